This design comes from an exercise in tuning for small area and a short achievable clock period on the open sky130 flow, not from production work. RTL that was checked went through simulation tests only; none was proved equivalent to the original. Runs are listed by start time; runs that overlapped did not see each other's results, and the first one shown may already differ from the original design. Not every run is shown, and edits may drop behaviour that the tests do not exercise. Only the layout flow was run in run 2; the RTL was not checked for function there. No activity file was given, so power comes from the tool's default toggle rates.

File: flow/config.mk
export PLATFORM = sky130hd
export DESIGN_NAME = singlecycle
export DESIGN_NICKNAME = singlecycle
export VERILOG_FILES = /design/flow/design.v
export SDC_FILE = /design/flow/constraint.sdc
export NUM_CORES = 4
export LEC_CHECK = 0
export CAP_MARGIN = 20
export CORE_MARGIN = 2
export CORE_UTILIZATION = 35
export SETUP_SLACK_MARGIN = 0.5
export SLEW_MARGIN = 20
export SYNTH_HIERARCHICAL = 1
File: flow/constraint.sdc
create_clock -name core_clock -period 30.0 [get_ports {i_clk}]
set_input_delay 6.0000 -clock core_clock [delete_from_list [all_inputs] [get_ports {i_clk}]]
set_output_delay 6.0000 -clock core_clock [all_outputs]
set_load 0.01 [all_outputs]
File: flow/design.v
module cell_aoi222 (
    input  logic a1, a2, b1, b2, c1, c2,
    output logic y
);
    assign y = ~((a1 & a2) | (b1 & b2) | (c1 & c2));
endmodule
module rf_rdbit (
    input  logic [31:1] d,
    input  logic [31:1] s,
    output logic        y
);
    logic [10:0] t;
    for (genvar g = 0; g < 10; g++) begin : g_aoi
        cell_aoi222 u (.a1(d[3*g+1]), .a2(s[3*g+1]), .b1(d[3*g+2]), .b2(s[3*g+2]),
                       .c1(d[3*g+3]), .c2(s[3*g+3]), .y(t[g]));
    end
    assign t[10] = ~(d[31] & s[31]);
    assign y = ~(&t[3:0]) | ~(&t[7:4]) | ~(&t[10:8]);
endmodule
module singlecycle (
    input  logic        i_clk,
    input  logic        i_reset,
    input  logic [31:0] i_io_sw,
    output logic [31:0] o_io_lcd,
    output logic [31:0] o_io_ledg,
    output logic [31:0] o_io_ledr,
    output logic [6:0]  o_io_hex0,
    output logic [6:0]  o_io_hex1,
    output logic [6:0]  o_io_hex2,
    output logic [6:0]  o_io_hex3,
    output logic [6:0]  o_io_hex4,
    output logic [6:0]  o_io_hex5,
    output logic [6:0]  o_io_hex6,
    output logic [6:0]  o_io_hex7,
    output logic [31:0] o_pc_debug,
    output logic [31:0] o_imem_addr,
    input  logic [31:0] i_imem_data,
    output logic [12:0] o_dmem_addr,
    output logic [31:0] o_dmem_wdata,
    output logic [3:0]  o_dmem_be,
    output logic        o_dmem_we,
    input  logic [31:0] i_dmem_rdata
);
    logic [31:0] ins;
    logic [4:0]  opc;
    logic [2:0]  f3;
    logic        b30;
    assign ins = i_imem_data;
    assign opc = ins[6:2];
    assign f3  = ins[14:12];
    assign b30 = ins[30];
    logic is_op, is_opimm, is_lui, is_auipc, is_jal, is_jalr, is_br, is_load, is_store;
    assign is_op    = (opc == 5'b01100);
    assign is_opimm = (opc == 5'b00100);
    assign is_lui   = (opc == 5'b01101);
    assign is_auipc = (opc == 5'b00101);
    assign is_jal   = (opc == 5'b11011);
    assign is_jalr  = (opc == 5'b11001);
    assign is_br    = (opc == 5'b11000);
    assign is_load  = (opc == 5'b00000);
    assign is_store = (opc == 5'b01000);
    logic [31:0] imm_i, imm_s, imm_b, imm_j, imm_u;
    assign imm_i = {{20{ins[31]}}, ins[31:20]};
    assign imm_s = {{20{ins[31]}}, ins[31:25], ins[11:7]};
    assign imm_b = {{20{ins[31]}}, ins[7], ins[30:25], ins[11:8], 1'b0};
    assign imm_j = {{12{ins[31]}}, ins[19:12], ins[20], ins[30:21], 1'b0};
    assign imm_u = {ins[31:12], 12'b0};
    logic [31:1][31:0] rf;
    logic [31:1]       rf_v;
    logic [31:1]       sel1, sel2, wsel;
    logic [31:0]       rs1, rs2, wb;
    logic              rd_we;
    assign rd_we = ~i_reset & (is_op | is_opimm | is_lui | is_auipc | is_jal | is_jalr | is_load);
    logic [31:0][31:1] rf_t;    
    always_comb begin
        for (int i = 1; i < 32; i++) begin
            sel1[i] = (ins[19:15] == i[4:0]) & rf_v[i];
            sel2[i] = (ins[24:20] == i[4:0]) & rf_v[i];
            wsel[i] = (ins[11:7]  == i[4:0]) & rd_we;
            for (int b = 0; b < 32; b++) rf_t[b][i] = rf[i][b];
        end
    end
    for (genvar b = 0; b < 32; b++) begin : g_rd
        rf_rdbit u_rs1 (.d(rf_t[b]), .s(sel1), .y(rs1[b]));
        rf_rdbit u_rs2 (.d(rf_t[b]), .s(sel2), .y(rs2[b]));
    end
    always_ff @(posedge i_clk) begin
        for (int i = 1; i < 32; i++)
            if (wsel[i]) rf[i] <= wb;
    end
    always_ff @(posedge i_clk) begin
        if (i_reset) rf_v <= '0;
        else         rf_v <= rf_v | wsel;
    end
    logic [31:0] pc, pc4, tgt, pc_next;
    assign pc4 = pc + 32'd4;
    assign tgt = pc + (is_jal ? imm_j : is_auipc ? imm_u : imm_b);
    logic [31:0] maddr;
    assign maddr = rs1 + ((~ins[6] & ins[5]) ? imm_s : imm_i);
    logic [31:0] opb, addsub, sh_in, sh_out, alu;
    logic [32:0] diff;
    logic        sub, ltu, lts, eq, brc;
    assign opb = is_opimm ? imm_i : rs2;
    assign sub = (f3 != 3'b000) | is_br | (is_op & b30);
    assign diff = {1'b0, rs1} + {1'b0, opb ^ {32{sub}}} + {32'd0, sub};
    assign addsub = diff[31:0];
    assign ltu = ~diff[32];
    assign lts = ltu ^ rs1[31] ^ opb[31];
    assign eq  = (rs1 == rs2);
    always_comb begin
        case (f3)
            3'b000:  brc = eq;
            3'b001:  brc = ~eq;
            3'b100:  brc = lts;
            3'b101:  brc = ~lts;
            3'b110:  brc = ltu;
            3'b111:  brc = ~ltu;
            default: brc = 1'b0;
        endcase
    end
    always_comb begin
        for (int i = 0; i < 32; i++)
            sh_in[i] = f3[2] ? rs1[i] : rs1[31-i];
    end
    logic [31:0] sh_wide, sh1, sh2, sh3, sh4;
    logic        fill;
    assign fill = f3[2] & b30 & rs1[31];
    assign sh1 = opb[4] ? {{16{fill}}, sh_in[31:16]} : sh_in;
    assign sh2 = opb[3] ? {{8{fill}},  sh1[31:8]}    : sh1;
    assign sh3 = opb[2] ? {{4{fill}},  sh2[31:4]}    : sh2;
    assign sh4 = opb[1] ? {{2{fill}},  sh3[31:2]}    : sh3;
    assign sh_wide = opb[0] ? {fill, sh4[31:1]}     : sh4;
    always_comb begin
        for (int i = 0; i < 32; i++)
            sh_out[i] = f3[2] ? sh_wide[i] : sh_wide[31-i];
    end
    always_comb begin
        case (f3)
            3'b000:  alu = addsub;
            3'b001:  alu = sh_out;
            3'b010:  alu = {31'd0, lts};
            3'b011:  alu = {31'd0, ltu};
            3'b100:  alu = rs1 ^ opb;
            3'b101:  alu = sh_out;
            3'b110:  alu = rs1 | opb;
            default: alu = rs1 & opb;
        endcase
    end
    logic is_ram, is_ledr, is_ledg, is_hex03, is_hex47, is_lcd, is_sw;
    assign is_ram   = (maddr[31:15] == 17'd0);
    assign is_ledr  = (maddr[31:12] == 20'h10000);
    assign is_ledg  = (maddr[31:12] == 20'h10001);
    assign is_hex03 = (maddr[31:12] == 20'h10002);
    assign is_hex47 = (maddr[31:12] == 20'h10003);
    assign is_lcd   = (maddr[31:12] == 20'h10004);
    assign is_sw    = (maddr[31:12] == 20'h10010);
    logic acc_word, acc_half, misal, st_ok;
    assign acc_word = f3[1];
    assign acc_half = ~f3[1] & f3[0];
    assign misal    = (acc_word & (maddr[1] | maddr[0])) | (acc_half & maddr[0]);
    assign st_ok    = is_store & ~i_reset & ~misal & ~f3[2] & ~(f3[1] & f3[0]);
    logic [3:0]  st_be;
    logic [31:0] st_data;
    always_comb begin
        if (f3[1])      st_be = 4'b1111;
        else if (f3[0]) st_be = maddr[1] ? 4'b1100 : 4'b0011;
        else            st_be = 4'b0001 << maddr[1:0];
        st_data[7:0]   = rs2[7:0];
        st_data[15:8]  = (f3[1:0] == 2'b00) ? rs2[7:0] : rs2[15:8];
        st_data[23:16] = f3[1] ? rs2[23:16] : rs2[7:0];
        st_data[31:24] = f3[1] ? rs2[31:24] : f3[0] ? rs2[15:8] : rs2[7:0];
    end
    assign o_dmem_addr  = maddr[14:2];
    assign o_dmem_wdata = st_data;
    assign o_dmem_be    = st_be;
    assign o_dmem_we    = st_ok & is_ram;
    logic [31:0] ledr, ledg, lcd;
    logic [6:0]  hex [0:7];
    logic [31:0] io_d;
    logic [3:0]  hex_en_lo, hex_en_hi;
    logic        ledr_en, ledg_en, lcd_en;
    assign io_d = i_reset ? 32'd0 : st_data;
    assign ledr_en = i_reset | (st_ok & is_ledr);
    assign ledg_en = i_reset | (st_ok & is_ledg);
    assign lcd_en  = i_reset | (st_ok & is_lcd);
    for (genvar k = 0; k < 4; k++) begin : g_hex_en
        assign hex_en_lo[k] = i_reset | (st_ok & is_hex03 & st_be[k]);
        assign hex_en_hi[k] = i_reset | (st_ok & is_hex47 & st_be[k]);
    end
    logic [31:0] rs2_z;
    assign rs2_z = i_reset ? 32'd0 : rs2;
    always_ff @(posedge i_clk) begin
        if (ledr_en) ledr <= rs2_z;
        if (ledg_en) ledg <= rs2_z;
        if (lcd_en)  lcd  <= rs2_z;
        for (int k = 0; k < 4; k++) begin
            if (hex_en_lo[k]) hex[k]   <= io_d[8*k +: 7];
            if (hex_en_hi[k]) hex[k+4] <= io_d[8*k +: 7];
        end
    end
    assign o_io_ledr = ledr;
    assign o_io_ledg = ledg;
    assign o_io_lcd  = lcd;
    assign o_io_hex0 = hex[0];
    assign o_io_hex1 = hex[1];
    assign o_io_hex2 = hex[2];
    assign o_io_hex3 = hex[3];
    assign o_io_hex4 = hex[4];
    assign o_io_hex5 = hex[5];
    assign o_io_hex6 = hex[6];
    assign o_io_hex7 = hex[7];
    logic [31:0] ld, ram_ld;
    logic [7:0]  lb;
    logic [15:0] lh;
    always_comb begin
        case (maddr[1:0])
            2'b00:   lb = i_dmem_rdata[7:0];
            2'b01:   lb = i_dmem_rdata[15:8];
            2'b10:   lb = i_dmem_rdata[23:16];
            default: lb = i_dmem_rdata[31:24];
        endcase
        lh = maddr[1] ? i_dmem_rdata[31:16] : i_dmem_rdata[15:0];
        if (acc_word)      ram_ld = i_dmem_rdata;
        else if (acc_half) ram_ld = {{16{~f3[2] & lh[15]}}, lh};
        else               ram_ld = {{24{~f3[2] & lb[7]}}, lb};
        ld = '0;
        if (!misal) begin
            if (is_ram)   ld = ram_ld;
            if (is_ledr)  ld = ledr;
            if (is_ledg)  ld = ledg;
            if (is_hex03) ld = {1'b0, hex[3], 1'b0, hex[2], 1'b0, hex[1], 1'b0, hex[0]};
            if (is_hex47) ld = {1'b0, hex[7], 1'b0, hex[6], 1'b0, hex[5], 1'b0, hex[4]};
            if (is_lcd)   ld = lcd;
            if (is_sw)    ld = i_io_sw;
        end
    end
    always_comb begin
        if (is_load)                wb = ld;
        else if (is_jal | is_jalr)  wb = pc4;
        else if (is_lui)            wb = imm_u;
        else if (is_auipc)          wb = tgt;
        else                        wb = alu;
    end
    always_comb begin
        if (is_jalr)                          pc_next = maddr;
        else if (is_jal | (is_br & brc))      pc_next = tgt;
        else                                  pc_next = pc4;
    end
    always_ff @(posedge i_clk) begin
        if (i_reset) pc <= '0;
        else         pc <= pc_next;
        o_pc_debug <= pc;
    end
    assign o_imem_addr = pc;
endmodule
File: flow/run.sh
#!/bin/bash
# synth_recipe.tcl (not shown) runs the flow's synth.tcl, then flattens the netlist and writes it again
# the make line also repeats each setting of config.mk as NAME=value (left out here)
make -C /OpenROAD-flow-scripts/flow DESIGN_CONFIG=/design/flow/config.mk WORK_HOME=/design/flow/orfs CLKGATE_MAP_FILE= SYNTH_SCRIPT=/design/flow/synth_recipe.tcl finish
==> results.yml, run 1 <==
status:
  status: "no timing/DRC/antenna violations"
sta:
  setup_viol: 0
  fmax_mhz: 49.17
  tns_ns: 0
  worst_slack_ns: 9.660
  tightest_slew_ns: 1.171
  finalHoldViolCount: 0
  relSlewSlack_pct: 20.40
  finClkSkew_ns: 0.05008
  fin_crit_sh_pct: 67.80
  final.min_clock_period_ns: 20.34
  rsz0062_at_grt: "no"
  slew_violations: 0
layout:
  layout.nets: 5848
  register_area_um2: 36250
  layout_commonest_cell: "edfxtp_1"
  instances_no_fill: 8089
  layout-drive-gt1-share_pct: 11.29
  area_growth_pct: 19.13
  final_cell_area_um2: 75600
  multi_input_area_um2: 26210
  final_cell_mix: "edfxtp_1, a222oi_1, clkdlybuf4s50_1"
  nFillCells: 16940
pwr:
  p_leak_nw: 27.24
  pwr-share-seq_pct: 49.8
  p_clk_share_pct: 41.0
  vdd_ir_drop_max_uv: 40.44
  p_int_mw: 2.897
  switching_power_uw: 997.5
  power_density_nw_per_um2: 51.52
  switching_share_pct: 25.61
  finalPower_mw: 3.895
  combPwrFrac_pct: 9.2
place:
  place_congestion: 1.032
  post-place-ws_ns: 9.984
  io_buffers: 361
  dp_hpwl_um: 200400
  placed_cell_area_um2: 71350
  place_inst: 7825
setup_path:
  path_max_fanout: 32
  worstPathRequired_ns: 24.00
  reg2regPathDepth: 25
  reg2reg_from: "rf_v[28]"
  r2r_slack_ns: 21.17
  worstSetupStartpointType: "primary input"
  cp_slowest_cell: "clkdlybuf4s50_1"
  cp_top_family: "simple AND/OR/NAND/NOR gates"
  worst_path_most_repeated_cell: "buf_4"
  cp.depth: 22
  arrival_ns: 14.34
  crit_type: "primary input to output port"
  r2r_end: "rf[912]"
  cp_num_buf_inv: 5
  cpPeakStageDelay_ns: 0.97
  endpoint_kind: "output port"
  critical_path.cell_chain: "clkdlybuf4s50_1 > nor2b_1 > and2_1 > and3_1 > buf_4 > a222oi_1 > nand4_1 > a2111o_1 > buf_4 > ha_1 > fa_1 > a211oi_1 > o21ai_1 > a21oi_2 > o41ai_1 > xor2_1 > or3_1 > nor4_4 > buf_4 > nand2_2 > nor3_1 > clkdlybuf4s50_1"
hold_path:
  hp-start: "pc[7]"
  min_to: "o_pc_debug[7]"
  min_path_type: "flop to flop"
  holdPathStages: 0
clock_network:
  numCtsBuffers: 133
  cts_setup_buffers: 0
  clk_latency_ns: 0.82
  clockBufferDepth: 3
  cts_tree: "done"
  root_buffer: "clkbuf_16"
  cts_resized: 0
  cts-htree-levels: 4
  cts_hold_buf: 0
  clk_pin_slew_worst_paths_ns: 0.06
  cts_sinks: 1239
synth:
  synth.cell_area_um2: 63460
  ys_seq_area_share_pct: 57.13
  synth_edf_count: 1144
  synthArstFlopShare_pct: 0
  syn_avg_cell_area_um2: 12.53
  synth_warnings: 8
  yosysUniqueCellTypes: 118
  netlist_instances: 5063
  synth_ff_type: "edfxtp_1"
  ys_seq_elements: 1239
grt:
  grt_usage_pct: 32.24
  grt_pass1_vias: 53100
  grt_max_degree: 69
  grt_pass1_wl_um: 421600
  antenna_found_initial: 38
  gr-total-overflow: 0
detailed_routing:
  vias: 56500
  drt-vias-per-instance: 6.985
  routed_wl_um: 309200
  drt_pre_antenna_iters: 13
  wl_per_cell_um: 38.22
  drc_errors: 0
  drtAntennaViolNets: 0
  drt_iter0_drc: 12820
floorplan:
  fp-row-count: 156
  ios: 364
  die_w_um: 429.8
  die-area_um2: 184700
  start_util_pct: 35.15
  die_h_um: 429.8
  core_um2: 180500
run:
  cap_viol_max_count: 0
## per-module statistics from Yosys (local to each module, per instance)
module / flip-flops and latches / copies in the design
singlecycle: 1239 / 1
rf_rdbit: 0 / 64
cell_aoi222: 0 / 640
## layout make-up
| type | count | share of cell area, % |
|---|---|---|
| Antenna cell | 23 | 0.07613 |
| Clock inverter | 80 | 0.9467 |
| Clock buffer | 161 | 4.583 |
| Multi-Input combinational cell | 3484 | 34.67 |
| Timing Repair Buffer | 610 | 7.233 |
| Tap cell | 2370 | 3.923 |
| Inverter | 122 | 0.6091 |
| Sequential cell | 1239 | 47.96 |
## layer usage
metal,GRT usage (%),part of all wire (%)
met2,47.15,43
met5,0,0.027
met4,22.55,8.2
met1,40.57,35
met3,9.969,14
## cells by family after synthesis
logic type,after synthesis,synth area share (%)
muxes,122,2.498
and+or+nand+nor,1298,10.21
buffers and inverters,340,2.291
AOI/OAI and AO/OA,1742,22.41
DFF,1239,57.13
xor gates and xnor gates,162,2.271
adders and majority gates,160,3.190
## flip-flops by register name, summed over array words and instances, names as in the netlist
register	flops
hex	56
rf_v	31
o_pc_debug	32
ledr	32
pc	32
ledg	32
lcd	32
rf	992
## synth_stat cells (all sizes together), types with 26 or more instances
cell,count,share of area [%]
a2111o,70,1.2
a211oi,56,0.68
a21o,64,0.76
a21oi,247,2.0
a221oi,30,0.45
a222oi,641,10
a22oi,42,0.50
a31oi,33,0.35
and2,41,0.41
and3,91,0.90
buf,82,0.76
clkbuf,136,0.80
dfxtp,95,3.0
edfxtp,1144,54
ha,157,3.1
inv,121,0.72
mux2,28,0.50
mux2i,68,1.1
mux4,26,0.92
nand2,348,2.1
nand3,89,0.73
nand4,164,1.6
nor2,304,1.8
nor2b,82,0.81
nor3,69,0.56
o211ai,48,0.57
o21a,28,0.33
o21ai,208,1.7
o22ai,32,0.32
xnor2,89,1.3
xor2,73,1.0
## worst reg2reg max path, stage by stage, from the launching register on
cell	delay [ns]
dfxtp_1	0.32
and3_1	0.15
buf_4	0.30
a222oi_1	0.44
nand4_1	0.37
a2111o_1	0.46
buf_4	0.25
o21ai_0	0.18
and2_1	0.17
buf_4	0.35
inv_2	0.41
a21boi_0	0.53
fa_1	0.31
a21oi_1	0.10
o31ai_1	0.51
o22ai_1	0.35
o2bb2ai_1	0.23
buf_4	0.20
o21a_1	0.13
nor2_1	0.04
xnor2_1	0.41
a221oi_2	0.14
o31ai_1	0.75
o2111ai_1	0.68
o31ai_4	0.29
buf_4	0.41
## worst max path at each step
stage | startpoint | end
floorplan | i_imem_data[15] | o_dmem_we
global placement | i_imem_data[18] | o_dmem_we
detailed placement | i_imem_data[18] | o_dmem_we
CTS | i_imem_data[18] | o_dmem_we
global route | i_imem_data[18] | o_dmem_we
finish | i_imem_data[18] | o_dmem_we
## power groups by stage
| stage | Sequential [mW] | Clock [mW] | Combinational [mW] |
|---|---|---|---|
| 2_1_floorplan | 1.98 | 0 | 0.162 |
| 3_3_place_gp | 1.98 | 0 | 0.340 |
| 3_5_place_dp | 1.98 | 0 | 0.344 |
| 4_1_cts | 1.94 | 1.60 | 0.345 |
| 5_1_grt | 1.94 | 1.67 | 0.369 |
| 6_report | 1.94 | 1.60 | 0.358 |
## per-stage QoR
step / hold slack [ns] / util, %
5_1_grt: 0.4524 / 41.86
2_1_floorplan: 0.4004 / -
6_report: 0.4309 / 41.87
3_3_place_gp: 0.4256 / 39.52
4_1_cts: 0.4335 / 41.84
3_5_place_dp: 0.4217 / 39.52
==> inputs of run 2 (changes only) <==
==> flow/design.v (replaced) <==
module add_inc4 (
    input  logic [31:0] a,
    output logic [31:0] y
);
    logic [32:2] c;
    assign y[1:0] = a[1:0];
    assign y[2]   = ~a[2];
    assign c[3]   = a[2];
    for (genvar i = 3; i < 32; i++) begin : g_ha
        cell_ha u (.a(a[i]), .b(c[i]), .s(y[i]), .co(c[i+1]));
    end
endmodule
module add_rip #(
    parameter int N = 8
) (
    input  logic [N-1:0] a,
    input  logic [N-1:0] b,
    input  logic         ci,
    output logic [N-1:0] s,
    output logic         co
);
    logic [N:0] c;
    assign c[0] = ci;
    for (genvar i = 0; i < N; i++) begin : g_fa
        cell_fa u (.a(a[i]), .b(b[i]), .c(c[i]), .s(s[i]), .co(c[i+1]));
    end
    assign co = c[N];
endmodule
module add_csel #(
    parameter int NB = 4,
    parameter int W  = 8
) (
    input  logic [NB*W-1:0] a,
    input  logic [NB*W-1:0] b,
    input  logic            ci,
    output logic [NB*W-1:0] s,
    output logic            co
);
    logic [NB:0] c;
    assign c[0] = ci;
    add_rip #(.N(W)) u_lo (.a(a[W-1:0]), .b(b[W-1:0]), .ci(ci), .s(s[W-1:0]), .co(c[1]));
    for (genvar k = 1; k < NB; k++) begin : g_blk
        logic [W-1:0] s0, s1;
        logic         c0, c1;
        add_rip #(.N(W)) u0 (.a(a[k*W +: W]), .b(b[k*W +: W]), .ci(1'b0), .s(s0), .co(c0));
        add_rip #(.N(W)) u1 (.a(a[k*W +: W]), .b(b[k*W +: W]), .ci(1'b1), .s(s1), .co(c1));
        assign s[k*W +: W] = c[k] ? s1 : s0;
        assign c[k+1]      = c[k] ? c1 : c0;
    end
    assign co = c[NB];
endmodule
module add_mem (
    input  logic [31:0] a,
    input  logic [11:0] b,
    output logic [31:0] y,
    output logic        ram
);
    logic [14:0] bl;
    logic [15:0] lo;
    logic        s, c15, up;
    logic [31:15] d, ab, flip;
    assign s  = b[11];
    assign bl = {{3{s}}, b};
    assign lo = {1'b0, a[14:0]} + {1'b0, bl};
    assign c15 = lo[15];
    assign y[14:0] = lo[14:0];
    assign up = c15 ^ s;
    assign d  = s ? ~a[31:15] : a[31:15];
    always_comb begin
        flip[15] = 1'b1;
        for (int i = 16; i < 32; i++) flip[i] = flip[i-1] & d[i-1];
    end
    assign y[31:15] = a[31:15] ^ (flip & {17{up}});
    always_comb begin
        for (int i = 16; i < 32; i++) ab[i] = (a[i] ^ s) ~^ (a[i-1] | s);
        ab[15] = (a[15] ^ s) ~^ c15;
    end
    assign ram = &ab;
endmodule
module shift_r (
    input  logic [31:0] a,
    input  logic        right,
    input  logic        fill,
    input  logic [4:0]  s,
    output logic [31:0] y
);
    logic [5:0][31:0] x;    
    logic [5:0]       f;
    for (genvar i = 0; i < 32; i++) begin : g_rev
        cell_mux2i u (.a0(a[31-i]), .a1(a[i]), .s(right), .y(x[0][i]));
    end
    assign f[0] = ~fill;
    for (genvar k = 0; k < 5; k++) begin : g_st
        localparam int SH = 16 >> k;
        if (k > 0) begin : g_f
            assign f[k] = ~f[k-1];
        end
        for (genvar i = 0; i < 32; i++) begin : g_b
            cell_mux2i u (.a0(x[k][i]), .a1((i + SH < 32) ? x[k][(i + SH) % 32] : f[k]),
                          .s(s[4-k]), .y(x[k+1][i]));
        end
    end
    assign y = x[5];
endmodule
module andor #(
    parameter int N = 3
) (
    input  logic [N-1:0] d,
    input  logic [N-1:0] s,
    output logic         y
);
    localparam int G = N / 3;
    localparam int R = N % 3;
    localparam int T = G + (R != 0 ? 1 : 0);
    logic [T-1:0] t;
    for (genvar g = 0; g < G; g++) begin : g_aoi
        cell_aoi222 u (.a1(d[3*g]), .a2(s[3*g]), .b1(d[3*g+1]), .b2(s[3*g+1]),
                       .c1(d[3*g+2]), .c2(s[3*g+2]), .y(t[g]));
    end
    if (R == 2) begin : g_r2
        cell_aoi22 u (.a1(d[3*G]), .a2(s[3*G]), .b1(d[3*G+1]), .b2(s[3*G+1]), .y(t[G]));
    end else if (R == 1) begin : g_r1
        assign t[G] = ~(d[3*G] & s[3*G]);
    end
    assign y = ~(&t);
endmodule
module cell_aoi222 (
    input  logic a1, a2, b1, b2, c1, c2,
    output logic y
);
    assign y = ~((a1 & a2) | (b1 & b2) | (c1 & c2));
endmodule
module cell_aoi22 (
    input  logic a1, a2, b1, b2,
    output logic y
);
    assign y = ~((a1 & a2) | (b1 & b2));
endmodule
module cell_mux2i (
    input  logic a0, a1, s,
    output logic y
);
    assign y = ~(s ? a1 : a0);
endmodule
module cell_fa (
    input  logic a, b, c,
    output logic s, co
);
    assign s  = a ^ b ^ c;
    assign co = (a & b) | (c & (a ^ b));
endmodule
module cell_ha (
    input  logic a, b,
    output logic s, co
);
    assign s  = a ^ b;
    assign co = a & b;
endmodule
module rf_rdbit #(
    parameter bit EXTRA = 1'b0
) (
    input  logic [31:1] d,
    input  logic [31:1] s,
    input  logic        d0,
    input  logic        s0,
    output logic        y
);
    logic [10:0] t;
    for (genvar g = 0; g < 10; g++) begin : g_aoi
        cell_aoi222 u (.a1(d[3*g+1]), .a2(s[3*g+1]), .b1(d[3*g+2]), .b2(s[3*g+2]),
                       .c1(d[3*g+3]), .c2(s[3*g+3]), .y(t[g]));
    end
    if (EXTRA) begin : g_x
        cell_aoi22 u (.a1(d[31]), .a2(s[31]), .b1(d0), .b2(s0), .y(t[10]));
    end else begin : g_n
        assign t[10] = ~(d[31] & s[31]);
    end
    assign y = ~(&t[3:0]) | ~(&t[7:4]) | ~(&t[10:8]);
endmodule
module singlecycle (
    input  logic        i_clk,
    input  logic        i_reset,
    input  logic [31:0] i_io_sw,
    output logic [31:0] o_io_lcd,
    output logic [31:0] o_io_ledg,
    output logic [31:0] o_io_ledr,
    output logic [6:0]  o_io_hex0,
    output logic [6:0]  o_io_hex1,
    output logic [6:0]  o_io_hex2,
    output logic [6:0]  o_io_hex3,
    output logic [6:0]  o_io_hex4,
    output logic [6:0]  o_io_hex5,
    output logic [6:0]  o_io_hex6,
    output logic [6:0]  o_io_hex7,
    output logic [31:0] o_pc_debug,
    output logic [31:0] o_imem_addr,
    input  logic [31:0] i_imem_data,
    output logic [12:0] o_dmem_addr,
    output logic [31:0] o_dmem_wdata,
    output logic [3:0]  o_dmem_be,
    output logic        o_dmem_we,
    input  logic [31:0] i_dmem_rdata
);
    logic [31:0] ins;
    logic [4:0]  opc;
    logic [2:0]  f3;
    logic        b30;
    assign ins = i_imem_data;
    assign opc = ins[6:2];
    assign f3  = ins[14:12];
    assign b30 = ins[30];
    logic is_op, is_opimm, is_lui, is_auipc, is_jal, is_jalr, is_br, is_load, is_store, is_alu;
    assign is_op    = (opc == 5'b01100);
    assign is_opimm = (opc == 5'b00100);
    assign is_lui   = (opc == 5'b01101);
    assign is_auipc = (opc == 5'b00101);
    assign is_jal   = (opc == 5'b11011);
    assign is_jalr  = (opc == 5'b11001);
    assign is_br    = (opc == 5'b11000);
    assign is_load  = (opc == 5'b00000);
    assign is_store = (opc == 5'b01000);
    assign is_alu   = is_op | is_opimm;
    logic [31:0] imm_i, imm_s, imm_b, imm_j, imm_u;
    assign imm_i = {{20{ins[31]}}, ins[31:20]};
    assign imm_s = {{20{ins[31]}}, ins[31:25], ins[11:7]};
    assign imm_b = {{20{ins[31]}}, ins[7], ins[30:25], ins[11:8], 1'b0};
    assign imm_j = {{12{ins[31]}}, ins[19:12], ins[20], ins[30:21], 1'b0};
    assign imm_u = {ins[31:12], 12'b0};
    logic [31:1][31:0] rf;
    logic [31:1]       rf_v;
    logic [31:1]       sel1, sel2, wsel;
    logic [31:0]       rs1, rs2, wb;
    logic              rd_we;
    assign rd_we = ~i_reset & (is_alu | is_lui | is_auipc | is_jal | is_jalr | is_load);
    logic [31:0][31:1] rf_t;    
    always_comb begin
        for (int i = 1; i < 32; i++) begin
            sel1[i] = (ins[19:15] == i[4:0]) & rf_v[i];
            sel2[i] = (ins[24:20] == i[4:0]) & rf_v[i] & ~is_opimm & ~i_reset;
            wsel[i] = (ins[11:7]  == i[4:0]) & rd_we;
            for (int b = 0; b < 32; b++) rf_t[b][i] = rf[i][b];
        end
    end
    for (genvar b = 0; b < 32; b++) begin : g_rd
        rf_rdbit #(.EXTRA(1'b0)) u_rs1 (.d(rf_t[b]), .s(sel1), .d0(1'b0), .s0(1'b0), .y(rs1[b]));
        rf_rdbit #(.EXTRA(1'b1)) u_rs2 (.d(rf_t[b]), .s(sel2), .d0(imm_i[b]), .s0(is_opimm & ~i_reset), .y(rs2[b]));
    end
    always_ff @(posedge i_clk) begin
        for (int i = 1; i < 32; i++)
            if (wsel[i]) rf[i] <= wb;
    end
    always_ff @(posedge i_clk) begin
        if (i_reset) rf_v <= '0;
        else         rf_v <= rf_v | wsel;
    end
    logic [31:0] pc, pc4, tgt, maddr, opb, addsub;
    logic [32:0] diff;
    logic        sub;
    add_inc4 u_pc4 (.a(pc), .y(pc4));
    logic tgt_co, sub_co;
    add_csel #(.NB(2), .W(16)) u_tgt (.a(pc), .b(is_jal ? imm_j : is_auipc ? imm_u : imm_b), .ci(1'b0),
                                      .s(tgt), .co(tgt_co));
    logic is_ram;
    add_mem  u_mem (.a(rs1), .b((~ins[6] & ins[5]) ? imm_s[11:0] : imm_i[11:0]), .y(maddr), .ram(is_ram));
    assign opb = rs2;    
    assign sub = is_br | (f3 == 3'b010) | (f3 == 3'b011) | (is_op & b30);
    add_csel #(.NB(4), .W(8)) u_sub (.a(rs1), .b(opb ^ {32{sub}}), .ci(sub), .s(diff[31:0]), .co(diff[32]));
    assign addsub = diff[31:0];
    logic [31:0] lx, la;
    assign lx = rs1 ^ opb;
    assign la = rs1 & opb;
    logic ltu, lts, eq, brc;
    assign ltu = ~diff[32];
    assign lts = ltu ^ rs1[31] ^ opb[31];
    assign eq  = ~|lx;
    always_comb begin
        case (f3)
            3'b000:  brc = eq;
            3'b001:  brc = ~eq;
            3'b100:  brc = lts;
            3'b101:  brc = ~lts;
            3'b110:  brc = ltu;
            3'b111:  brc = ~ltu;
            default: brc = 1'b0;
        endcase
    end
    logic [31:0] sh_r;
    shift_r u_sh (.a(rs1), .right(f3[2]), .fill(f3[2] & b30 & rs1[31]), .s(opb[4:0]), .y(sh_r));
    logic is_ledr, is_ledg, is_hex03, is_hex47, is_lcd, is_sw;
    assign is_ledr  = (maddr[31:12] == 20'h10000);
    assign is_ledg  = (maddr[31:12] == 20'h10001);
    assign is_hex03 = (maddr[31:12] == 20'h10002);
    assign is_hex47 = (maddr[31:12] == 20'h10003);
    assign is_lcd   = (maddr[31:12] == 20'h10004);
    assign is_sw    = (maddr[31:12] == 20'h10010);
    logic acc_word, acc_half, acc_byte, misal, st_ok;
    assign acc_word = f3[1];
    assign acc_half = ~f3[1] & f3[0];
    assign acc_byte = ~f3[1] & ~f3[0];
    assign misal    = (acc_word & (maddr[1] | maddr[0])) | (acc_half & maddr[0]);
    assign st_ok    = is_store & ~i_reset & ~misal & ~f3[2] & ~(f3[1] & f3[0]);
    logic [3:0]  st_be;
    logic [31:0] st_data;
    always_comb begin
        if (f3[1])      st_be = 4'b1111;
        else if (f3[0]) st_be = maddr[1] ? 4'b1100 : 4'b0011;
        else            st_be = 4'b0001 << maddr[1:0];
        st_data[7:0]   = rs2[7:0];
        st_data[15:8]  = (f3[1:0] == 2'b00) ? rs2[7:0] : rs2[15:8];
        st_data[23:16] = f3[1] ? rs2[23:16] : rs2[7:0];
        st_data[31:24] = f3[1] ? rs2[31:24] : f3[0] ? rs2[15:8] : rs2[7:0];
    end
    assign o_dmem_addr  = maddr[14:2];
    assign o_dmem_wdata = st_data;
    assign o_dmem_be    = st_be;
    assign o_dmem_we    = st_ok & is_ram;
    logic [31:0] ledr, ledg, lcd;
    logic [6:0]  hex [0:7];
    logic [31:0] io_d, rs2_z;    
    logic [3:0]  hex_en_lo, hex_en_hi;
    logic        ledr_en, ledg_en, lcd_en;
    assign io_d    = st_data;
    assign rs2_z   = rs2;
    assign ledr_en = i_reset | (st_ok & is_ledr);
    assign ledg_en = i_reset | (st_ok & is_ledg);
    assign lcd_en  = i_reset | (st_ok & is_lcd);
    for (genvar k = 0; k < 4; k++) begin : g_hex_en
        assign hex_en_lo[k] = i_reset | (st_ok & is_hex03 & st_be[k]);
        assign hex_en_hi[k] = i_reset | (st_ok & is_hex47 & st_be[k]);
    end
    always_ff @(posedge i_clk) begin
        if (ledr_en) ledr <= rs2_z;
        if (ledg_en) ledg <= rs2_z;
        if (lcd_en)  lcd  <= rs2_z;
        for (int k = 0; k < 4; k++) begin
            if (hex_en_lo[k]) hex[k]   <= io_d[8*k +: 7];
            if (hex_en_hi[k]) hex[k+4] <= io_d[8*k +: 7];
        end
    end
    assign o_io_ledr = ledr;
    assign o_io_ledg = ledg;
    assign o_io_lcd  = lcd;
    assign o_io_hex0 = hex[0];
    assign o_io_hex1 = hex[1];
    assign o_io_hex2 = hex[2];
    assign o_io_hex3 = hex[3];
    assign o_io_hex4 = hex[4];
    assign o_io_hex5 = hex[5];
    assign o_io_hex6 = hex[6];
    assign o_io_hex7 = hex[7];
    logic [31:0] hex_lo, hex_hi;
    assign hex_lo = {1'b0, hex[3], 1'b0, hex[2], 1'b0, hex[1], 1'b0, hex[0]};
    assign hex_hi = {1'b0, hex[7], 1'b0, hex[6], 1'b0, hex[5], 1'b0, hex[4]};
    logic ld_ok, ld_ram;
    assign ld_ok  = is_load & ~misal;
    assign ld_ram = ld_ok & is_ram;
    logic s_l0, s_l1, s_l2, s_l3, s_m0, s_m1, s_w, s_x8, s_x16;
    logic sgn;
    assign s_l0 = ld_ram & (acc_word | (acc_half & ~maddr[1]) | (acc_byte & maddr[1:0] == 2'b00));
    assign s_l1 = ld_ram & acc_byte & (maddr[1:0] == 2'b01);
    assign s_l2 = ld_ram & ((acc_half & maddr[1]) | (acc_byte & maddr[1:0] == 2'b10));
    assign s_l3 = ld_ram & acc_byte & (maddr[1:0] == 2'b11);
    assign s_m0 = ld_ram & (acc_word | (acc_half & ~maddr[1]));
    assign s_m1 = ld_ram & acc_half & maddr[1];
    assign s_w  = ld_ram & acc_word;
    always_comb begin
        if (acc_half) sgn = maddr[1] ? i_dmem_rdata[31] : i_dmem_rdata[15];
        else case (maddr[1:0])
            2'b00:   sgn = i_dmem_rdata[7];
            2'b01:   sgn = i_dmem_rdata[15];
            2'b10:   sgn = i_dmem_rdata[23];
            default: sgn = i_dmem_rdata[31];
        endcase
    end
    assign s_x8  = ld_ram & acc_byte & ~f3[2];
    assign s_x16 = ld_ram & (acc_byte | acc_half) & ~f3[2];
    logic s_ledr, s_ledg, s_lcd, s_sw, s_hlo, s_hhi;
    assign s_ledr = ld_ok & is_ledr;
    assign s_ledg = ld_ok & is_ledg;
    assign s_lcd  = ld_ok & is_lcd;
    assign s_sw   = ld_ok & is_sw;
    assign s_hlo  = ld_ok & is_hex03;
    assign s_hhi  = ld_ok & is_hex47;
    logic s_add, s_shr, s_shl, s_xo, s_ao, s_slt, s_sltu, s_pc4, s_auipc, s_lui;
    assign s_add   = is_alu & (f3 == 3'b000);
    assign s_shr   = is_alu & (f3 == 3'b101);
    assign s_shl   = is_alu & (f3 == 3'b001);
    assign s_xo    = is_alu & (f3 == 3'b100 || f3 == 3'b110);
    assign s_ao    = is_alu & (f3 == 3'b111 || f3 == 3'b110);
    assign s_slt   = is_alu & (f3 == 3'b010);
    assign s_sltu  = is_alu & (f3 == 3'b011);
    assign s_pc4   = is_jal | is_jalr;
    assign s_auipc = is_auipc;
    assign s_lui   = is_lui;
    for (genvar b = 0; b < 32; b++) begin : g_wb
        localparam int NB = (b == 0) ? 16 : (b < 8) ? 14 : (b < 12) ? 13 :
                            (b < 16) ? 14 : 13;
        logic [NB-1:0] d, s;
        if (b == 0) begin : g0
            assign d = {lts, ltu, i_dmem_rdata[24], i_dmem_rdata[16], i_dmem_rdata[8], i_dmem_rdata[0],
                        hex_hi[b], hex_lo[b], i_io_sw[b], lcd[b], ledg[b], ledr[b],
                        tgt[b], pc4[b], lx[b], la[b]};
            assign s = {s_slt, s_sltu, s_l3, s_l2, s_l1, s_l0,
                        s_hhi, s_hlo, s_sw, s_lcd, s_ledg, s_ledr,
                        s_auipc, s_pc4, s_xo, s_ao};
        end else if (b < 8) begin : g1
            assign d = {i_dmem_rdata[b+24], i_dmem_rdata[b+16], i_dmem_rdata[b+8], i_dmem_rdata[b],
                        hex_hi[b], hex_lo[b], i_io_sw[b], lcd[b], ledg[b], ledr[b],
                        tgt[b], pc4[b], lx[b], la[b]};
            assign s = {s_l3, s_l2, s_l1, s_l0,
                        s_hhi, s_hlo, s_sw, s_lcd, s_ledg, s_ledr,
                        s_auipc, s_pc4, s_xo, s_ao};
        end else if (b < 16) begin : g2
            if (b < 12) begin : g2a
                assign d = {sgn, i_dmem_rdata[b+16], i_dmem_rdata[b],
                            hex_hi[b], hex_lo[b], i_io_sw[b], lcd[b], ledg[b], ledr[b],
                            tgt[b], pc4[b], lx[b], la[b]};
                assign s = {s_x8, s_m1, s_m0,
                            s_hhi, s_hlo, s_sw, s_lcd, s_ledg, s_ledr,
                            s_auipc, s_pc4, s_xo, s_ao};
            end else begin : g2b
                assign d = {ins[b], sgn, i_dmem_rdata[b+16], i_dmem_rdata[b],
                            hex_hi[b], hex_lo[b], i_io_sw[b], lcd[b], ledg[b], ledr[b],
                            tgt[b], pc4[b], lx[b], la[b]};
                assign s = {s_lui, s_x8, s_m1, s_m0,
                            s_hhi, s_hlo, s_sw, s_lcd, s_ledg, s_ledr,
                            s_auipc, s_pc4, s_xo, s_ao};
            end
        end else begin : g3
            assign d = {ins[b], sgn, i_dmem_rdata[b],
                        hex_hi[b], hex_lo[b], i_io_sw[b], lcd[b], ledg[b], ledr[b],
                        tgt[b], pc4[b], lx[b], la[b]};
            assign s = {s_lui, s_x16, s_w,
                        s_hhi, s_hlo, s_sw, s_lcd, s_ledg, s_ledr,
                        s_auipc, s_pc4, s_xo, s_ao};
        end
        andor #(.N(NB + 3)) u_wb (.d({addsub[b], sh_r[b], sh_r[31-b], d}), .s({s_add, s_shr, s_shl, s}), .y(wb[b]));
    end
    logic s_pjalr, s_ptgt, s_pinc;
    assign s_pjalr = ~i_reset & is_jalr;
    assign s_ptgt  = ~i_reset & (is_jal | (is_br & brc));
    assign s_pinc  = ~i_reset & ~is_jalr & ~(is_jal | (is_br & brc));
    logic [31:0] pc_next_n;
    for (genvar b = 0; b < 32; b++) begin : g_pcn
        cell_aoi222 u (.a1(maddr[b]), .a2(s_pjalr), .b1(tgt[b]), .b2(s_ptgt),
                       .c1(pc4[b]), .c2(s_pinc), .y(pc_next_n[b]));
    end
    always_ff @(posedge i_clk) begin
        pc         <= ~pc_next_n;
        o_pc_debug <= pc;
    end
    assign o_imem_addr = pc;
endmodule
==> flow/flow/run.sh (new file) <==
#!/bin/bash
# The standard ORFS layout (standard.sh), with these changes:
#  - ports are buffered with plain buffers instead of delay cells;
#  - the clock tree uses clkbuf_8 leaf clusters and no dummy loads;
#  - timing repair aims below the period (SETUP_SLACK_MARGIN).
# Every tool's output stays in orfs/logs; make's output goes to flow_make.log.
set -u
source flow/settings.sh
bash standard.sh \
  BUFFER_PORTS_ARGS="-buffer_cell $PORT_BUF" \
  CTS_ARGS="-sink_clustering_enable -repair_clock_nets -dont_use_dummy_load -sink_clustering_size $CTS_SIZE -sink_clustering_max_diameter $CTS_DIAM -buf_list $CTS_BUF" \
  SETUP_SLACK_MARGIN="$SETUP_MARGIN" \
  finish > flow_make.log 2>&1
==> flow/flow/settings.sh (new file) <==
PORT_BUF=sky130_fd_sc_hd__buf_2
CTS_SIZE=20
CTS_DIAM=50
CTS_BUF=sky130_fd_sc_hd__clkbuf_8
SETUP_MARGIN=0.5
==> flow/standard.sh (new file) <==
#!/bin/bash
# synth_recipe.tcl (not shown) runs the flow's synth.tcl, then flattens the netlist and writes it again
# the make line also repeats each setting of config.mk as NAME=value (left out here)
make -C /OpenROAD-flow-scripts/flow DESIGN_CONFIG=/design/flow/config.mk WORK_HOME=/design/flow/orfs CLKGATE_MAP_FILE= SYNTH_SCRIPT=/design/flow/synth_recipe.tcl "${@:-finish}"
--- a/flow/config.mk
+++ b/flow/config.mk
@@ -8,5 +8,5 @@
 export CAP_MARGIN = 20
 export CORE_MARGIN = 2
-export CORE_UTILIZATION = 35
+export CORE_UTILIZATION = 50
 export SETUP_SLACK_MARGIN = 0.5
 export SLEW_MARGIN = 20
removed: flow/run.sh
==> run 2 against run 1 <==
Effect of this change: first-iteration DRC count fell by 20%; worst hold slack got worse by 0.033 ns; sequential share of layout area rose by 8.7 points; clock-buffer cell count fell by 49; die area fell by 35%; still clean; flip-flop and latch count did not move; critical endpoint unchanged; routed wire length fell by 24%; core utilization rose by 13 points; sequential power fell by 3%; worst setup slack improved by 2.2 ns; register-to-register slack got worse by 0.74 ns; synthesized cell count fell by 26%.
==> results.yml, run 2 <==
status:
  status: "no timing/DRC/antenna violations"
layout:
  top_regs: "rf x992, hex x56"
  regMostFlops: "rf"
  layout-drive-gt1-share_pct: 20.34
  largest_register_ffs: 992
  register_area_um2: 36250
  final_cell_mix: "edfxtp_1, a222oi_1, buf_2"
  multi_input_area_um2: 20930
  layout.nets: 4461
  nFillCells: 9498
  area_growth_pct: 8.965
  layout_commonest_cell: "edfxtp_1"
setup_path:
  reg2regPathDepth: 24
  cp.depth: 18
  arrival_ns: 12.11
  path_max_fanout: 32
  critical_path.cell_chain: "buf_2 > nor2b_1 > nor2b_1 > and3_1 > buf_4 > a222oi_1 > nand4_1 > a2111o_1 > ha_1 > nand3_1 > a211oi_2 > o31ai_2 > a22oi_4 > xor2_1 > nor3_1 > inv_1 > nor2_1 > buf_2"
  crit_end: "o_dmem_we"
  startpoint: "i_imem_data[19]"
  cpPeakStageDelay_ns: 0.78
  worstPathRequired_ns: 24.00
  r2r_end: "pc[15]"
  cp_slowest_cell: "nor3_1"
  reg2reg_from: "rf_v[1]"
  worstSetupStartpointType: "primary input"
  cp_top_family: "simple AND/OR/NAND/NOR gates"
  r2r_slack_ns: 20.43
  endpoint_kind: "output port"
  crit_type: "primary input to output port"
  cp_num_buf_inv: 4
sta:
  tightest_slew_ns: 1.326
  fin_crit_sh_pct: 60.36
  relSlewSlack_pct: 11.61
  tns_ns: 0
  fmax_mhz: 55.23
  final.min_clock_period_ns: 18.11
  slew_violations: 0
  finalHoldViolCount: 0
  finClkSkew_ns: 0.1135
  rsz0062_at_grt: "no"
  fin_hold_ws_ns: 0.3975
  setup_viol: 0
pwr:
  pwr-share-seq_pct: 64.8
  switching_share_pct: 22.58
  p_leak_nw: 23.39
  finalPower_mw: 2.919
  vdd_ir_drop_max_uv: 35.17
  p_int_mw: 2.260
  p_clk_share_pct: 29.9
  switching_power_uw: 659.1
  combPwrFrac_pct: 5.3
  power_density_nw_per_um2: 45.59
grt:
  grt_usage_pct: 37.90
  grt_pass1_vias: 42210
  grt_pass1_wl_um: 322700
  antenna_found_initial: 11
  gr-total-overflow: 0
  grt_max_degree: 44
detailed_routing:
  routed_wl_um: 235500
  drt_iter0_drc: 10200
  drt-vias-per-instance: 7.774
  drtAntennaViolNets: 0
  wl_per_cell_um: 41.34
  vias: 44290
  drc_errors: 0
  drt_pre_antenna_iters: 15
hold_path:
  min_path_type: "flop to flop"
clock_network:
  cts_hold_buf: 0
  root_buffer: "clkbuf_8"
  cts_setup_buffers: 0
  clk_latency_ns: 0.86
  clockBufferDepth: 3
  cts_tree: "done"
  cts_resized: 0
  cts-htree-levels: 3
  numCtsBuffers: 112
  clk_pin_slew_worst_paths_ns: 0.06
  cts_sinks: 1239
floorplan:
  core_um2: 116400
  start_util_pct: 50.50
  die_w_um: 346.8
  die_h_um: 346.8
  fp-row-count: 125
  ios: 364
  die-area_um2: 120300
place:
  dp_hpwl_um: 154800
  io_buffers: 361
  place_congestion: 1.004
synth:
  syn_avg_cell_area_um2: 15.69
  synth_warnings: 9
  synth.cell_area_um2: 58770
  netlist_instances: 3746
run:
  cap_viol_max_count: 0
==> run 2: metrics by stage <==
stage | setup WS [ns] | area [µm²] | utilization [%] | cells
after floorplan | 11.60 | 58820 | - | 3759
after detailed placement | 12.33 | 62440 | 53.66 | 5575
after global routing | 11.81 | 64030 | 55.03 | 5694
after CTS | 12.34 | 63980 | 54.99 | 5687
final | 11.89 | 64040 | 55.03 | 5697
after global placement | 12.30 | 62420 | 53.64 | 5574
==> run 2: worst min-delay path by stage <==
stage	from	endpoint	slack, ns	depth (start not counted)
final	pc[15]	o_pc_debug[15]	0.40	0
after global routing	pc[15]	o_pc_debug[15]	0.40	0
after CTS	pc[15]	o_pc_debug[15]	0.40	0
after detailed placement	pc[10]	o_pc_debug[10]	0.42	0
after global placement	pc[10]	o_pc_debug[10]	0.41	0
after floorplan	pc[0]	o_pc_debug[0]	0.43	0
==> run 2: layer usage <==
metal | GRT usage [%] | wire (µm) | up-vias
met5 | 0 | 117 | -
met4 | 19.81 | 14060 | 4
met3 | 11.33 | 34120 | 654
met2 | 58.91 | 105900 | 3733
met1 | 48.03 | 81380 | 22260
li1 | - | - | 17640
==> run 2: area by class of cell <==
class | count | share of cell area [%]
clock buffer | 112 | 2.407
tap | 1524 | 2.978
sequential | 1239 | 56.62
antenna | 9 | 0.03517
multi-input combinational | 2211 | 32.68
inverter | 67 | 0.3927
timing repair buffer | 535 | 4.893
==> run 2: power by group through the flow <==
| stage | sequential (mW) | combinational [mW] | clock [mW] |
|---|---|---|---|
| after CTS | 1.89 | 0.150 | 0.875 |
| after global placement | 1.93 | 0.147 | 0 |
| final | 1.89 | 0.155 | 0.872 |
| after floorplan | 1.93 | 0.0892 | 0 |
| after global routing | 1.89 | 0.162 | 0.933 |
| after detailed placement | 1.93 | 0.149 | 0 |
==> inputs of run 3 (changes only) <==
--- a/flow/design.v
+++ b/flow/design.v
@@ -261,6 +261,7 @@
     add_csel #(.NB(2), .W(16)) u_tgt (.a(pc), .b(is_jal ? imm_j : is_auipc ? imm_u : imm_b), .ci(1'b0),
                                       .s(tgt), .co(tgt_co));
-    logic is_ram;
-    add_mem  u_mem (.a(rs1), .b((~ins[6] & ins[5]) ? imm_s[11:0] : imm_i[11:0]), .y(maddr), .ram(is_ram));
+    logic is_ram, ram_we;
+    add_mem  u_mem (.a(rs1), .b((~ins[6] & ins[5]) ? imm_s[11:0] : imm_i[11:0]), .y(maddr), .ram(ram_we));
+    assign is_ram = (maddr[31:15] == 17'd0);
     assign opb = rs2;    
     assign sub = is_br | (f3 == 3'b010) | (f3 == 3'b011) | (is_op & b30);
@@ -314,5 +315,5 @@
     assign o_dmem_wdata = st_data;
     assign o_dmem_be    = st_be;
-    assign o_dmem_we    = st_ok & is_ram;
+    assign o_dmem_we    = st_ok & ram_we;
     logic [31:0] ledr, ledg, lcd;
     logic [6:0]  hex [0:7];
--- a/flow/flow/run.sh
+++ b/flow/flow/run.sh
@@ -3,5 +3,5 @@
 #  - ports are buffered with plain buffers instead of delay cells;
 #  - the clock tree uses clkbuf_8 leaf clusters and no dummy loads;
-#  - timing repair aims below the period (SETUP_SLACK_MARGIN).
+#  - timing repair aims below the period (SETUP_SLACK_MARGIN in settings.sh).
 # Every tool's output stays in orfs/logs; make's output goes to flow_make.log.
 set -u
==> flow/flow/settings.sh (replaced) <==
PORT_BUF=sky130_fd_sc_hd__buf_2
CTS_SIZE=20
CTS_DIAM=50
CTS_BUF=sky130_fd_sc_hd__clkbuf_8
SETUP_MARGIN=12.5
--- a/flow/config.mk
+++ b/flow/config.mk
@@ -8,5 +8,5 @@
 export CAP_MARGIN = 20
 export CORE_MARGIN = 2
-export CORE_UTILIZATION = 50
+export CORE_UTILIZATION = 60
 export SETUP_SLACK_MARGIN = 0.5
 export SLEW_MARGIN = 20
==> run 3 against run 2 <==
Effect of this change: worst hold slack got worse by 0.019 ns; sequential power hardly changed; clock-buffer cell count shrank 3; maximum frequency up 3.8%; clock skew is 0.0041 ns lower; cell area decreased by 0.60%; flip-flop and latch count unchanged.
==> results.yml, run 3 <==
status:
  status: "no timing/DRC/antenna violations"
layout:
  regMostFlops: "rf"
  largest_register_ffs: 992
  final_util_pct: 65.72
  layout_commonest_cell: "edfxtp_1"
  top_regs: "rf x992, hex x56"
  area_growth_pct: 8.469
  nFillCells: 6837
  final_cell_mix: "edfxtp_1, a222oi_1, buf_2"
  instances_no_fill: 5471
  layout-drive-gt1-share_pct: 19.86
  layout.nets: 4481
pwr:
  p_int_mw: 2.257
  vdd_ir_drop_max_uv: 56.65
  p_clk_share_pct: 29.3
  switching_power_uw: 658.4
  finalPower_mw: 2.915
  p_leak_nw: 22.49
  combPwrFrac_pct: 5.7
  power_density_nw_per_um2: 45.81
  switching_share_pct: 22.58
  pwr-share-seq_pct: 65.0
sta:
  fin_crit_sh_pct: 58.14
  slew_violations: 0
  setup_viol: 0
  final.min_clock_period_ns: 17.44
  finalHoldViolCount: 0
  tns_ns: 0
  relSlewSlack_pct: 20.11
  rsz0062_at_grt: "no"
  fin_hold_ws_ns: 0.3782
  finClkSkew_ns: 0.1094
  fmax_mhz: 57.33
  tightest_slew_ns: 1.196
detailed_routing:
  vias: 45960
  wl_per_cell_um: 42.54
  drc_errors: 0
  drt-vias-per-instance: 8.401
  drtAntennaViolNets: 0
  drt_pre_antenna_iters: 22
  drt_iter0_drc: 12550
  routed_wl_um: 232800
setup_path:
  endpoint_kind: "output port"
  path_max_fanout: 32
  reg2regPathDepth: 22
  worstPathRequired_ns: 24.00
  r2r_slack_ns: 20.25
  r2r_end: "rf[480]"
  startpoint: "i_imem_data[15]"
  arrival_ns: 11.44
  crit_end: "o_dmem_addr[12]"
  crit_type: "primary input to output port"
  reg2reg_from: "rf_v[13]"
  worstSetupStartpointType: "primary input"
synth:
  syn_avg_cell_area_um2: 15.54
  netlist_instances: 3776
  synth.cell_area_um2: 58680
  synth_warnings: 9
floorplan:
  die_w_um: 316.7
  die-area_um2: 100300
  fp-row-count: 114
  ios: 364
  core_um2: 96850
  die_h_um: 316.7
  start_util_pct: 60.59
run:
  cap_viol_max_count: 0
clock_network:
  cts_sinks: 1239
  cts_hold_buf: 0
  cts-htree-levels: 3
  cts_tree: "done"
  clk_latency_ns: 0.86
  root_buffer: "clkbuf_8"
  cts_setup_buffers: 0
  numCtsBuffers: 109
  clockBufferDepth: 3
  clk_pin_slew_worst_paths_ns: 0.10
grt:
  grt_max_degree: 52
  grt_usage_pct: 45.24
  grt_pass1_wl_um: 319200
  gr-total-overflow: 0
  grt_pass1_vias: 43650
  antenna_found_initial: 8
hold_path:
  min_path_type: "flop to flop"
place:
  io_buffers: 361
  place_inst: 5345
  dp_hpwl_um: 153900
  place_congestion: 1.008
[run 3: worst min path at each step]
stage                      to  cells past startpoint  slack [ns]   start
2_1_floorplan   o_pc_debug[0]                      0        0.43   pc[0]
3_3_place_gp   o_pc_debug[14]                      0        0.41  pc[14]
3_5_place_dp    o_pc_debug[7]                      0        0.42   pc[7]
4_1_cts        o_pc_debug[14]                      0        0.38  pc[14]
5_1_grt        o_pc_debug[14]                      0        0.38  pc[14]
6_report       o_pc_debug[14]                      0        0.38  pc[14]
[run 3: area by class of cell]
type	instances	area, µm²	share of cell area (%)
Multi-Input combinational cell	2218	20870	32.78
Tap cell	1276	1597	2.508
Antenna cell	11	27.53	0.04325
Clock buffer	109	1500	2.357
Inverter	96	360.3	0.5661
Timing Repair Buffer	522	3045	4.785
Sequential cell	1239	36250	56.96
[run 3: stage by stage]
| step | instance area [µm²] | worst slack, ns |
|---|---|---|
| floorplan | 58730 | 13.23 |
| global placement | 61970 | 12.51 |
| detailed placement | 61990 | 12.42 |
| CTS | 63500 | 12.56 |
| global route | 63640 | 12.51 |
| finish | 63650 | 12.56 |
[run 3: repair_timing]
item	in CTS	in global routing
pin swaps	0	2
hold endpoints to repair	0	0
gates resized for setup	2	3
endpoints found under the setup margin	1	3
[run 3: per-layer routing]
| metal | global-route usage (%) | vias to the layer above | part of all wire, % |
|---|---|---|---|
| met5 | 0 | - | 0.021 |
| met3 | 16.60 | 941 | 17 |
| li1 | - | 17680 | - |
| met1 | 56.69 | 22540 | 33 |
| met4 | 22.27 | 8 | 6.4 |
| met2 | 69.89 | 4791 | 44 |
[run 3: critical path, cell delays in order]
cell,delay [ns]
buf_2,0.36
nor3b_1,0.70
and3_1,0.28
buf_4,0.48
a222oi_1,0.22
nand4_1,0.18
a2111o_1,0.49
ha_1,0.29
inv_1,0.07
fa_1,0.41
nor2b_1,0.14
o21a_1,0.14
o21ai_1,0.14
a21boi_0,0.35
o21ai_0,0.17
a21oi_1,0.26
xor2_2,0.48
buf_2,0.24
[run 3: power groups by stage]
stage / sequential (mW) / combinational, mW / clock [mW]
after floorplan: 1.93 / 0.0927 / 0
after global routing: 1.90 / 0.173 / 0.904
after global placement: 1.93 / 0.153 / 0
after detailed placement: 1.93 / 0.158 / 0
final: 1.90 / 0.166 / 0.853
after CTS: 1.90 / 0.159 / 0.849
==> inputs of run 4 (changes only) <==
--- a/flow/design.v
+++ b/flow/design.v
@@ -112,16 +112,15 @@
     localparam int G = N / 3;
     localparam int R = N % 3;
-    localparam int T = G + (R != 0 ? 1 : 0);
-    logic [T-1:0] t;
+    logic [G-1:0] t;
     for (genvar g = 0; g < G; g++) begin : g_aoi
         cell_aoi222 u (.a1(d[3*g]), .a2(s[3*g]), .b1(d[3*g+1]), .b2(s[3*g+1]),
                        .c1(d[3*g+2]), .c2(s[3*g+2]), .y(t[g]));
     end
-    if (R == 2) begin : g_r2
-        cell_aoi22 u (.a1(d[3*G]), .a2(s[3*G]), .b1(d[3*G+1]), .b2(s[3*G+1]), .y(t[G]));
-    end else if (R == 1) begin : g_r1
-        assign t[G] = ~(d[3*G] & s[3*G]);
+    logic [R:0] r;
+    assign r[0] = 1'b1;
+    for (genvar k = 0; k < R; k++) begin : g_r
+        assign r[k+1] = ~(d[3*G+k] & s[3*G+k]);
     end
-    assign y = ~(&t);
+    assign y = ~((&t) & (&r));
 endmodule
 module cell_aoi222 (
@@ -171,10 +170,8 @@
                        .c1(d[3*g+3]), .c2(s[3*g+3]), .y(t[g]));
     end
-    if (EXTRA) begin : g_x
-        cell_aoi22 u (.a1(d[31]), .a2(s[31]), .b1(d0), .b2(s0), .y(t[10]));
-    end else begin : g_n
-        assign t[10] = ~(d[31] & s[31]);
-    end
-    assign y = ~(&t[3:0]) | ~(&t[7:4]) | ~(&t[10:8]);
+    logic x;
+    assign t[10] = ~(d[31] & s[31]);
+    assign x     = EXTRA ? ~(d0 & s0) : 1'b1;
+    assign y = ~(&t[3:0]) | ~(&t[7:4]) | ~(&t[10:8] & x);
 endmodule
 module singlecycle (
@@ -395,46 +392,52 @@
     assign s_lui   = is_lui;
     for (genvar b = 0; b < 32; b++) begin : g_wb
-        localparam int NB = (b == 0) ? 16 : (b < 8) ? 14 : (b < 12) ? 13 :
-                            (b < 16) ? 14 : 13;
+        localparam int NB = (b == 0) ? 14 : (b < 8) ? 12 : (b < 12) ? 11 :
+                            (b < 16) ? 12 : 11;
         logic [NB-1:0] d, s;
         if (b == 0) begin : g0
             assign d = {lts, ltu, i_dmem_rdata[24], i_dmem_rdata[16], i_dmem_rdata[8], i_dmem_rdata[0],
-                        hex_hi[b], hex_lo[b], i_io_sw[b], lcd[b], ledg[b], ledr[b],
+                        i_io_sw[b], lcd[b], ledg[b], ledr[b],
                         tgt[b], pc4[b], lx[b], la[b]};
             assign s = {s_slt, s_sltu, s_l3, s_l2, s_l1, s_l0,
-                        s_hhi, s_hlo, s_sw, s_lcd, s_ledg, s_ledr,
+                        s_sw, s_lcd, s_ledg, s_ledr,
                         s_auipc, s_pc4, s_xo, s_ao};
         end else if (b < 8) begin : g1
             assign d = {i_dmem_rdata[b+24], i_dmem_rdata[b+16], i_dmem_rdata[b+8], i_dmem_rdata[b],
-                        hex_hi[b], hex_lo[b], i_io_sw[b], lcd[b], ledg[b], ledr[b],
+                        i_io_sw[b], lcd[b], ledg[b], ledr[b],
                         tgt[b], pc4[b], lx[b], la[b]};
             assign s = {s_l3, s_l2, s_l1, s_l0,
-                        s_hhi, s_hlo, s_sw, s_lcd, s_ledg, s_ledr,
+                        s_sw, s_lcd, s_ledg, s_ledr,
                         s_auipc, s_pc4, s_xo, s_ao};
         end else if (b < 16) begin : g2
             if (b < 12) begin : g2a
                 assign d = {sgn, i_dmem_rdata[b+16], i_dmem_rdata[b],
-                            hex_hi[b], hex_lo[b], i_io_sw[b], lcd[b], ledg[b], ledr[b],
+                            i_io_sw[b], lcd[b], ledg[b], ledr[b],
                             tgt[b], pc4[b], lx[b], la[b]};
                 assign s = {s_x8, s_m1, s_m0,
-                            s_hhi, s_hlo, s_sw, s_lcd, s_ledg, s_ledr,
+                            s_sw, s_lcd, s_ledg, s_ledr,
                             s_auipc, s_pc4, s_xo, s_ao};
             end else begin : g2b
                 assign d = {ins[b], sgn, i_dmem_rdata[b+16], i_dmem_rdata[b],
-                            hex_hi[b], hex_lo[b], i_io_sw[b], lcd[b], ledg[b], ledr[b],
+                            i_io_sw[b], lcd[b], ledg[b], ledr[b],
                             tgt[b], pc4[b], lx[b], la[b]};
                 assign s = {s_lui, s_x8, s_m1, s_m0,
-                            s_hhi, s_hlo, s_sw, s_lcd, s_ledg, s_ledr,
+                            s_sw, s_lcd, s_ledg, s_ledr,
                             s_auipc, s_pc4, s_xo, s_ao};
             end
         end else begin : g3
             assign d = {ins[b], sgn, i_dmem_rdata[b],
-                        hex_hi[b], hex_lo[b], i_io_sw[b], lcd[b], ledg[b], ledr[b],
+                        i_io_sw[b], lcd[b], ledg[b], ledr[b],
                         tgt[b], pc4[b], lx[b], la[b]};
             assign s = {s_lui, s_x16, s_w,
-                        s_hhi, s_hlo, s_sw, s_lcd, s_ledg, s_ledr,
+                        s_sw, s_lcd, s_ledg, s_ledr,
                         s_auipc, s_pc4, s_xo, s_ao};
         end
-        andor #(.N(NB + 3)) u_wb (.d({addsub[b], sh_r[b], sh_r[31-b], d}), .s({s_add, s_shr, s_shl, s}), .y(wb[b]));
+        if (b % 8 != 7) begin : g_hx
+            andor #(.N(NB + 5)) u_wb (.d({addsub[b], sh_r[b], sh_r[31-b], hex_hi[b], hex_lo[b], d}),
+                                      .s({s_add, s_shr, s_shl, s_hhi, s_hlo, s}), .y(wb[b]));
+        end else begin : g_nhx
+            andor #(.N(NB + 3)) u_wb (.d({addsub[b], sh_r[b], sh_r[31-b], d}),
+                                      .s({s_add, s_shr, s_shl, s}), .y(wb[b]));
+        end
     end
     logic s_pjalr, s_ptgt, s_pinc;
==> flow/flow/settings.sh (replaced) <==
PORT_BUF=sky130_fd_sc_hd__buf_2
CTS_SIZE=16
CTS_DIAM=40
CTS_BUF=sky130_fd_sc_hd__clkbuf_8
SETUP_MARGIN=0.5
--- a/flow/config.mk
+++ b/flow/config.mk
@@ -8,5 +8,5 @@
 export CAP_MARGIN = 20
 export CORE_MARGIN = 2
-export CORE_UTILIZATION = 60
+export CORE_UTILIZATION = 55
 export SETUP_SLACK_MARGIN = 0.5
 export SLEW_MARGIN = 20
==> run 4 against run 3 <==
Effect of this change: cell count is 2.8% higher; non-clock buffer count increased by 19; synthesized cell count is 1.7% lower; power is 5.4% higher; die area up 7.9%; largest cell class unchanged; highest routed layer unchanged.
==> results.yml, run 4 <==
status:
  status: "no timing/DRC/antenna violations"
floorplan:
  fp-row-count: 119
  die_w_um: 329.0
  ios: 364
  die-area_um2: 108200
  start_util_pct: 55.33
  die_h_um: 329.0
  core_um2: 105000
hold_path:
  hp-start: "pc[7]"
  holdPathStages: 0
  min_path_type: "flop to flop"
  min_to: "o_pc_debug[7]"
sta:
  fin_crit_sh_pct: 59.69
  tightest_slew_ns: 1.325
  rsz0062_at_grt: "no"
  slew_violations: 0
  setup_viol: 0
  final.min_clock_period_ns: 17.91
  tns_ns: 0
  finalHoldViolCount: 0
  finClkSkew_ns: 0.09670
  relSlewSlack_pct: 11.64
  worst_slack_ns: 12.09
  fmax_mhz: 55.85
layout:
  top_regs: "rf x992, hex x56"
  layout-drive-gt1-share_pct: 20.43
  nFillCells: 8008
  multi_input_area_um2: 20620
  instances_no_fill: 5625
  layout_commonest_cell: "edfxtp_1"
  register_area_um2: 36250
  largest_register_ffs: 992
  area_growth_pct: 10.61
  final_cell_mix: "edfxtp_1, a222oi_1, buf_2"
  layout.nets: 4526
  regMostFlops: "rf"
clock_network:
  clk_latency_ns: 0.89
  numCtsBuffers: 150
  cts_hold_buf: 0
  root_buffer: "clkbuf_8"
  cts-htree-levels: 4
  cts_sinks: 1239
  cts_resized: 0
  clockBufferDepth: 3
  cts_setup_buffers: 0
  clk_pin_slew_worst_paths_ns: 0.07
  cts_tree: "done"
place:
  place_congestion: 1.059
  dp_hpwl_um: 166200
  place_inst: 5464
  post-place-ws_ns: 12.50
  io_buffers: 361
detailed_routing:
  drt_iter0_drc: 12870
  drt-vias-per-instance: 8.248
  routed_wl_um: 250700
  wl_per_cell_um: 44.56
  drc_errors: 0
  drt_pre_antenna_iters: 22
  vias: 46390
  drtAntennaViolNets: 0
grt:
  grt_usage_pct: 45.15
  grt_max_degree: 52
  antenna_found_initial: 16
  gr-total-overflow: 0
  grt_pass1_vias: 44270
  grt_pass1_wl_um: 337600
pwr:
  vdd_ir_drop_max_uv: 50.55
  finalPower_mw: 3.074
  p_leak_nw: 23.05
  pwr-share-seq_pct: 61.8
  switching_power_uw: 693.5
  p_int_mw: 2.380
  switching_share_pct: 22.56
  power_density_nw_per_um2: 47.84
  combPwrFrac_pct: 5.6
  p_clk_share_pct: 32.6
setup_path:
  path_max_fanout: 32
  endpoint_kind: "output port"
  reg2regPathDepth: 24
  crit_type: "primary input to output port"
  worstPathRequired_ns: 24.00
  worstSetupStartpointType: "primary input"
  r2r_end: "pc[0]"
  r2r_slack_ns: 20.02
  reg2reg_from: "rf_v[19]"
  arrival_ns: 11.91
run:
  cap_viol_max_count: 0
synth:
  synth_warnings: 9
  synth.cell_area_um2: 58080
  syn_avg_cell_area_um2: 15.65
  netlist_instances: 3711
## run 4: how the worst max path moves through the flow
stage	start	endpoint	slack (ns)	depth (start not counted)
2_1_floorplan	i_imem_data[6]	pc[0]	13.89	24
3_3_place_gp	i_imem_data[15]	o_dmem_we	12.54	17
3_5_place_dp	i_imem_data[17]	o_dmem_we	12.50	17
4_1_cts	i_imem_data[17]	o_dmem_we	12.46	17
5_1_grt	i_imem_data[17]	o_dmem_we	12.12	17
6_report	i_imem_data[15]	o_dmem_we	12.09	17
## run 4: final cells by class
| class | count | area share [%] |
|---|---|---|
| flip-flops and latches | 1239 | 56.44 |
| clock buffers | 150 | 3.214 |
| diodes | 5 | 0.01948 |
| repair buffers | 541 | 4.970 |
| inverters | 95 | 0.5551 |
| well taps | 1391 | 2.709 |
| multi-input cells | 2204 | 32.10 |
## run 4: through the flow
stage | utilization [%] | cell area [µm²] | hold WS [ns]
2_1_floorplan | - | 58100 | 0.4278
3_3_place_gp | 59.09 | 62030 | 0.4012
3_5_place_dp | 59.14 | 62080 | 0.4003
4_1_cts | 61.10 | 64140 | 0.3967
5_1_grt | 61.19 | 64230 | 0.3938
6_report | 61.20 | 64240 | 0.4080
## run 4: power groups by stage
| stage | logic (mW) | registers, mW | clock network [mW] |
|---|---|---|---|
| 2_1_floorplan | 0.0864 | 1.93 | 0 |
| 3_3_place_gp | 0.158 | 1.94 | 0 |
| 3_5_place_dp | 0.163 | 1.94 | 0 |
| 4_1_cts | 0.164 | 1.90 | 1.00 |
| 5_1_grt | 0.177 | 1.90 | 1.07 |
| 6_report | 0.172 | 1.90 | 1.00 |
## run 4: worst max-delay path: stages
cell,delay (ns)
buf_2,0.27
and3_1,0.34
and3_1,0.22
buf_4,0.30
a222oi_1,0.93
nand2_1,0.20
a2111o_1,0.71
ha_1,0.50
a2111oi_2,0.35
o21ai_1,0.15
a211oi_2,0.42
o21ai_0,0.21
a31oi_1,0.45
xnor2_1,0.13
nor3_1,0.25
and2_1,0.26
buf_2,0.16
## run 4: metal layers
metal  track usage [%]  vias up  wire (µm)
met1             54.77    22970      81120
met3             15.71      965      39130
met5            0.3043        -        100
met2             69.41     4682     111600
li1                  -    17770          -
met4             28.08       16      18680
==> inputs of run 5 (changes only) <==
==> flow/flow/settings.sh (replaced) <==
PORT_BUF=sky130_fd_sc_hd__buf_2
CTS_SIZE=16
CTS_DIAM=60
CTS_BUF=sky130_fd_sc_hd__clkbuf_8
SETUP_MARGIN=14
--- a/flow/config.mk
+++ b/flow/config.mk
@@ -8,5 +8,5 @@
 export CAP_MARGIN = 20
 export CORE_MARGIN = 2
-export CORE_UTILIZATION = 55
+export CORE_UTILIZATION = 60
 export SETUP_SLACK_MARGIN = 0.5
 export SLEW_MARGIN = 20
==> run 5 against run 4 <==
Effect of this change: worst hold slack improved by 0.0079 ns; flip-flop and latch count did not move; critical path depth did not move; cell count fell by 1.1%; sequential share of layout area fell by 1.0 points; sequential power barely moved; cell area rose by 1.9%; routed wire length rose by 4.2%; synthesized area did not move; worst setup slack improved by 1.5 ns; core utilization rose by 6.8 points; clock-buffer cell count fell by 49; critical path type unchanged.
==> results.yml, run 5 <==
pwr:
  p_leak_nw: 23.51
  vdd_ir_drop_max_uv: 54.32
  power_density_nw_per_um2: 44.62
clock_network:
  cts_tree: "done"
  cts-htree-levels: 3
  root_buffer: "clkbuf_8"
  clk_latency_ns: 0.87
  clk_pin_slew_worst_paths_ns: 0.10
  numCtsBuffers: 101
  cts_sinks: 1239
  cts_hold_buf: 0
  clockBufferDepth: 3
grt:
  met3_usage_pct: 21.11
  busiest_layer: "met2"
  grt_pass1_vias: 45610
  gr-total-overflow: 0
  grt_usage_pct: 50.47
  grt_pass1_wl_um: 347700
  grt_max_degree: 52
  antenna_found_initial: 22
  use_met2_pct: 74.94
  met1_usage_pct: 60.56
setup_path:
  worstSetupStartpointType: "primary input"
  endpoint_kind: "output port"
  reg2reg_from: "rf_v[7]"
  arrival_ns: 10.43
  crit_type: "primary input to output port"
  worstPathRequired_ns: 24.00
  reg2regPathDepth: 24
  path_max_fanout: 16
  r2r_slack_ns: 20.08
  r2r_end: "rf[910]"
floorplan:
  die_w_um: 315.1
  fp-row-count: 114
  die-area_um2: 99300
  start_util_pct: 60.32
  die_h_um: 315.1
  core_um2: 96280
  ios: 364
status:
  status: "no timing/DRC/antenna violations"
sta:
  fmax_mhz: 60.87
  worst_slack_ns: 13.57
  slew_violations: 0
  tns_ns: 0
  finalHoldViolCount: 0
  final.min_clock_period_ns: 16.43
  finClkSkew_ns: 0.1102
  setup_viol: 0
  tightest_slew_ns: 1.366
  rsz0062_at_grt: "yes"
  relSlewSlack_pct: 8.931
  fin_crit_sh_pct: 54.76
layout:
  layout.nets: 4576
  largest_register_ffs: 992
  register_area_um2: 36250
  multi_input_area_um2: 21190
  layout-drive-gt1-share_pct: 23.00
  nFillCells: 6494
  top_regs: "rf x992, hex x56"
  area_growth_pct: 12.70
  layout_commonest_cell: "edfxtp_1"
  regMostFlops: "rf"
  final_cell_mix: "edfxtp_1, a222oi_1, buf_2"
hold_path:
  min_to: "o_pc_debug[6]"
  holdPathStages: 0
  hp-start: "pc[6]"
  min_path_type: "flop to flop"
place:
  dp_hpwl_um: 166300
  place_congestion: 1.017
  post-place-ws_ns: 12.65
  io_buffers: 361
synth:
  synth_warnings: 9
  syn_avg_cell_area_um2: 15.65
  synth.cell_area_um2: 58080
  netlist_instances: 3711
detailed_routing:
  vias: 48440
  drt-vias-per-instance: 8.707
  routed_wl_um: 261100
  drt_iter0_drc: 14600
  drtAntennaViolNets: 0
  wl_per_cell_um: 46.93
  drt_pre_antenna_iters: 19
  drc_errors: 0
run:
  cap_viol_max_count: 0
==> run 5: cell types whose count changed in the layout (fill, tap and decap cells not counted), sizes merged <==
cell / delta
buf: +79
bufbuf: +8
clkbuf: -44
diode: +3
nand4: +1
or4: +6
==> run 5: through the flow <==
step	instances	area [µm²]	util, %	total power, mW	hold slack [ns]
after floorplan	3716	58100	-	2.021	0.4278
after global placement	5340	61870	64.26	2.095	0.3990
after detailed placement	5343	61900	64.30	2.101	0.4050
after CTS	5493	64540	67.04	2.888	0.4192
after global routing	5557	65440	67.97	2.971	0.4365
final	5563	65450	67.98	2.920	0.4159
==> run 5: layout make-up <==
class	instances	share of cell area [%]
multi-input combinational	2211	32.37
tap	1276	2.439
inverter	95	0.5448
sequential	1239	55.39
antenna	8	0.03059
timing repair buffer	633	7.096
clock buffer	101	2.124
==> run 5: how the worst max path moves through the flow <==
stage / startpoint / to / slack [ns] / cells after the start
after global placement: i_imem_data[17] / o_dmem_we / 12.61 / 17
after floorplan: i_imem_data[15] / o_dmem_we / 14.34 / 14
after CTS: i_imem_data[18] / o_dmem_we / 13.77 / 17
final: i_imem_data[18] / o_dmem_we / 13.57 / 17
after global routing: i_imem_data[18] / o_dmem_we / 13.58 / 17
after detailed placement: i_imem_data[17] / o_dmem_we / 12.65 / 17
==> run 5: what timing repair did <==
action	in CTS	in global routing
endpoints found under the setup margin	49	42
gates cloned	13	7
pin swaps	66	42
gates resized for setup	157	55
setup buffers	36	43
==> run 5: worst max-delay path: stages <==
cell and delay [ns]:
buf_4 0.18, and2_4 0.22, and3_4 0.21, buf_12 0.16, a222oi_1 0.52, nand4_1 0.38, a2111o_2 0.64, ha_4 0.30
a2111oi_4 0.33, o21ai_2 0.14, a211oi_4 0.39, o21ai_2 0.12, a31oi_4 0.26, xnor2_2 0.09, nor3_2 0.15, and2_4 0.20
buf_6 0.10
==> run 5: per-layer routing <==
layer	wire, µm	vias to the layer above
li1	-	17890
met1	79160	23290
met2	109800	5749
met3	46440	1481
met4	25140	28
met5	502	-
==> run 5: where the power goes <==
| group | internal [mW] | switching [mW] |
|---|---|---|
| logic | 0.0586 | 0.126 |
| clock network | 0.299 | 0.538 |
| registers | 1.89 | 0.0127 |
| total | 2.24 | 0.677 |
==> inputs of run 6 (changes only) <==
--- a/flow/design.v
+++ b/flow/design.v
@@ -51,11 +51,13 @@
 endmodule
 module add_mem (
-    input  logic [31:0] a,
+    input  logic [31:0] a_n,    
     input  logic [11:0] b,
     output logic [31:0] y,
     output logic        ram
 );
+    logic [31:0] a;
     logic [14:0] bl;
     logic [15:0] lo;
+    assign a = ~a_n;
     logic        s, c15, up;
     logic [31:15] d, ab, flip;
@@ -175,4 +177,19 @@
     assign y = ~(&t[3:0]) | ~(&t[7:4]) | ~(&t[10:8] & x);
 endmodule
+module rf_rdbit2 (
+    input  logic [31:1] d,
+    input  logic [31:1] s,
+    output logic        y,
+    output logic        yn
+);
+    logic [10:0] t;
+    for (genvar g = 0; g < 10; g++) begin : g_aoi
+        cell_aoi222 u (.a1(d[3*g+1]), .a2(s[3*g+1]), .b1(d[3*g+2]), .b2(s[3*g+2]),
+                       .c1(d[3*g+3]), .c2(s[3*g+3]), .y(t[g]));
+    end
+    assign t[10] = ~(d[31] & s[31]);
+    assign yn = &t;
+    assign y  = ~yn;
+endmodule
 module singlecycle (
     input  logic        i_clk,
@@ -227,5 +244,5 @@
     logic [31:1]       rf_v;
     logic [31:1]       sel1, sel2, wsel;
-    logic [31:0]       rs1, rs2, wb;
+    logic [31:0]       rs1, rs1_n, rs2, wb;
     logic              rd_we;
     assign rd_we = ~i_reset & (is_alu | is_lui | is_auipc | is_jal | is_jalr | is_load);
@@ -240,5 +257,5 @@
     end
     for (genvar b = 0; b < 32; b++) begin : g_rd
-        rf_rdbit #(.EXTRA(1'b0)) u_rs1 (.d(rf_t[b]), .s(sel1), .d0(1'b0), .s0(1'b0), .y(rs1[b]));
+        rf_rdbit2 u_rs1 (.d(rf_t[b]), .s(sel1), .y(rs1[b]), .yn(rs1_n[b]));
         rf_rdbit #(.EXTRA(1'b1)) u_rs2 (.d(rf_t[b]), .s(sel2), .d0(imm_i[b]), .s0(is_opimm & ~i_reset), .y(rs2[b]));
     end
@@ -259,5 +276,5 @@
                                       .s(tgt), .co(tgt_co));
     logic is_ram, ram_we;
-    add_mem  u_mem (.a(rs1), .b((~ins[6] & ins[5]) ? imm_s[11:0] : imm_i[11:0]), .y(maddr), .ram(ram_we));
+    add_mem  u_mem (.a_n(rs1_n), .b((~ins[6] & ins[5]) ? imm_s[11:0] : imm_i[11:0]), .y(maddr), .ram(ram_we));
     assign is_ram = (maddr[31:15] == 17'd0);
     assign opb = rs2;    
==> run 6 against run 5 <==
Effect of this change: still clean on timing, DRC and antenna; power grew 0.34%; critical path depth grew 2; cell area grew 1.4%; sequential power is essentially flat; non-clock buffer count grew 26; via count grew 2.2%; first-iteration DRC count grew 1.1%; maximum frequency shrank 1.5%; flip-flop and latch count is the same; sequential share of layout area shrank 0.75 points; synthesized area grew 1.0%; critical path type unchanged; largest power group unchanged.
==> results.yml, run 6 <==
clock_network:
  clk_latency_ns: 0.87
  root_buffer: "clkbuf_8"
  cts_hold_buf: 0
  cts-htree-levels: 3
  clk_pin_slew_worst_paths_ns: 0.09
  cts_sinks: 1239
  clockBufferDepth: 3
  numCtsBuffers: 102
  cts_tree: "done"
pwr:
  power_density_nw_per_um2: 44.17
  p_leak_nw: 23.88
  vdd_ir_drop_max_uv: 53.45
layout:
  instances_no_fill: 5635
  top_regs: "rf x992, hex x56"
  largest_register_ffs: 992
  regMostFlops: "rf"
  final_cell_mix: "edfxtp_1, a222oi_1, buf_2"
  nFillCells: 6481
  layout-drive-gt1-share_pct: 24.38
  layout.nets: 4636
  area_growth_pct: 13.07
  layout_commonest_cell: "edfxtp_1"
sta:
  fin_crit_sh_pct: 55.58
  slew_violations: 0
  finalHoldViolCount: 0
  final.min_clock_period_ns: 16.68
  setup_viol: 0
  tns_ns: 0
  rsz0062_at_grt: "yes"
  fin_hold_ws_ns: 0.4050
  fmax_mhz: 59.97
  relSlewSlack_pct: 1.423
  tightest_slew_ns: 1.479
  finClkSkew_ns: 0.1456
place:
  io_buffers: 361
  dp_hpwl_um: 180300
  place_inst: 5395
  place_congestion: 1.075
setup_path:
  reg2reg_from: "rf_v[19]"
  path_max_fanout: 5
  worstPathRequired_ns: 24.00
  endpoint_kind: "output port"
  reg2regPathDepth: 25
  crit_type: "primary input to output port"
  startpoint: "i_imem_data[15]"
  worstSetupStartpointType: "primary input"
  arrival_ns: 10.68
detailed_routing:
  drt_pre_antenna_iters: 15
  drc_errors: 0
  wl_per_cell_um: 47.63
  drtAntennaViolNets: 0
  vias: 49520
  drt-vias-per-instance: 8.787
  drt_iter0_drc: 14760
  routed_wl_um: 268400
status:
  status: "no timing/DRC/antenna violations"
hold_path:
  holdPathStages: 0
  hp-start: "pc[12]"
  min_path_type: "flop to flop"
grt:
  antenna_found_initial: 32
  grt_max_degree: 53
  grt_pass1_wl_um: 358300
  grt_usage_pct: 52.06
  gr-total-overflow: 0
  grt_pass1_vias: 45730
floorplan:
  die_h_um: 316.7
  die_w_um: 316.7
  die-area_um2: 100300
  core_um2: 96850
  start_util_pct: 60.59
  ios: 364
  fp-row-count: 114
run:
  cap_viol_max_count: 0
synth:
  synth.cell_area_um2: 58680
  syn_avg_cell_area_um2: 15.64
  netlist_instances: 3752
  synth_warnings: 9
==> run 6: worst paths after layout <==
path	to	slack, ns
setup reg to reg	pc[5]	20.20
hold reg to reg	o_pc_debug[12]	0.40
setup / recovery	o_dmem_we	13.32
hold / removal	o_pc_debug[12]	0.40
==> run 6: repair_timing <==
item	in CTS	in global routing
gates cloned	7	3
gates resized for setup	180	63
endpoints found under the setup margin	46	72
buffers inserted	64	31
pin swaps	121	31
==> run 6: layout make-up <==
class | instances | area (µm²) | area share, %
Sequential cell | 1239 | 36250 | 54.64
Clock buffer | 102 | 1404 | 2.116
Antenna cell | 20 | 50.05 | 0.07543
Timing Repair Buffer | 659 | 4583 | 6.908
Tap cell | 1276 | 1597 | 2.406
Multi-Input combinational cell | 2249 | 22120 | 33.34
Inverter | 90 | 341.6 | 0.5148
==> run 6: through the flow <==
step	total power, mW	util, %	worst slack [ns]	instance area (µm²)
floorplan	2.021	-	14.35	58710
global placement	2.094	64.57	12.49	62540
detailed placement	2.099	64.62	12.42	62590
CTS	2.898	67.73	13.71	65590
global route	2.973	68.46	13.46	66310
finish	2.930	68.51	13.32	66350
==> run 6: routing by layer <==
metal	global-route usage [%]	part of all wire, %	vias up
met5	2.462	0.20	-
met4	29.43	8.1	36
met3	31.36	22	1418
met2	70.05	39	6113
met1	64.37	31	23760
li1	-	-	18180
==> run 6: power by group <==
part           switching, mW  internal (mW)  leakage, nW
combinational          0.127         0.0581         11.9
clock                  0.545          0.302        0.734
sequential            0.0128           1.89         11.2
==> run 6: worst max-delay path, stage by stage <==
cell       delay [ns]
buf_16           0.14
and3_4           0.19
and3_4           0.20
buf_12           0.15
buf_8            0.13
a222oi_1         1.03
nand2_1          0.14
buf_4            0.21
a2111oi_4        0.51
inv_1            0.17
ha_4             0.20
a21o_1           0.18
nand4b_1         0.24
o22ai_4          0.28
o311ai_4         0.14
xor2_1           0.19
nor3_2           0.23
and2_1           0.19
buf_2            0.13
==> inputs of run 7 (changes only) <==
--- a/flow/design.v
+++ b/flow/design.v
@@ -51,13 +51,11 @@
 endmodule
 module add_mem (
-    input  logic [31:0] a_n,    
+    input  logic [31:0] a,
     input  logic [11:0] b,
     output logic [31:0] y,
     output logic        ram
 );
-    logic [31:0] a;
     logic [14:0] bl;
     logic [15:0] lo;
-    assign a = ~a_n;
     logic        s, c15, up;
     logic [31:15] d, ab, flip;
@@ -177,19 +175,4 @@
     assign y = ~(&t[3:0]) | ~(&t[7:4]) | ~(&t[10:8] & x);
 endmodule
-module rf_rdbit2 (
-    input  logic [31:1] d,
-    input  logic [31:1] s,
-    output logic        y,
-    output logic        yn
-);
-    logic [10:0] t;
-    for (genvar g = 0; g < 10; g++) begin : g_aoi
-        cell_aoi222 u (.a1(d[3*g+1]), .a2(s[3*g+1]), .b1(d[3*g+2]), .b2(s[3*g+2]),
-                       .c1(d[3*g+3]), .c2(s[3*g+3]), .y(t[g]));
-    end
-    assign t[10] = ~(d[31] & s[31]);
-    assign yn = &t;
-    assign y  = ~yn;
-endmodule
 module singlecycle (
     input  logic        i_clk,
@@ -244,5 +227,5 @@
     logic [31:1]       rf_v;
     logic [31:1]       sel1, sel2, wsel;
-    logic [31:0]       rs1, rs1_n, rs2, wb;
+    logic [31:0]       rs1, rs2, wb;
     logic              rd_we;
     assign rd_we = ~i_reset & (is_alu | is_lui | is_auipc | is_jal | is_jalr | is_load);
@@ -257,5 +240,5 @@
     end
     for (genvar b = 0; b < 32; b++) begin : g_rd
-        rf_rdbit2 u_rs1 (.d(rf_t[b]), .s(sel1), .y(rs1[b]), .yn(rs1_n[b]));
+        rf_rdbit #(.EXTRA(1'b0)) u_rs1 (.d(rf_t[b]), .s(sel1), .d0(1'b0), .s0(1'b0), .y(rs1[b]));
         rf_rdbit #(.EXTRA(1'b1)) u_rs2 (.d(rf_t[b]), .s(sel2), .d0(imm_i[b]), .s0(is_opimm & ~i_reset), .y(rs2[b]));
     end
@@ -276,5 +259,5 @@
                                       .s(tgt), .co(tgt_co));
     logic is_ram, ram_we;
-    add_mem  u_mem (.a_n(rs1_n), .b((~ins[6] & ins[5]) ? imm_s[11:0] : imm_i[11:0]), .y(maddr), .ram(ram_we));
+    add_mem  u_mem (.a(rs1), .b((~ins[6] & ins[5]) ? imm_s[11:0] : imm_i[11:0]), .y(maddr), .ram(ram_we));
     assign is_ram = (maddr[31:15] == 17'd0);
     assign opb = rs2;    
==> flow/flow/settings.sh (replaced) <==
PORT_BUF=sky130_fd_sc_hd__buf_2
CTS_SIZE=16
CTS_DIAM=60
CTS_BUF=sky130_fd_sc_hd__clkbuf_8
SETUP_MARGIN=13.5
==> run 7 against run 6 <==
Effect of this change: combinational power decreased by 6%; routed wire length decreased by 10%; critical path depth unchanged; via count decreased by 6.6%; clock skew decreased by 0.052 ns; worst setup slack improved by 0.0057 ns; die area decreased by 1.0%; sequential power about the same; sequential share of layout area increased by 2.1 points; cell count decreased by 2.9%.
==> results.yml, run 7 <==
layout:
  layout_commonest_cell: "edfxtp_1"
  top_regs: "rf x992, hex x56"
  layout.nets: 4486
  area_growth_pct: 10.01
  instances_no_fill: 5474
  largest_register_ffs: 992
  regMostFlops: "rf"
  final_cell_mix: "edfxtp_1, a222oi_1, buf_2"
  layout-drive-gt1-share_pct: 20.72
pwr:
  vdd_ir_drop_max_uv: 49.40
  p_leak_nw: 22.82
  power_density_nw_per_um2: 45.27
detailed_routing:
  drt_iter0_drc: 13180
  wl_per_cell_um: 44.06
  drtAntennaViolNets: 0
  drt-vias-per-instance: 8.449
  vias: 46250
  routed_wl_um: 241200
  drc_errors: 0
  drt_pre_antenna_iters: 22
synth:
  synth_warnings: 9
  syn_avg_cell_area_um2: 15.65
  synth.cell_area_um2: 58080
  netlist_instances: 3711
setup_path:
  reg2reg_from: "rf_v[4]"
  worstSetupStartpointType: "primary input"
  arrival_ns: 10.67
  crit_type: "primary input to output port"
  worstPathRequired_ns: 24.00
  reg2regPathDepth: 24
  endpoint_kind: "output port"
  path_max_fanout: 19
  startpoint: "i_imem_data[15]"
sta:
  finClkSkew_ns: 0.09408
  fmax_mhz: 59.99
  tns_ns: 0
  tightest_slew_ns: 1.308
  finalHoldViolCount: 0
  relSlewSlack_pct: 12.81
  rsz0062_at_grt: "yes"
  final.min_clock_period_ns: 16.67
  slew_violations: 0
  fin_crit_sh_pct: 55.57
  setup_viol: 0
floorplan:
  die_w_um: 315.1
  ios: 364
  die_h_um: 315.1
  die-area_um2: 99300
  core_um2: 96280
  fp-row-count: 114
  start_util_pct: 60.32
hold_path:
  min_path_type: "flop to flop"
  hp-start: "pc[8]"
  holdPathStages: 0
grt:
  gr-total-overflow: 0
  grt_pass1_vias: 43350
  grt_max_degree: 52
  grt_pass1_wl_um: 326000
  antenna_found_initial: 12
  grt_usage_pct: 47.04
clock_network:
  cts_tree: "done"
  cts_sinks: 1239
  clk_latency_ns: 0.83
  numCtsBuffers: 99
  cts-htree-levels: 3
  clockBufferDepth: 3
  root_buffer: "clkbuf_8"
  clk_pin_slew_worst_paths_ns: 0.08
place:
  io_buffers: 361
  place_inst: 5341
  place_congestion: 1.034
  dp_hpwl_um: 162000
run:
  cap_viol_max_count: 0
status:
  status: "no timing/DRC/antenna violations"
## run 7: cell type report
type / instances / area, µm²
diodes: 9 / 22.52
repair buffers: 551 / 3425
clock buffers: 99 / 1363
inverters: 95 / 356.6
fillers: 6848 / 32390
flip-flops and latches: 1239 / 36250
well taps: 1276 / 1597
multi-input cells: 2205 / 20880
## run 7: per-stage QoR
stage | worst slack [ns] | power, mW | hold WS, ns | instance area (µm²) | util [%]
2_1_floorplan | 13.89 | 2.021 | 0.4278 | 58100 | -
3_3_place_gp | 12.59 | 2.091 | 0.3974 | 61840 | 64.23
4_1_cts | 13.33 | 2.877 | 0.4056 | 63420 | 65.87
6_report | 13.33 | 2.893 | 0.4142 | 63890 | 66.36
5_1_grt | 13.35 | 2.955 | 0.4140 | 63870 | 66.34
3_5_place_dp | 12.62 | 2.097 | 0.4094 | 61870 | 64.26
## run 7: where the power goes
| part | internal (mW) | leakage (nW) | switching (mW) |
|---|---|---|---|
| Combinational | 0.0526 | 10.8 | 0.120 |
| Clock | 0.293 | 0.712 | 0.528 |
| Sequential | 1.89 | 11.3 | 0.0124 |
| Total | 2.23 | 22.8 | 0.661 |
## run 7: worst paths after layout
path                   end  slack [ns]
min reg2reg  o_pc_debug[8]        0.41
min          o_pc_debug[8]        0.41
max reg2reg          pc[6]       20.17
max              o_dmem_we       13.33
## run 7: what timing repair did
item / in CTS / in global routing
setup buffers: 3 / 16
resized for setup: 51 / 54
setup endpoints to repair: 10 / 12
cloned: 0 / 1
pin swaps: 11 / 35
hold buffers: 0 / 0
## run 7: critical path, cell delays in order
cell and delay [ns]:
buf_6 0.16, and3_4 0.22, and3_1 0.21, buf_12 0.17, buf_12 0.18, a222oi_1 1.02, nand2_1 0.13, a2111o_2 0.56
ha_4 0.33, nand4_1 0.15, a21oi_2 0.18, a211oi_2 0.08, buf_4 0.16, o21ai_4 0.18, a31oi_4 0.14, xnor2_2 0.16
nor3_2 0.27, and2_4 0.20, buf_2 0.13
## run 7: routing by layer
| metal | up-vias | track usage, % | routed length, µm |
|---|---|---|---|
| met5 | - | 0 | 80 |
| met4 | 12 | 27.95 | 19100 |
| met3 | 1018 | 16.82 | 40370 |
| met2 | 4894 | 72.14 | 105400 |
| met1 | 22650 | 57.48 | 76190 |
| li1 | 17680 | - | - |

-- afterwards: timing with drivers on the ports --
Ports are ideal in the flow. The routed layouts listed here were re-timed in OpenROAD.
Step 1 sets driving cells, clkbuf_16 on the clock port and buf_2 on the other inputs (assumed; they add their load-dependent delay and slew).
Step 2, shift: input delay + t, output delay - t, t = (earliest + latest rising clock arrival at the registers) / 2. This alone moves slack from input paths to output paths.
Slacks: ideal ports / drivers / drivers and shift; pairs: ideal ports / drivers.
run	shift t [ns]	setup slack, ns	worst setup path after step 2	clock arrival spread, ns	slew at the worst register clock pin (ns)
run 1	0.877	9.660 / 9.626 / 9.626	input to output	0.050 / 0.050	0.08 / 0.08
run 2	0.876	11.893 / 11.870 / 11.870	input to output	0.114 / 0.114	0.12 / 0.12
run 3	0.869	12.557 / 12.536 / 12.536	input to output	0.110 / 0.109	0.12 / 0.12
run 4	0.929	12.094 / 12.063 / 12.063	input to output	0.097 / 0.097	0.09 / 0.09
run 5	0.881	13.571 / 13.361 / 13.299	input to register	0.110 / 0.110	0.11 / 0.11
run 6	0.871	13.325 / 13.124 / 13.124	input to output	0.146 / 0.146	0.12 / 0.12
run 7	0.841	13.330 / 13.280 / 13.204	input to register	0.094 / 0.094	0.10 / 0.10
After both steps setup and hold are still met in every run listed. For run 5, which loses most, drivers alone change the setup slack by -0.210 ns; drivers and shift together by -0.272 ns.
